Background: an optimization exercise with open tools, aiming at small area, a short achievable clock period and few clock cycles per item. Do not read the settings as production practice.
RTL that was checked went through simulation tests only; none was proved equivalent to the original.
Order is by start time. A run may have started before the one above it ended, and the first run may already hold edits.
Some runs may be left out. An edit can pass the tests and still lose a function that they never use.
The RTL of runs 8 and 16 was laid out without a check of its function.
Power figures rest on the tool's default switching activity, not on a simulated workload.

==> design/flow/config.mk <==
export PLATFORM = sky130hd
export DESIGN_NAME = unsignedDiv
export DESIGN_NICKNAME = unsignedDiv
export VERILOG_FILES = /design/flow/design.v
export SDC_FILE = /design/flow/constraint.sdc
export NUM_CORES = 4
export LEC_CHECK = 0
export CAP_MARGIN = 20
export CORE_MARGIN = 2
export CORE_UTILIZATION = 40
export SLEW_MARGIN = 20
==> design/flow/constraint.sdc <==
create_clock -name core_clock -period 3.5 [get_ports {CLK}]
set_input_delay 0.7000 -clock core_clock [delete_from_list [all_inputs] [get_ports {CLK}]]
set_output_delay 0.7000 -clock core_clock [all_outputs]
set_load 0.01 [all_outputs]
==> design/flow/design.v <==
`timescale 1ns / 1ps
module unsignedDiv #(parameter N = 32)
                    (input valid, CLK, RST, 
                     input [N-1:0] divisor, dividend,
                     output reg ready,
                     output reg [N-1:0] quotient, remainder);
    localparam IDLE = 0, OP = 1, LAST = 2, DONE = 3;    
    localparam CW = $clog2(N);
    reg [1:0] current_state, next_state;
    reg q;
    reg [N-1:0] d, rh, rl;
    reg [CW-1:0] counter;
    reg [N:0] rem;
    reg [N-1:0] rh_temp;
    always @(*) begin
        rem = {rh, rl[N-1]};
        if(rem >= {1'b0, d}) begin
            rh_temp = rem[N-1:0] - d;
            q = 1;
        end
        else begin
            rh_temp = rem[N-1:0];
            q = 0;
        end
    end
    always @(*) begin
        case(current_state) 
            IDLE: next_state = (valid) ? OP : IDLE;
            OP: next_state = (counter < N-2) ? OP : LAST;
            LAST: next_state = DONE;
            DONE: next_state = IDLE;
            default: next_state = IDLE;
        endcase  
    end
    always @(posedge CLK or posedge RST) begin
        if(RST) begin current_state <= IDLE; 
                      counter <= 0; 
                      d <= 0;
                      rh <= 0;
                      rl <= 0;
                      ready <= 1;
                      quotient <= 0;
                      remainder <= 0;
                      end
        else begin
            current_state <= next_state;
            case(current_state)
                IDLE: if(valid) begin
                        d <= divisor;
                        rl <= dividend;
                        rh <= 0;
                        ready <= 0;
                      end
                OP: begin
                        {rh, rl} <= {rh_temp, rl[N-2:0], q};
                        counter <= counter + 1;
                    end
                LAST: begin
                        {rh, rl} <= {rh_temp, rl[N-2:0], q};
                      end
                DONE: begin
                        counter <= 0;
                        quotient <= rl;
                        remainder <= rh;
                        ready <= 1;
                      end
            endcase
        end
    end
endmodule
==> design/flow/run.sh <==
#!/bin/bash
# synth_recipe.tcl (not shown) runs the flow's synth.tcl, then flattens the netlist and writes it again
# the make line also repeats each setting of config.mk as NAME=value (left out here)
make -C /OpenROAD-flow-scripts/flow DESIGN_CONFIG=/design/flow/config.mk WORK_HOME=/design/flow/orfs CLKGATE_MAP_FILE= SYNTH_SCRIPT=/design/flow/synth_recipe.tcl finish
==> impl_metrics.toml, run 1 <==
[status]
outcome = "complete, no violations"

[cts]
clock_sink_count = 168
cts_setup_buffers = 0
post_cts.resized_instances = 0
cts.clk_slew.worst_paths_ns = 0.07
cts_tree = "yes"
cts_root_buf = "clkbuf_16"
cts_buffer_depth = 2
ctsHtreeMaxLevel = 4
numCtsBuffers = 17
worst_skew_pair_latency_ns = 0.44
ctsHoldBuffers = 0

[placement]
port-buffer-count = 131
routabilityCongestion = 0.873
place_hpwl_mm = 13.7
placement.cell_area_sq_um = 10300
placement.setup.worst_slack_ns = 0.594

[setup_path]
path_max_fanout = 11
cp_cell_instances = "ha_1 > a21o_1 > a21o_1 > a21oi_1 > a21oi_1 > nor3_1 > nand2_1 > nand2_2 > buf_4 > mux2i_1 > o21ai_1"
critical_path.n_buffers_inverters = 1
timing.critical_path.arrival_ns = 3.21
critPathSlowestCell = "dfrtp_1"
crit_path_max_incr_delay_ns = 0.42
timing.rr.end = "rh[19]"
cp.required_ns = 3.80
r2r-start = "rh[21]"
worstSetupStartpointType = "register"
cpLargestDelayFamily = "compound AO/OA/AOI/OAI gates"
critPathKind = "register to register"
r2r_setup_slk_ns = 0.59
cp-end-kind = "register"
r2r.worst_path.cells = 11

[floorplanning]
chipHeight_um = 151
floorplan.io_pins = 132
die_w_um = 151
die_area_sq_um = 22900
initial_core_util = 0.410
core_region_area_sq_um = 21200
std_cell_rows = 53

[global_route]
globalRouteOverflowTotal = 0
number_of_antenna_violations_at_the_first_check_in_global_routing = 0
first_pass_grt_wire_length_mm = 32.7
grtUsageTotal = 0.182
grt_max_degree = 99
grt_pass1_vias = 6206

[logic_synthesis]
netlist_top_cells_count = "dfrtp_1, mux2_2, nand2_1"
ys_async_sr_fraction = 1.00
synth.top_cells.by_area = "dfrtp_1, mux2_2, mux2i_1, ha_1, o21ai_0"
most_common_cell_in_the_netlist = "dfrtp_1"
synth-warning-count = 1
synth_edf_count = 0
synthCells = 794
synth.lib_cells_used.distinct = 58
seq_area_frac_synth = 0.485
synth.largest_area_cell = "dfrtp_1"
syn_nets = 899
netlist.area_leader.share = 0.482
syn_area_per_cell_sq_um = 10.9
yosys_register_bits = 168
synth-main-ff-cell = "dfrtp_1"
syn_area_sq_um = 8670

[min_path]
worst_hold_path.endpoint = "rl[31]"
number_of_stages_on_the_worst_hold_path = 2
holdCritPathClass = "register to register"
worst_hold_startpoint = "rl[31]"

[sta]
drv_slew = 0
hold_violations = 0
period_needed_ns = 2.91
slew-limit-headroom = 0.318
fin_skew_ns = 0.0120
layout_setup_ws_ns = 0.590
setup_repair_after_global_routing_missed_its_margin = "false"
setup_tns_ns = 0
timing_worst_slew_pin_value_ns = 1.02
final.hold.worst_slack_ns = 0.505
timing.fmax_ghz = 0.344
min_period_over_period = 0.831
setup_violations = 0

[finish]
nNetsFinal = 1022
layout.filler_cells = 1940
post_route_cells_drive_above_1_share = 0.168
area_growth_pct = 25.6
antennaDiodeCount = 0
finalInstanceArea_sq_um = 10900

[detailed_routing]
wire_length_after_detailed_routing_mm = 19.7
number_of_design_rule_violations_left_after_detail_routing = 0
first_iter_violations = 395
drtAntennaViolNets = 0
drt-vias-per-instance = 5.15
drt_first_pass_iters = 5
routed_wire_length_per_instance_um = 16.4
vias = 6208

[pwr]
vdd_drop_max_mv = 0.378
power.density_cell_area_nw_per_um2 = 700
cellLeakagePower_nw = 4.90

[job]
max_cap_viol_count = 0
[stage by stage]
step / power [mW] / std cells / util
detailed placement: 5.80 / 1173 / 0.487
global placement: 5.78 / 1173 / 0.487
CTS: 7.70 / 1205 / 0.515
finish: 7.62 / 1205 / 0.515
floorplan: 5.02 / 794 / -
global route: 8.23 / 1205 / 0.515
[tightest hold or removal path, stage by stage, from the launching register on]
cell,delay [ns]
dfrtp_1,0.36
nand2_1,0.05
o21ai_0,0.06
[power by group]
group	leakage [nW]	internal, mW	switching, mW
clock	0.286	0.953	0.903
combinational	2.58	1.31	1.70
sequential	2.04	2.42	0.338
total	4.90	4.68	2.94
[worst max-delay path by stage]
stage,from,cells past startpoint,to,slack [ns]
after floorplan,RST,1,async pin,0.66
after global placement,d[1],12,rh[18],0.66
after global routing,d[10],12,rh[20],0.31
after CTS,d[1],12,rh[19],0.59
final,rh[21],11,rh[19],0.59
after detailed placement,d[1],12,rh[19],0.59
[routing by layer]
metal	routed length (um)	GRT usage	vias up
li1	-	-	3068
met2	9180	0.283	100
met4	209	0.0528	0
met1	9710	0.259	3024
met5	0	0	-
met3	602	0.0367	16
[flip-flops by register name, summed over array words and instances (netlist names), named ones only]
register	cells
d	32
remainder	32
rl	32
rh	32
quotient	32
ready	1
counter	5
current_state	1
[cell type report]
class	count	area, sq um	area share
flip-flops and latches	168	4210	0.386
repair buffers	141	1420	0.131
well taps	275	344	0.0316
multi-input cells	546	4170	0.383
clock inverters	15	153	0.0140
clock buffers	17	425	0.0391
inverters	43	165	0.0152
[kinds of logic after synthesis]
kind of cell | after synthesis | share of synthesized area
flip-flops | 168 | 0.485
multiplexers | 147 | 0.184
AND/OR/NAND/NOR | 155 | 0.0806
buffers and inverters | 80 | 0.0365
XOR/XNOR | 31 | 0.0313
AO/OA/AOI/OAI | 175 | 0.127
adder cells (fa/ha/maj) | 38 | 0.0557
[cells in the final DEF (no fill, tap or decap), drive strengths merged, types with 3 or more instances in the layout]
cell type        n
o22ai            3
nand2           82
buf             10
clkinv           6
mux2            96
o31ai            4
nor2            27
xor2            15
nand4            9
nor3             9
o21ai           81
nand3            9
o21a             6
clkdlybuf4s50  131
mux2i           51
a21oi           34
a31oi            4
a21boi           3
nor2b            5
a21o             8
o21bai           6
clkbuf          17
a32oi           12
dfrtp          167
xnor2           16
ha              37
inv             51
Testbench counts, summed over its fixed seeds: cycles 81,600, items 2,400.
==> run 2, diff against run 1 <==
==> design/flow/design.v (replaced) <==
`timescale 1ns / 1ps
module unsignedDiv #(parameter N = 32)
                    (input valid, CLK, RST,
                     input [N-1:0] divisor, dividend,
                     output reg ready,
                     output [N-1:0] quotient, remainder);
    localparam CW = $clog2(N);
    localparam S_WAIT = 2'd0, S_SHIFT = 2'd1, S_RUN = 2'd2;
    reg [1:0] st;
    reg [N-1:0] R, Q, D;
    reg [CW-1:0] sh, cnt;
    assign quotient  = Q;
    assign remainder = R;
    function automatic [CW:0] lzc(input [N-1:0] x);
        integer i;
        begin
            lzc = N;
            for (i = 0; i < N; i = i + 1)
                if (x[i]) lzc = N - 1 - i;
        end
    endfunction
    wire [CW:0] lza = lzc(dividend);
    wire [CW:0] lzb = lzc(divisor);
    wire bz = lzb[CW];
    wire quick = bz | (lza > lzb);
    wire [CW:0] diff = lzb - lza;
    wire [N:0] sub = {1'b0, R} - {1'b0, D};
    wire ge = ~sub[N];
    always @(posedge CLK or posedge RST) begin
        if (RST) begin
            ready <= 1'b1;
            st <= S_WAIT;
            R <= 0;
            Q <= 0;
        end else if (ready) begin
            if (valid) begin
                ready <= 1'b0;
                R <= dividend;
                Q <= {N{bz}};
                st <= quick ? S_WAIT : S_SHIFT;
            end
        end else begin
            case (st)
                S_WAIT: ready <= 1'b1;
                S_SHIFT: st <= S_RUN;
                default: begin
                    if (ge) R <= sub[N-1:0];
                    Q <= {Q[N-2:0], ge};
                    if (cnt == 0) ready <= 1'b1;
                end
            endcase
        end
    end
    always @(posedge CLK) begin
        if (ready) begin
            D <= divisor;
            sh <= diff[CW-1:0];
            cnt <= diff[CW-1:0];
        end else if (st == S_SHIFT) begin
            D <= D << sh;
        end else begin
            D <= D >> 1;
            cnt <= cnt - 1'b1;
        end
    end
endmodule
==> run 2 against run 1 <==
Effect of this change:
- maximum frequency decreased by 14%
- still clean on timing, DRC and antenna
- sequential share of layout area decreased by 16 points
- global-route usage grew 7.1 points
- core utilization increased by 1.5 points
- synthesized cell count up 41%
- worst hold slack improved by 0.013 ns
- non-clock buffer count is 97 higher
- clock skew down 0.0042 ns
- critical path type is now input pin to register
- count of clock-buffer cells in the layout fell by 7
- critical endpoint is now st[0]
- design area is 5.8% higher
==> impl_metrics.toml, run 2 <==
[status]
outcome = "complete, no violations"

[detailed_routing]
wire_length_after_detailed_routing_mm = 29.9
routed-wl-met2_mm = 13.2
drt_first_pass_iters = 5
wl_met1_mm = 13.6
dr.max_layer_used = "met4"
number_of_design_rule_violations_left_after_detail_routing = 0
first_iter_violations = 723
met3RoutedLength_mm = 2.24
drt-vias-per-instance = 5.71
routed_wire_length_per_instance_um = 18.7
vias = 9103
drtAntennaViolNets = 0

[finish]
nNetsFinal = 1422
largest_registers = "D x32, Q x32, R x32"
layout.cells.most_common = "nand2_1"
finish.utilization = 0.530
post_route_cells_drive_above_1_share = 0.144
layout.cells.most_common_list = "nand2_1, nor2_1, clkdlybuf4s50_1"
layout.filler_cells = 2125
antennaDiodeCount = 0
area_growth_pct = 30.0

[cts]
clock_sink_count = 109
cts_buffer_depth = 2
ctsHoldBuffers = 0
cts_tree = "yes"
cts_root_buf = "clkbuf_16"
worst_skew_pair_latency_ns = 0.37
cts.clk_slew.worst_paths_ns = 0.08
ctsHtreeMaxLevel = 3
numCtsBuffers = 9

[sta]
slew-limit-headroom = 0.264
drv_slew = 0
min_period_over_period = 0.965
fin_skew_ns = 0.00789
hold_violations = 0
period_needed_ns = 3.38
timing_worst_slew_pin_value_ns = 1.10
setup_violations = 0
timing.fmax_ghz = 0.296

[logic_synthesis]
netlist.area_leader.share = 0.186
syn_nets = 1233
most_common_cell_in_the_netlist = "nand2_1"
synth.top_cells.by_area = "dfrtp_1, nand2_1, dfxtp_1, a21oi_1, ha_1"
synth-main-ff-cell = "dfrtp_1"
ys_async_sr_fraction = 0.615
synth.largest_area_cell = "dfrtp_1"
netlist_top_cells_count = "nand2_1, nor2_1, a21oi_1"
synthCells = 1120
synth.lib_cells_used.distinct = 73
yosys_register_bits = 109
syn_area_sq_um = 8860
synth_edf_count = 12
seq_area_frac_synth = 0.298
syn_area_per_cell_sq_um = 7.91
synth-warning-count = 1

[setup_path]
critPathSlowestCell = "a211o_1"
critPathMostFrequentCell = "o21a_1"
cp_cell_instances = "dlygate4sd2_1 > nor2_2 > o31ai_4 > a211oi_2 > o31ai_1 > buf_4 > a211oi_4 > o31ai_2 > a211o_1 > a21oi_2 > ha_4 > nor2b_1 > o21a_1 > o21a_1 > o21ai_1 > nand2b_1 > a21oi_1 > a31oi_1 > o22ai_1"
r2r.worst_path.cells = 11
critical_path.n_buffers_inverters = 2
path_max_fanout = 3
cpLargestDelayFamily = "compound AO/OA/AOI/OAI gates"
worst-path-stages = 19
worstSetupStartpointType = "input pin"
cp.required_ns = 3.79
critPathKind = "input pin to register"
crit_path_max_incr_delay_ns = 0.31
timing.critical_path.arrival_ns = 3.66
cp-end-kind = "register"

[floorplanning]
std_cell_rows = 54
die_w_um = 153
initial_core_util = 0.407
chipHeight_um = 153
floorplan.io_pins = 132
die_area_sq_um = 23400
core_region_area_sq_um = 21800

[global_route]
grtUsageTotal = 0.253
globalRouteOverflowTotal = 0
first_pass_grt_wire_length_mm = 47.2
grt_pass1_vias = 8683
number_of_antenna_violations_at_the_first_check_in_global_routing = 0
grt_max_degree = 65

[job]
max_cap_viol_count = 0

[min_path]
number_of_stages_on_the_worst_hold_path = 2
holdCritPathClass = "register to register"

[placement]
port-buffer-count = 131
place_hpwl_mm = 22.8
routabilityCongestion = 0.932
[run 2: metal layers]
metal,up-vias,GRT usage
met1,4290,0.364
met4,0,0.0838
met2,351,0.385
met3,48,0.0479
li1,4414,-
met5,-,0
[run 2: worst reg2reg max path: cells and delay by family (launching register included)]
| family | cells | cell delay (ns) |
|---|---|---|
| flip-flops | 1 | 0.48 |
| AND/OR/NAND/NOR | 4 | 0.83 |
| AO/OA/AOI/OAI | 4 | 0.99 |
| adder cells (fa/ha/maj) | 1 | 0.38 |
| buffers and inverters | 2 | 0.37 |
[run 2: through the flow]
stage | hold slack [ns] | TNS, ns | std cells | area [sq um] | setup WS (ns)
2_1_floorplan | 0.524 | 0 | 1120 | 8860 | 0.345
3_3_place_gp | 0.501 | -2.53 | 1577 | 11100 | -0.454
3_5_place_dp | 0.506 | -2.98 | 1577 | 11100 | -0.529
4_1_cts | 0.523 | 0 | 1593 | 11400 | 0.00546
5_1_grt | 0.547 | -0.0241 | 1594 | 11500 | -0.0241
6_report | 0.518 | 0 | 1594 | 11500 | 0.122
[run 2: area by class of cell]
cell class	count	area [sq um]	area share
tap	280	350	0.0304
inverter	65	244	0.0212
clock buffer	10	239	0.0207
timing repair buffer	238	2140	0.185
clock inverter	6	50.0	0.00434
multi-input combinational	886	5860	0.509
sequential	109	2640	0.229
[run 2: worst paths after layout]
kind	to	startpoint	slack [ns]
worst max register to register	R[16]	D[18]	0.31
max in group asynchronous	R[11]	RST	1.92
worst min-delay path	R[2]	R[2]	0.52
worst min register to register	R[2]	R[2]	0.52
worst max-delay path	st[0]	dividend[0]	0.12
min in group asynchronous	Q[31]	RST	0.83
[run 2: logic make-up after synthesis]
family,after synthesis,share of synthesized area
compound gates,349,0.248
mux,60,0.101
fa+ha+maj,46,0.0667
simple gates,410,0.209
xor+xnor,21,0.0208
flops,109,0.298
buf+inv,125,0.0563
[run 2: repair_timing]
item / in CTS / in global routing
setup endpoints to repair: 3 / 6
pin swaps: 12 / 26
buffers inserted: 0 / 1
resized for setup: 16 / 28
Testbench counts for the RTL of run 2, summed over its fixed seeds: cycles 19,213, items 2,400.
Power of run 2 is not shown: the default activity estimate is doubtful for this run.
==> run 3, diff against run 2 <==
--- a/design/flow/config.mk
+++ b/design/flow/config.mk
@@ -10,2 +10,3 @@
 export CORE_UTILIZATION = 40
+export SETUP_SLACK_MARGIN = 1.5
 export SLEW_MARGIN = 20
==> run 3 against run 2 <==
Effect of this change:
- still clean on timing, DRC and antenna
- synthesized area is the same
- sequential cell count is the same
- first-iteration DRC count grew 39%
- die area is the same
- critical path depth shrank 1
- critical endpoint is now cnt[4]
==> impl_metrics.toml, run 3 <==
[status]
outcome = "complete, no violations"

[logic_synthesis]
synth-main-ff-cell = "dfrtp_1"
most_common_cell_in_the_netlist = "nand2_1"
syn_area_per_cell_sq_um = 7.91
netlist_top_cells_count = "nand2_1, nor2_1, a21oi_1"
synth-warning-count = 1
syn_nets = 1233
synth_edf_count = 12
seq_area_frac_synth = 0.298
synth.top_cells.by_area = "dfrtp_1, nand2_1, dfxtp_1, a21oi_1, ha_1"
syn_area_sq_um = 8860
ys_async_sr_fraction = 0.615
synth.lib_cells_used.distinct = 73
yosys_register_bits = 109
netlist.area_leader.share = 0.186
synth.largest_area_cell = "dfrtp_1"
synthCells = 1120

[finish]
nNetsFinal = 1517
layout.cells.most_common = "nand2_1"
finalInstanceArea_sq_um = 13800
layout.filler_cells = 1836
seqCellArea_sq_um = 2700
layout.cells.most_common_list = "nand2_1, buf_4, nor2_1"
antennaDiodeCount = 0
area_growth_pct = 56.3
largest_registers = "D x32, Q x32, R x32"
multiInputGateArea_sq_um = 7050
post_route_cells_drive_above_1_share = 0.367

[setup_path]
cp.required_ns = 3.63
r2r-start = "D[9]"
cp_cell_instances = "buf_6 > nor2_4 > o31ai_4 > a211oi_2 > o31ai_1 > buf_4 > a211oi_2 > o31ai_1 > a211o_1 > buf_4 > a21o_1 > fa_2 > inv_2 > a21o_1 > a21oi_2 > xnor2_1 > nand2_1 > o21ai_1"
crit_path_max_incr_delay_ns = 0.38
timing.critical_path.from = "dividend[1]"
critPathSlowestCell = "fa_2"
timing.critical_path.arrival_ns = 3.26
cp-end-kind = "register"
critPathKind = "input pin to register"
path_max_fanout = 2
worstSetupStartpointType = "input pin"

[floorplanning]
die_area_sq_um = 23400
floorplan.io_pins = 132
die_w_um = 153
core_region_area_sq_um = 21800
chipHeight_um = 153
initial_core_util = 0.407
std_cell_rows = 54

[global_route]
number_of_antenna_violations_at_the_first_check_in_global_routing = 0
grt_max_degree = 73
globalRouteOverflowTotal = 0
grtUsageTotal = 0.291
first_pass_grt_wire_length_mm = 53.8
grt_pass1_vias = 9638

[sta]
min_period_over_period = 0.895
hold_violations = 0
drv_slew = 0
timing_worst_slew_pin_value_ns = 1.18
slew-limit-headroom = 0.202
setup_violations = 0
period_needed_ns = 3.13
fin_skew_ns = 0.00987
setup_repair_after_global_routing_missed_its_margin = "true"
timing.fmax_ghz = 0.319

[detailed_routing]
met3RoutedLength_mm = 2.91
routed-wl-met2_mm = 16.8
drt_first_pass_iters = 6
dr.max_layer_used = "met4"
drt-vias-per-instance = 5.97
vias = 10100
routed_wire_length_per_instance_um = 21.2
wire_length_after_detailed_routing_mm = 35.9
number_of_design_rule_violations_left_after_detail_routing = 0
drtAntennaViolNets = 0
first_iter_violations = 1008
wl_met1_mm = 14.9

[min_path]
worst_hold_startpoint = "R[31]"
holdCritPathClass = "register to register"

[cts]
numCtsBuffers = 9
cts_buffer_depth = 2
cts.clk_slew.worst_paths_ns = 0.08
cts_tree = "yes"
ctsHtreeMaxLevel = 3
worst_skew_pair_latency_ns = 0.37
clock_sink_count = 109
cts_root_buf = "clkbuf_16"

[placement]
routabilityCongestion = 0.950
port-buffer-count = 131
place_hpwl_mm = 22.8
placement.cell_area_sq_um = 11100

[job]
max_cap_viol_count = 0
==> run 3: changes by cell type in the layout (fill, tap and decap cells not counted), sizes merged, moves of 3 or more <==
cell	previous run	this run
clkinvlp	0	3
o21a	18	21
nand2	170	173
clkbuf	10	13
dlymetal6s2s	6	15
buf	107	208
clkdlybuf4s50	120	28
dlygate4sd2	5	69
clkdlybuf4s15	0	4
==> run 3: layout make-up <==
cell class,instances,area share
multi-input combinational,892,0.510
timing repair buffer,327,0.232
sequential,109,0.195
tap,280,0.0253
inverter,65,0.0183
clock buffer,10,0.0165
clock inverter,6,0.00371
==> run 3: worst paths after layout <==
check | endpoint | slack [ns] | cells after the start
worst max-delay path | cnt[4] | 0.37 | 18
worst min-delay path | R[31] | 0.53 | 1
worst max register to register | R[10] | 0.71 | 13
worst min register to register | R[31] | 0.53 | 1
max in group asynchronous | ready | 2.01 | 3
min in group asynchronous | R[26] | 0.78 | 2
==> run 3: routing by layer <==
layer,vias to the layer above,track usage
met2,533,0.469
met1,4816,0.399
met4,0,0.107
li1,4622,-
met3,106,0.0394
met5,-,0
==> run 3: critical path, delay by kind of cell <==
family / cells / cell delay (ns)
AO/OA/AOI/OAI: 10 / 1.41
XOR/XNOR: 1 / 0.14
adder cells (fa/ha/maj): 1 / 0.38
buffers and inverters: 4 / 0.45
AND/OR/NAND/NOR: 2 / 0.19
==> run 3: through the flow <==
stage | std cells | utilization | worst slack [ns] | hold slack (ns) | setup TNS (ns)
3_5_place_dp | 1565 | 0.511 | -0.509 | 0.522 | -2.76
5_1_grt | 1689 | 0.636 | 0.227 | 0.543 | 0
2_1_floorplan | 1120 | - | 0.455 | 0.524 | 0
3_3_place_gp | 1565 | 0.511 | -0.424 | 0.512 | -2.11
6_report | 1689 | 0.636 | 0.368 | 0.529 | 0
4_1_cts | 1662 | 0.596 | 0.270 | 0.527 | 0
==> run 3: what timing repair did <==
item	CTS	global route
gates cloned	13	1
pin swaps	78	68
hold buffers	0	0
endpoints found under the setup margin	163	123
setup buffers	68	26
resized for setup	362	187
==> run 3: cells by family (layout without fill, tap and decap cells) <==
logic type	count (synthesis)	in the layout	share of synthesized area
fa+ha+maj	46	46	0.0667
buf+inv	125	408	0.0563
xor+xnor	21	21	0.0208
simple gates	410	413	0.209
compound gates	349	352	0.248
mux	60	60	0.101
flops	109	109	0.298
Power of run 3 is not shown: the default activity estimate is doubtful for this run.
==> run 4, diff against run 3 <==
--- a/design/flow/config.mk
+++ b/design/flow/config.mk
@@ -10,3 +10,3 @@
 export CORE_UTILIZATION = 40
-export SETUP_SLACK_MARGIN = 1.5
+export SETUP_SLACK_MARGIN = 0.8
 export SLEW_MARGIN = 20
==> run 4 against run 3 <==
Effect of this change:
- highest routed layer unchanged
- critical path depth fell by 2
- synthesized area did not move
- global-route usage fell by 2.3 points
- non-clock buffer count fell by 47
- routed wire length fell by 10%
- via count fell by 6.3%
- still clean
==> impl_metrics.toml, run 4 <==
[finish]
largest_registers = "D x32, Q x32, R x32"
layout.cells.most_common_list = "nand2_1, buf_4, clkdlybuf4s50_1"
antennaDiodeCount = 0
post_route_cells_drive_above_1_share = 0.258
area_growth_pct = 42.2
nNetsFinal = 1467
layout.cells.most_common = "nand2_1"
layout.filler_cells = 1942

[logic_synthesis]
seq_area_frac_synth = 0.298
netlist.area_leader.share = 0.186
ys_async_sr_fraction = 0.615
syn_area_per_cell_sq_um = 7.91
most_common_cell_in_the_netlist = "nand2_1"
synth.lib_cells_used.distinct = 73
synth.top_cells.by_area = "dfrtp_1, nand2_1, dfxtp_1, a21oi_1, ha_1"
synth.largest_area_cell = "dfrtp_1"
netlist_top_cells_count = "nand2_1, nor2_1, a21oi_1"
yosys_register_bits = 109
synth-main-ff-cell = "dfrtp_1"
syn_nets = 1233
syn_area_sq_um = 8860
synth_edf_count = 12
synthCells = 1120
synth-warning-count = 1

[min_path]
worst_hold_startpoint = "Q[31]"
holdCritPathClass = "register to register"
number_of_stages_on_the_worst_hold_path = 2
worst_hold_path.endpoint = "Q[31]"

[cts]
numCtsBuffers = 9
worst_skew_pair_latency_ns = 0.37
cts_tree = "yes"
ctsHtreeMaxLevel = 3
cts.clk_slew.worst_paths_ns = 0.09
cts_buffer_depth = 2
cts_root_buf = "clkbuf_16"
clock_sink_count = 109

[detailed_routing]
drt-vias-per-instance = 5.76
routed_wire_length_per_instance_um = 19.7
wire_length_after_detailed_routing_mm = 32.2
drt_first_pass_iters = 5
drtAntennaViolNets = 0
number_of_design_rule_violations_left_after_detail_routing = 0
vias = 9443
first_iter_violations = 743

[setup_path]
cp.required_ns = 3.80
r2r-start = "R[0]"
cp-end-kind = "register"
cp_cell_instances = "clkdlybuf4s50_1 > o31ai_2 > a211oi_1 > buf_4 > o31ai_4 > a211o_1 > a21o_1 > ha_1 > nor2b_1 > o21a_1 > o21a_1 > o21ai_1 > nand2b_1 > a21oi_2 > a31oi_1 > o22ai_1"
r2r.worst_path.cells = 13
critPathKind = "input pin to register"
timing.critical_path.from = "divisor[11]"
r2r_setup_slk_ns = 0.63
crit_path_max_incr_delay_ns = 0.52
timing.rr.end = "R[24]"
path_max_fanout = 3
timing.critical_path.arrival_ns = 3.39
critPathMostFrequentCell = "o21a_1"
worstSetupStartpointType = "input pin"
critPathSlowestCell = "clkdlybuf4s50_1"

[floorplanning]
die_area_sq_um = 23400
floorplan.io_pins = 132
std_cell_rows = 54
die_w_um = 153
chipHeight_um = 153
initial_core_util = 0.407
core_region_area_sq_um = 21800

[global_route]
grt_max_degree = 72
first_pass_grt_wire_length_mm = 49.4
grtUsageTotal = 0.267
grt_pass1_vias = 8830
number_of_antenna_violations_at_the_first_check_in_global_routing = 0
globalRouteOverflowTotal = 0

[placement]
place_hpwl_mm = 23.1
port-buffer-count = 131
routabilityCongestion = 0.988

[sta]
setup_tns_ns = 0
timing_worst_slew_pin_value_ns = 1.17
setup_repair_after_global_routing_missed_its_margin = "true"
hold_violations = 0
period_needed_ns = 3.10
slew-limit-headroom = 0.212
drv_slew = 0
fin_skew_ns = 0.0108
timing.fmax_ghz = 0.323
min_period_over_period = 0.885
setup_violations = 0

[job]
max_cap_viol_count = 0

[status]
outcome = "complete, no violations"
==> run 4: cell type report <==
class / instances / area (sq um) / share of cell area
Sequential cell: 109 / 2690 / 0.214
Tap cell: 280 / 350 / 0.0278
Timing Repair Buffer: 280 / 2620 / 0.208
Clock buffer: 10 / 229 / 0.0182
Clock inverter: 6 / 51.3 / 0.00407
Inverter: 65 / 244 / 0.0194
Multi-Input combinational cell: 889 / 6410 / 0.509
==> run 4: cells by family (layout without fill, tap and decap cells) <==
| logic type | count (synthesis) | after routing | share of synthesized area |
|---|---|---|---|
| compound gates | 349 | 352 | 0.248 |
| flops | 109 | 109 | 0.298 |
| simple gates | 410 | 410 | 0.209 |
| buf+inv | 125 | 361 | 0.0563 |
| mux | 60 | 60 | 0.101 |
| fa+ha+maj | 46 | 46 | 0.0667 |
| xor+xnor | 21 | 21 | 0.0208 |
==> run 4: worst max path at each step <==
| stage | slack (ns) | depth (start not counted) | endpoint |
|---|---|---|---|
| after floorplan | 0.45 | 17 | st[0] |
| after global placement | -0.46 | 19 | st[0] |
| after detailed placement | -0.46 | 19 | st[0] |
| after CTS | 0.29 | 19 | st[0] |
| after global routing | 0.26 | 19 | st[0] |
| final | 0.40 | 16 | st[0] |
==> run 4: metal layers <==
metal | global-route usage | part of all wire | vias up
met3 | 0.0326 | 0.057 | 53
met1 | 0.384 | 0.45 | 4535
met4 | 0.0864 | 0.027 | 0
li1 | - | - | 4518
met5 | 0 | 0 | -
met2 | 0.420 | 0.46 | 337
==> run 4: what timing repair did <==
| item | 4_1_cts | 5_1_grt |
|---|---|---|
| resized for setup | 141 | 126 |
| endpoints found under the hold margin | 0 | 0 |
| pin swaps | 39 | 64 |
| gates cloned | 7 | 0 |
| endpoints found under the setup margin | 75 | 83 |
| hold buffers | 0 | 0 |
| buffers inserted | 19 | 21 |
==> run 4: worst max-delay path: cells and delay by family <==
| kind | cells | cell delay [ns] |
|---|---|---|
| buf+inv | 2 | 0.69 |
| simple gates | 2 | 0.22 |
| fa+ha+maj | 1 | 0.29 |
| compound gates | 11 | 1.49 |
==> run 4: per-stage QoR <==
stage	hold WS, ns	utilization	area (sq um)	cells	setup slack [ns]
detailed placement	0.503	0.511	11100	1576	-0.461
floorplan	0.524	-	8890	1120	0.455
global placement	0.502	0.511	11100	1576	-0.462
CTS	0.532	0.549	11900	1618	0.292
finish	0.532	0.579	12600	1639	0.403
global route	0.564	0.579	12600	1639	0.256
Power of run 4 is not shown: the default activity estimate is doubtful for this run.
==> run 5, diff against run 4 <==
--- a/design/flow/design.v
+++ b/design/flow/design.v
@@ -10,20 +10,45 @@
     reg [N-1:0] R, Q, D;
-    reg [CW-1:0] sh, cnt;
+    reg [CW-1:0] cnt, la;
     assign quotient  = Q;
     assign remainder = R;
-    function automatic [CW:0] lzc(input [N-1:0] x);
-        integer i;
+    function automatic [CW-1:0] lzc(input [N-1:0] x);
+        reg [N-1:0] v;
+        integer s;
         begin
-            lzc = N;
-            for (i = 0; i < N; i = i + 1)
-                if (x[i]) lzc = N - 1 - i;
+            v = x;
+            for (s = CW - 1; s >= 0; s = s - 1) begin
+                lzc[s] = ~|(v >> (N - (1 << s)));
+                if (lzc[s]) v = v << (1 << s);
+            end
         end
     endfunction
-    wire [CW:0] lza = lzc(dividend);
-    wire [CW:0] lzb = lzc(divisor);
-    wire bz = lzb[CW];
-    wire quick = bz | (lza > lzb);
-    wire [CW:0] diff = lzb - lza;
-    wire [N:0] sub = {1'b0, R} - {1'b0, D};
-    wire ge = ~sub[N];
+    wire [N:0] bt;           
+    genvar gi;
+    assign bt[N] = 1'b0;
+    generate for (gi = N - 1; gi >= 0; gi = gi - 1) begin : g_bt
+        assign bt[gi] = bt[gi+1] | divisor[gi];
+    end endgenerate
+    wire bz = ~bt[0];
+    wire quick = bz | ~|(dividend & ~bt[N:1]);
+    wire [CW-1:0] diff = cnt - la;
+    function automatic [N:0] psub(input [N-1:0] a, input [N-1:0] b);
+        reg [N-1:0] p, g, G, P;
+        integer l, i;
+        begin
+            p = a ^ ~b;
+            g = a & ~b;
+            G = g; P = p;
+            G[0] = g[0] | p[0];      
+            for (l = 0; (1 << l) < N; l = l + 1)
+                for (i = 0; i < N; i = i + 1)
+                    if ((i >> l) & 1) begin
+                        G[i] = G[i] | (P[i] & G[((i >> l) << l) - 1]);
+                        P[i] = P[i] & P[((i >> l) << l) - 1];
+                    end
+            psub[N] = G[N-1];                        
+            psub[N-1:0] = p ^ {G[N-2:0], 1'b1};
+        end
+    endfunction
+    wire [N:0] sub = psub(R, D);
+    wire ge = sub[N];
     always @(posedge CLK or posedge RST) begin
@@ -56,6 +81,7 @@
             D <= divisor;
-            sh <= diff[CW-1:0];
-            cnt <= diff[CW-1:0];
+            cnt <= lzc(divisor);
+            la <= lzc(dividend);
         end else if (st == S_SHIFT) begin
-            D <= D << sh;
+            D <= D << diff;
+            cnt <= diff;
         end else begin
--- a/design/flow/config.mk
+++ b/design/flow/config.mk
@@ -10,3 +10,2 @@
 export CORE_UTILIZATION = 40
-export SETUP_SLACK_MARGIN = 0.8
 export SLEW_MARGIN = 20
==> run 5 against run 4 <==
Effect of this change:
- core utilization is 6.1 points lower
- worst hold slack worse by 0.012 ns
- final cell count is 9.8% lower
- critical endpoint is now R[18]
- highest routed layer unchanged
==> impl_metrics.toml, run 5 <==
[setup_path]
worstSetupStartpointType = "register"
timing.critical_path.arrival_ns = 3.53
critPathSlowestCell = "fa_1"
path_max_fanout = 29
crit_path_max_incr_delay_ns = 0.43
critical_path.n_buffers_inverters = 2
cp.required_ns = 3.75
cpLargestDelayFamily = "compound AO/OA/AOI/OAI gates"
cp_cell_instances = "inv_1 > ha_1 > fa_1 > nor2b_1 > o31ai_2 > a21o_1 > a211oi_1 > o211ai_1 > and3_1 > nor2_2 > buf_12 > mux2_4"
cp-end-kind = "register"
critPathKind = "register to register"

[logic_synthesis]
synthCells = 1034
syn_area_sq_um = 8460
syn_nets = 1144
seq_area_frac_synth = 0.306
netlist.area_leader.share = 0.195
netlist_top_cells_count = "nand2_1, a21oi_1, nor2_1"
synth-main-ff-cell = "dfrtp_1"
synth.top_cells.by_area = "dfrtp_1, dfxtp_1, nand2_1, a21oi_1, ha_1"
yosys_register_bits = 109
synth.lib_cells_used.distinct = 72
synth.largest_area_cell = "dfrtp_1"
most_common_cell_in_the_netlist = "nand2_1"
ys_async_sr_fraction = 0.615
synth-warning-count = 1
synth_edf_count = 7
syn_area_per_cell_sq_um = 8.18

[global_route]
first_pass_grt_wire_length_mm = 47.6
number_of_antenna_violations_at_the_first_check_in_global_routing = 0
grt_max_degree = 60
globalRouteOverflowTotal = 0
grtUsageTotal = 0.280
grt_pass1_vias = 8208

[detailed_routing]
first_iter_violations = 909
drt-vias-per-instance = 5.90
routed_wire_length_per_instance_um = 21.0
number_of_design_rule_violations_left_after_detail_routing = 0
wire_length_after_detailed_routing_mm = 31.0
drt_first_pass_iters = 7
drtAntennaViolNets = 0
vias = 8732

[cts]
clock_sink_count = 109
cts_tree = "yes"
worst_skew_pair_latency_ns = 0.37
ctsHoldBuffers = 0
cts_buffer_depth = 2
numCtsBuffers = 9
cts.clk_slew.worst_paths_ns = 0.08
cts_root_buf = "clkbuf_16"
ctsHtreeMaxLevel = 3

[floorplanning]
initial_core_util = 0.405
std_cell_rows = 53
die_w_um = 149
die_area_sq_um = 22300
chipHeight_um = 149
floorplan.io_pins = 132
core_region_area_sq_um = 20900

[placement]
port-buffer-count = 131
place_hpwl_mm = 24.0
routabilityCongestion = 0.976
placement.cell_area_sq_um = 10500

[sta]
setup_tns_ns = 0
timing.fmax_ghz = 0.305
drv_slew = 0
setup_violations = 0
min_period_over_period = 0.937
setup_repair_after_global_routing_missed_its_margin = "false"
period_needed_ns = 3.28
timing_worst_slew_pin_value_ns = 0.996
slew-limit-headroom = 0.331
hold_violations = 0
fin_skew_ns = 0.0193

[finish]
area_growth_pct = 27.9
layout.cells.most_common_list = "nand2_1, clkdlybuf4s50_1, a21oi_1"
antennaDiodeCount = 0
largest_registers = "D x32, Q x32, R x32"
layout.cells.most_common = "nand2_1"
post_route_cells_drive_above_1_share = 0.120
nNetsFinal = 1309
finalInstanceArea_sq_um = 10800
layout.filler_cells = 2012

[min_path]
holdCritPathClass = "register to register"

[status]
outcome = "complete, no violations"

[job]
max_cap_viol_count = 0
-- run 5: changes by cell type after synthesis, moves of 11 or more --
cell / delta
a21oi_1: -13
a221o_1: +14
and3_1: +14
mux2_4: +14
nand2_1: -15
nand3_1: +19
nor2_1: -38
nor3_1: -11
o21a_1: -11
-- run 5: cells by family (layout without fill, tap and decap cells) --
| logic type | after synthesis | in the layout | share of synthesized area |
|---|---|---|---|
| adders and majority gates | 43 | 43 | 0.0689 |
| and+or+nand+nor | 353 | 353 | 0.189 |
| muxes | 63 | 63 | 0.104 |
| DFF | 109 | 109 | 0.306 |
| xor gates and xnor gates | 19 | 19 | 0.0197 |
| buffers and inverters | 120 | 290 | 0.0578 |
| AOI/OAI and AO/OA | 327 | 327 | 0.254 |
-- run 5: final cells by class --
class                   count  area (sq um)  area share
clock inverters             7          75.1     0.00694
flip-flops and latches    109          2590       0.240
multi-input cells         805          5400       0.500
clock buffers               9           225      0.0208
repair buffers            212          1940       0.180
inverters                  62           233      0.0215
well taps                 275           344      0.0318
-- run 5: path summary, 6_finish.rpt --
path	startpoint	endpoint	slack (ns)	cells past startpoint
setup / recovery	R[0]	R[18]	0.22	12
hold / removal	D[0]	D[0]	0.52	2
setup reg to reg	R[0]	R[18]	0.22	12
hold reg to reg	D[0]	D[0]	0.52	2
max in group asynchronous	RST	R[4]	1.92	4
min in group asynchronous	RST	R[28]	0.79	3
-- run 5: per-stage QoR --
step | worst slack (ns) | utilization | hold slack [ns] | instances
global route | 0.0742 | 0.518 | 0.548 | 1479
global placement | -0.0572 | 0.501 | 0.505 | 1457
detailed placement | -0.0690 | 0.501 | 0.517 | 1457
CTS | 0.213 | 0.515 | 0.526 | 1473
floorplan | 0.373 | - | 0.469 | 1034
finish | 0.221 | 0.518 | 0.520 | 1479
-- run 5: tightest hold or removal path, stage by stage (launching register included) --
cell and delay (ns):
dfxtp_1 0.36, nand3_1 0.08, nand2_1 0.04
-- run 5: what timing repair did --
action,in CTS,in global routing
buffers inserted,0,6
gates resized for setup,0,2
endpoints found under the setup margin,0,3
-- run 5: metal layers --
metal / global-route usage / vias to the layer above / wire length (um)
li1: - / 4083 / -
met4: 0.115 / 0 / 1110
met1: 0.392 / 4193 / 13800
met2: 0.423 / 386 / 13700
met5: 0 / - / 0
met3: 0.0550 / 70 / 2480
Testbench counts for the RTL of run 5, summed over its fixed seeds: cycles 19,213, items 2,400.
Power of run 5 is not shown: the default activity estimate is doubtful for this run.
==> run 6, diff against run 5 <==
==> design/flow/flow/run.sh (new file) <==
#!/bin/bash
set -euo pipefail
export BUFFER_PORTS_ARGS="-buffer_cell sky130_fd_sc_hd__buf_1"
bash standard.sh finish > standard_flow.log 2>&1
==> design/flow/standard.sh (new file) <==
#!/bin/bash
# synth_recipe.tcl (not shown) runs the flow's synth.tcl, then flattens the netlist and writes it again
# the make line also repeats each setting of config.mk as NAME=value (left out here)
make -C /OpenROAD-flow-scripts/flow DESIGN_CONFIG=/design/flow/config.mk WORK_HOME=/design/flow/orfs CLKGATE_MAP_FILE= SYNTH_SCRIPT=/design/flow/synth_recipe.tcl "${@:-finish}"
--- a/design/flow/config.mk
+++ b/design/flow/config.mk
@@ -9,3 +9,3 @@
 export CORE_MARGIN = 2
-export CORE_UTILIZATION = 40
+export CORE_UTILIZATION = 60
 export SLEW_MARGIN = 20
removed: design/flow/run.sh
==> run 6 against run 5 <==
Effect of this change:
- critical endpoint is now D[31]
- register-to-register slack better by 0.05 ns
- design area decreased by 11%
- critical path type unchanged
- die area is 33% lower
- routed wire length is 10% lower
- core utilization grew 17 points
- worst setup slack better by 0.049 ns
- first-iteration DRC count is 11% higher
- via count fell by 1.1%
- still clean
- highest routed layer unchanged
- sequential cell count unchanged
==> impl_metrics.toml, run 6 <==
[status]
outcome = "complete, no violations"

[cts]
cts_root_buf = "clkbuf_16"
worst_skew_pair_latency_ns = 0.37
cts.clk_slew.worst_paths_ns = 0.08
clock_sink_count = 109
cts_tree = "yes"
cts_buffer_depth = 2
numCtsBuffers = 9
ctsHtreeMaxLevel = 3
ctsHoldBuffers = 0

[finish]
multiInputGateArea_sq_um = 5410
layout.cells.most_common = "nand2_1"
antennaDiodeCount = 0
seqCellArea_sq_um = 2590
area_growth_pct = 13.2
layout.filler_cells = 1190
largest_registers = "D x32, Q x32, R x32"
layout.cells.most_common_list = "nand2_1, buf_1, a21oi_1"
nNetsFinal = 1269
post_route_cells_drive_above_1_share = 0.0902

[sta]
slew-limit-headroom = 0.399
fin_skew_ns = 0.0107
hold_violations = 0
setup_violations = 0
setup_tns_ns = 0
timing_worst_slew_pin_value_ns = 0.900
setup_repair_after_global_routing_missed_its_margin = "false"
period_needed_ns = 3.23
min_period_over_period = 0.923
timing.fmax_ghz = 0.310
drv_slew = 0

[setup_path]
worstSetupStartpointType = "register"
critPathCapture = "D[31]"
r2r_setup_slk_ns = 0.27
timing.rr.end = "D[31]"
timing.critical_path.from = "cnt[0]"
cp.required_ns = 3.63
critPathKind = "register to register"
timing.critical_path.arrival_ns = 3.36
path_max_fanout = 19
r2r.worst_path.cells = 10
r2r-start = "cnt[0]"
cp-end-kind = "register"

[logic_synthesis]
synth-warning-count = 1
netlist_top_cells_count = "nand2_1, a21oi_1, nor2_1"
synthCells = 1034
syn_nets = 1144
synth-main-ff-cell = "dfrtp_1"
seq_area_frac_synth = 0.306
most_common_cell_in_the_netlist = "nand2_1"
ys_async_sr_fraction = 0.615
syn_area_sq_um = 8460
synth_edf_count = 7
netlist.area_leader.share = 0.195
syn_area_per_cell_sq_um = 8.18
synth.top_cells.by_area = "dfrtp_1, dfxtp_1, nand2_1, a21oi_1, ha_1"
synth.largest_area_cell = "dfrtp_1"
yosys_register_bits = 109
synth.lib_cells_used.distinct = 72

[floorplanning]
core_region_area_sq_um = 13800
floorplan.io_pins = 132
die_w_um = 123
initial_core_util = 0.612
die_area_sq_um = 15100
std_cell_rows = 43
chipHeight_um = 123

[job]
max_cap_viol_count = 0

[detailed_routing]
drt-vias-per-instance = 6.43
vias = 8636
routed_wire_length_per_instance_um = 20.7
first_iter_violations = 1006
number_of_design_rule_violations_left_after_detail_routing = 0
wire_length_after_detailed_routing_mm = 27.9
drt_first_pass_iters = 5
drtAntennaViolNets = 0

[global_route]
grt_pass1_vias = 7724
number_of_antenna_violations_at_the_first_check_in_global_routing = 0
first_pass_grt_wire_length_mm = 42.5
grt_max_degree = 76
grtUsageTotal = 0.374
globalRouteOverflowTotal = 0

[placement]
routabilityCongestion = 1.02
place_hpwl_mm = 21.1
port-buffer-count = 131

[min_path]
holdCritPathClass = "input pin to async pin"
==> run 6: cell counts after synthesis <==
Identical to the previous run, type by type.
==> run 6: cell families (layout without fill, tap and decap cells) <==
kind of cell / Yosys count / after routing / share of synthesized area
buffers and inverters: 120 / 250 / 0.0578
AND/OR/NAND/NOR: 353 / 353 / 0.189
AO/OA/AOI/OAI: 327 / 327 / 0.254
adder cells (fa/ha/maj): 43 / 43 / 0.0689
multiplexers: 63 / 63 / 0.104
XOR/XNOR: 19 / 19 / 0.0197
flip-flops: 109 / 109 / 0.306
==> run 6: what timing repair did <==
item                       CTS  global route
resized for setup            0             1
setup endpoints to repair    0             5
buffers inserted             0             0
==> run 6: critical path, cell delays in order (launching register included) <==
cell and delay, ns:
dfxtp_1 0.31, inv_1 0.11, ha_1 0.17, inv_1 0.07, fa_2 0.73, buf_4 0.32, o21ai_0 0.15, o21ai_0 0.35
o21ai_0 0.17, a211o_1 0.35, a32o_1 0.25
==> run 6: worst min path at each step <==
stage	end	start
final	Q[28]	RST
after global routing	R[28]	RST
after CTS	Q[28]	RST
after detailed placement	D[0]	D[0]
after global placement	D[0]	D[0]
after floorplan	D[0]	D[0]
==> run 6: metrics by stage <==
| stage | cells | util | hold WS (ns) | instance area [sq um] | setup slack [ns] |
|---|---|---|---|---|---|
| finish | 1344 | 0.693 | 0.383 | 9580 | 0.270 |
| detailed placement | 1328 | 0.672 | 0.514 | 9290 | 0.0704 |
| global placement | 1328 | 0.672 | 0.501 | 9290 | 0.158 |
| floorplan | 1034 | - | 0.469 | 8460 | 0.373 |
| CTS | 1344 | 0.692 | 0.390 | 9570 | 0.182 |
| global route | 1344 | 0.693 | 0.407 | 9580 | 0.0832 |
==> run 6: layout make-up <==
cell class | count | area share
Inverter | 62 | 0.0243
Clock buffer | 10 | 0.0239
Sequential cell | 109 | 0.271
Multi-Input combinational cell | 805 | 0.565
Timing Repair Buffer | 172 | 0.0874
Tap cell | 180 | 0.0235
Clock inverter | 6 | 0.00549
==> run 6: metal layers <==
layer | global-route usage | wire [um] | vias up
met5 | 0 | 0 | -
met4 | 0.167 | 1230 | 0
met3 | 0.0888 | 2760 | 84
met2 | 0.544 | 12100 | 455
met1 | 0.526 | 11800 | 4080
li1 | - | - | 4017
Power of run 6 is not shown: the default activity estimate is doubtful for this run.
==> run 7, diff against run 6 <==
--- a/design/flow/config.mk
+++ b/design/flow/config.mk
@@ -7,2 +7,3 @@
 export LEC_CHECK = 0
+export ABC_AREA = 1
 export CAP_MARGIN = 20
==> run 7 against run 6 <==
Effect of this change:
- maximum frequency increased by 8.4%
- non-clock buffer count fell by 21
- clock skew up 0.0030 ns
- routed wire length grew 6.0%
- core utilization down 1.3 points
- count of clock-buffer cells in the layout up 1
- critical endpoint is now R[19]
==> impl_metrics.toml, run 7 <==
[cts]
cts_buffer_depth = 2
cts_root_buf = "clkbuf_16"
numCtsBuffers = 9
cts_tree = "yes"
cts_setup_buffers = 0
worst_skew_pair_latency_ns = 0.37
cts.clk_slew.worst_paths_ns = 0.08
post_cts.resized_instances = 0
clock_sink_count = 109
ctsHoldBuffers = 0
ctsHtreeMaxLevel = 3

[sta]
period_needed_ns = 2.98
layout_setup_ws_ns = 0.519
setup_violations = 0
drv_slew = 0
final.hold.worst_slack_ns = 0.390
setup_repair_after_global_routing_missed_its_margin = "false"
hold_violations = 0
fin_skew_ns = 0.0137
min_period_over_period = 0.852
timing_worst_slew_pin_value_ns = 0.832
timing.fmax_ghz = 0.335
setup_tns_ns = 0
slew-limit-headroom = 0.445

[logic_synthesis]
synth_edf_count = 7
netlist.area_leader.share = 0.184
synth.lib_cells_used.distinct = 55
synth-warning-count = 1
synthCells = 1372
syn_area_sq_um = 8990
ys_async_sr_fraction = 0.615
netlist_top_cells_count = "nand2_1, inv_1, nor2_1"
syn_area_per_cell_sq_um = 6.55
syn_nets = 1482
synth.largest_area_cell = "dfrtp_1"
synth-main-ff-cell = "dfrtp_1"
synth.top_cells.by_area = "dfrtp_1, nand2_1, dfxtp_1, inv_1, nand3_1"
seq_area_frac_synth = 0.288
yosys_register_bits = 109
most_common_cell_in_the_netlist = "nand2_1"

[global_route]
globalRouteOverflowTotal = 0
number_of_antenna_violations_at_the_first_check_in_global_routing = 0
grt_max_degree = 69
grt_pass1_vias = 8621
first_pass_grt_wire_length_mm = 46.6
grtUsageTotal = 0.372

[finish]
layout.cells.most_common = "nand2_1"
layout.filler_cells = 1452
nNetsFinal = 1584
largest_registers = "D x32, Q x32, R x32"
finish.utilization = 0.679
layout.cells.most_common_list = "nand2_1, inv_1, buf_1"
antennaDiodeCount = 0
post_route_cells_drive_above_1_share = 0.0676
area_growth_pct = 10.2

[placement]
routabilityCongestion = 0.991
port-buffer-count = 131
place_hpwl_mm = 22.7
placement.setup.worst_slack_ns = 0.625

[setup_path]
path_max_fanout = 37
critPathKind = "register to register"
timing.critical_path.arrival_ns = 3.28
cp.required_ns = 3.80
worstSetupStartpointType = "register"
cp-end-kind = "register"

[floorplanning]
chipHeight_um = 126
std_cell_rows = 44
floorplan.io_pins = 132
core_region_area_sq_um = 14600
die_w_um = 126
die_area_sq_um = 16000
initial_core_util = 0.616

[detailed_routing]
routed_wire_length_per_instance_um = 17.8
number_of_design_rule_violations_left_after_detail_routing = 0
drtAntennaViolNets = 0
met3RoutedLength_mm = 3.15
wl_met1_mm = 12.7
drt_first_pass_iters = 6
drt-vias-per-instance = 5.84
vias = 9708
wire_length_after_detailed_routing_mm = 29.5
routed-wl-met2_mm = 12.8
first_iter_violations = 1251
dr.max_layer_used = "met4"

[min_path]
holdCritPathClass = "input pin to async pin"

[status]
outcome = "complete, no violations"

[job]
max_cap_viol_count = 0
-- run 7: kinds of logic (layout without fill, tap and decap cells) --
| group | count (synthesis) | count (layout) | share of synthesized area |
|---|---|---|---|
| simple gates | 721 | 721 | 0.347 |
| compound gates | 239 | 239 | 0.159 |
| buf+inv | 225 | 332 | 0.102 |
| flops | 109 | 109 | 0.288 |
| fa+ha+maj | 43 | 43 | 0.0648 |
| mux | 25 | 25 | 0.0278 |
| xor+xnor | 10 | 10 | 0.0106 |
-- run 7: critical path: stages, from the launching register on --
cell and delay (ns):
dfxtp_1 0.39, ha_1 0.24, fa_1 0.41, inv_1 0.07, nand3_1 0.06, nand2_1 0.09
nand3_1 0.07, nand2_1 0.11, nand2_1 0.08, nand2_2 0.07, nand2_1 0.07, nand2_2 0.15
nand3_2 0.09, nand2_2 0.19, nand2_2 0.09, nand3_2 0.09, nand2_4 0.06, inv_4 0.34
nand3_1 0.16, nand2_1 0.09
-- run 7: area by class of cell --
class	count	area (sq um)	area share
clock buffers	11	243	0.0245
clock inverters	5	86.3	0.00871
inverters	165	622	0.0628
multi-input cells	1038	5500	0.555
flip-flops and latches	109	2590	0.261
well taps	184	230	0.0232
repair buffers	151	642	0.0648
-- run 7: path summary, 6_finish.rpt --
path	start	to	slack, ns	cells past startpoint
max	D[0]	R[19]	0.52	19
min	RST	Q[13]	0.39	3
max reg2reg	D[0]	R[19]	0.52	19
min reg2reg	D[26]	D[25]	0.51	2
max in group asynchronous	RST	ready	2.67	3
min in group core_clock	D[26]	D[25]	0.51	2
-- run 7: layer usage --
layer | up-vias | GRT usage
li1 | 4707 | -
met1 | 4400 | 0.541
met2 | 533 | 0.563
met3 | 68 | 0.0692
met4 | 0 | 0.114
met5 | - | 0
-- run 7: through the flow --
step,instance area (sq um),instances
floorplan,8990,1372
global placement,9580,1647
detailed placement,9580,1647
CTS,9910,1663
global route,9910,1663
finish,9910,1663
Power of run 7 is not shown: the default activity estimate is doubtful for this run.
==> run 8, diff against run 7 <==
--- a/design/flow/design.v
+++ b/design/flow/design.v
@@ -42,7 +42,6 @@
             for (l = 0; (1 << l) < N; l = l + 1)
-                for (i = 0; i < N; i = i + 1)
-                    if ((i >> l) & 1) begin
-                        G[i] = G[i] | (P[i] & G[((i >> l) << l) - 1]);
-                        P[i] = P[i] & P[((i >> l) << l) - 1];
-                    end
+                for (i = N - 1; i >= (1 << l); i = i - 1) begin
+                    G[i] = G[i] | (P[i] & G[i - (1 << l)]);
+                    P[i] = P[i] & P[i - (1 << l)];
+                end
             psub[N] = G[N-1];                        
==> run 8 against run 7 <==
Effect of this change:
- first-iteration DRC count decreased by 11%
- critical path depth decreased by 12
- synthesized cell count increased by 3.4%
- maximum frequency increased by 1.5%
==> impl_metrics.toml, run 8 <==
[status]
outcome = "complete, no violations"

[finish]
post_route_cells_drive_above_1_share = 0.0596
layout.cells.most_common = "nand2_1"
multiInputGateArea_sq_um = 5790
layout.filler_cells = 1448
layout.cells.most_common_list = "nand2_1, nor2_1, inv_1"
largest_registers = "D x32, Q x32, R x32"
area_growth_pct = 9.85
nNetsFinal = 1628
seqCellArea_sq_um = 2590
antennaDiodeCount = 0

[setup_path]
r2r.worst_path.cells = 7
path_max_fanout = 27
cp_cell_instances = "inv_1 > ha_1 > o21ai_0 > o21ai_0 > o21ai_0 > o21ai_0 > o221ai_1"
worstSetupStartpointType = "register"
critPathKind = "register to register"
worst-path-stages = 7
critPathSlowestCell = "ha_1"
timing.critical_path.arrival_ns = 3.15
cp-end-kind = "register"
cpLargestDelayFamily = "compound AO/OA/AOI/OAI gates"
cp.required_ns = 3.72
critical_path.n_buffers_inverters = 1
crit_path_max_incr_delay_ns = 0.82
critPathMostFrequentCell = "o21ai_0"

[floorplanning]
die_w_um = 128
chipHeight_um = 128
initial_core_util = 0.611
core_region_area_sq_um = 15100
floorplan.io_pins = 132
std_cell_rows = 45
die_area_sq_um = 16400

[sta]
setup_tns_ns = 0
min_period_over_period = 0.839
slew-limit-headroom = 0.218
fin_skew_ns = 0.00867
layout_setup_ws_ns = 0.563
timing.fmax_ghz = 0.340
hold_violations = 0
setup_violations = 0
period_needed_ns = 2.94
timing_worst_slew_pin_value_ns = 1.17
setup_repair_after_global_routing_missed_its_margin = "false"
drv_slew = 0

[logic_synthesis]
synth.top_cells.by_area = "dfrtp_1, nand2_1, dfxtp_1, o21ai_0, nor2_1"
syn_area_sq_um = 9260
yosys_register_bits = 109
netlist.area_leader.share = 0.178
netlist_top_cells_count = "nand2_1, nor2_1, inv_1"
most_common_cell_in_the_netlist = "nand2_1"
ys_async_sr_fraction = 0.615
synth-main-ff-cell = "dfrtp_1"
synthCells = 1419
synth-warning-count = 1
seq_area_frac_synth = 0.280
syn_nets = 1526
synth_edf_count = 7
syn_area_per_cell_sq_um = 6.52
synth.largest_area_cell = "dfrtp_1"
synth.lib_cells_used.distinct = 58

[cts]
worst_skew_pair_latency_ns = 0.38
numCtsBuffers = 9
clock_sink_count = 109
cts_tree = "yes"
ctsHtreeMaxLevel = 3
cts_setup_buffers = 0
cts.clk_slew.worst_paths_ns = 0.08
ctsHoldBuffers = 0
post_cts.resized_instances = 0
cts_buffer_depth = 2
cts_root_buf = "clkbuf_16"

[global_route]
grt_max_degree = 53
first_pass_grt_wire_length_mm = 51.4
grt_pass1_vias = 9389
grtUsageTotal = 0.412
globalRouteOverflowTotal = 0
number_of_antenna_violations_at_the_first_check_in_global_routing = 0

[min_path]
holdCritPathClass = "input pin to async pin"

[job]
max_cap_viol_count = 0

[detailed_routing]
first_iter_violations = 1116
routed_wire_length_per_instance_um = 19.8
drt-vias-per-instance = 6.16
drt_first_pass_iters = 8
drtAntennaViolNets = 0
number_of_design_rule_violations_left_after_detail_routing = 0
wire_length_after_detailed_routing_mm = 33.9
vias = 10600

[placement]
port-buffer-count = 131
routabilityCongestion = 1.07
placement.setup.worst_slack_ns = 0.523
place_hpwl_mm = 26.6
## run 8: cell count changes after synthesis, sizes merged, moves of 4 or more
cell / previous run / this run
fa: 6 / 2
xor2: 6 / 12
nand3: 113 / 88
a21o: 3 / 9
o211ai: 5 / 10
nand4: 4 / 14
nand3b: 7 / 1
nand2: 438 / 389
a21oi: 31 / 51
a31oi: 35 / 39
nor2: 140 / 170
o21ai: 116 / 152
xnor2: 4 / 8
## run 8: kinds of logic (layout without fill, tap and decap cells)
group,count (synthesis),after routing,share of synthesized area
AND/OR/NAND/NOR,685,685,0.318
AO/OA/AOI/OAI,322,322,0.208
flip-flops,109,109,0.280
multiplexers,22,22,0.0238
buffers and inverters,221,328,0.0950
adder cells (fa/ha/maj),40,40,0.0557
XOR/XNOR,20,20,0.0197
## run 8: area by class of cell
| type | count | area share |
|---|---|---|
| multi-input combinational | 1089 | 0.569 |
| inverter | 161 | 0.0594 |
| clock inverter | 7 | 0.00837 |
| timing repair buffer | 151 | 0.0631 |
| sequential | 109 | 0.255 |
| clock buffer | 9 | 0.0221 |
| tap | 188 | 0.0231 |
## run 8: worst paths after layout
kind                         from  slack, ns  endpoint
max                        cnt[0]       0.56     D[11]
min                           RST       0.39      R[7]
max reg2reg                cnt[0]       0.56     D[11]
min reg2reg                 D[29]       0.49     D[28]
max in group asynchronous     RST       2.31     ready
min in group core_clock     D[29]       0.49     D[28]
## run 8: stage by stage
| stage | cell area (sq um) | util | hold slack, ns | cells |
|---|---|---|---|---|
| after floorplan | 9260 | - | 0.438 | 1419 |
| after global placement | 9860 | 0.651 | 0.466 | 1698 |
| after detailed placement | 9860 | 0.651 | 0.468 | 1698 |
| after CTS | 10200 | 0.671 | 0.419 | 1714 |
| after global routing | 10200 | 0.671 | 0.466 | 1714 |
| final | 10200 | 0.671 | 0.394 | 1714 |
## run 8: per-layer routing
metal	global-route usage	part of all wire	vias up
li1	-	-	4946
met1	0.559	0.40	4844
met2	0.629	0.43	662
met3	0.0843	0.11	111
met4	0.198	0.056	0
met5	0	0	-
Power of run 8 is not shown: the default activity estimate is doubtful for this run.
==> run 9, diff against run 8 <==
--- a/design/flow/design.v
+++ b/design/flow/design.v
@@ -42,6 +42,7 @@
             for (l = 0; (1 << l) < N; l = l + 1)
-                for (i = N - 1; i >= (1 << l); i = i - 1) begin
-                    G[i] = G[i] | (P[i] & G[i - (1 << l)]);
-                    P[i] = P[i] & P[i - (1 << l)];
-                end
+                for (i = 0; i < N; i = i + 1)
+                    if ((i >> l) & 1) begin
+                        G[i] = G[i] | (P[i] & G[((i >> l) << l) - 1]);
+                        P[i] = P[i] & P[((i >> l) << l) - 1];
+                    end
             psub[N] = G[N-1];                        
--- a/design/flow/config.mk
+++ b/design/flow/config.mk
@@ -8,5 +8,5 @@
 export ABC_AREA = 1
-export CAP_MARGIN = 20
+export CAP_MARGIN = 0
 export CORE_MARGIN = 2
-export CORE_UTILIZATION = 60
-export SLEW_MARGIN = 20
+export CORE_UTILIZATION = 70
+export SLEW_MARGIN = 0
==> run 9 against run 8 <==
Effect of this change:
- register-to-register slack better by 0.02 ns
- clock skew is 0.0030 ns higher
- non-clock buffer count is 3 lower
- synthesized cell count is 3.3% lower
- worst setup slack better by 0.023 ns
- design area is 3.3% lower
- critical path depth is 13 higher
- final cell count is 3.9% lower
- global-route usage is 1.8 points higher
- count of clock-buffer cells in the layout is 1 higher
- critical path type unchanged
==> impl_metrics.toml, run 9 <==
[status]
outcome = "complete, no violations"

[logic_synthesis]
syn_area_per_cell_sq_um = 6.55
netlist_top_cells_count = "nand2_1, inv_1, nor2_1"
netlist.area_leader.share = 0.184
synth-warning-count = 1
synth.top_cells.by_area = "dfrtp_1, nand2_1, dfxtp_1, inv_1, nand3_1"
synth-main-ff-cell = "dfrtp_1"
most_common_cell_in_the_netlist = "nand2_1"
syn_nets = 1482
synth.largest_area_cell = "dfrtp_1"
syn_area_sq_um = 8990
ys_async_sr_fraction = 0.615
synth.lib_cells_used.distinct = 55
yosys_register_bits = 109
synth_edf_count = 7
synthCells = 1372
seq_area_frac_synth = 0.288

[detailed_routing]
wire_length_after_detailed_routing_mm = 29.8
first_iter_violations = 1443
routed_wire_length_per_instance_um = 18.1
drtAntennaViolNets = 0
drt_first_pass_iters = 7
number_of_design_rule_violations_left_after_detail_routing = 0
drt-vias-per-instance = 6.16
vias = 10100

[cts]
ctsHoldBuffers = 0
worst_skew_pair_latency_ns = 0.37
cts_buffer_depth = 2
post_cts.resized_instances = 0
cts_setup_buffers = 0
ctsHtreeMaxLevel = 3
cts_root_buf = "clkbuf_16"
clock_sink_count = 109
cts_tree = "yes"
numCtsBuffers = 9
cts.clk_slew.worst_paths_ns = 0.08

[job]
max_cap_viol_count = 0

[sta]
setup_tns_ns = 0
min_period_over_period = 0.833
period_needed_ns = 2.91
fin_skew_ns = 0.0117
timing.fmax_ghz = 0.343
drv_slew = 0
layout_setup_ws_ns = 0.586
slew-limit-headroom = 0.278
hold_violations = 0
setup_repair_after_global_routing_missed_its_margin = "false"
setup_violations = 0
timing_worst_slew_pin_value_ns = 1.08

[setup_path]
cp-end-kind = "register"
worstSetupStartpointType = "register"
cp_cell_instances = "inv_1 > ha_1 > fa_1 > inv_1 > nand3_1 > nand2_1 > nand3_1 > nand2_1 > nand2_1 > nand2_2 > nand2_1 > nand2_2 > nand3_2 > nand2_2 > nand2_2 > nand3_2 > nand2_4 > inv_4 > nand3_1 > nand2_1"
critPathMostFrequentCell = "nand2_1"
path_max_fanout = 37
timing.critical_path.arrival_ns = 3.22
cp.required_ns = 3.80
critPathSlowestCell = "fa_1"
critPathKind = "register to register"
crit_path_max_incr_delay_ns = 0.41

[finish]
antennaDiodeCount = 0
post_route_cells_drive_above_1_share = 0.0664
layout.cells.most_common_list = "nand2_1, inv_1, buf_1"
final_cells = 1648
nNetsFinal = 1581
finalInstanceArea_sq_um = 9830
layout.cells.most_common = "nand2_1"
largest_registers = "D x32, Q x32, R x32"
area_growth_pct = 9.35

[floorplanning]
initial_core_util = 0.715
floorplan.io_pins = 132
die_area_sq_um = 13800
core_region_area_sq_um = 12600
chipHeight_um = 117
die_w_um = 117
std_cell_rows = 41

[min_path]
holdCritPathClass = "input pin to async pin"

[global_route]
globalRouteOverflowTotal = 0
grt_max_degree = 65
grt_pass1_vias = 9200
first_pass_grt_wire_length_mm = 47.1
number_of_antenna_violations_at_the_first_check_in_global_routing = 0
grtUsageTotal = 0.430

[placement]
placement.cell_area_sq_um = 9540
placedCellCount = 1632
port-buffer-count = 131
place_hpwl_mm = 22.6
routabilityCongestion = 1.06
placement.setup.worst_slack_ns = 0.679
[run 9: cell types whose count changed in the layout (fill, tap and decap cells not counted), sizes merged, moves of 5 or more]
cell	before	now
nand2	389	438
o21ai	152	116
nor2	170	140
nand3	88	113
a21oi	51	31
nand4	14	4
a21o	9	3
nand3b	1	7
xor2	12	6
o211ai	10	5
[run 9: cell type report]
cell class,count,area (sq um)
tap,172,215
fill,1022,2740
clock buffer,10,239
multi-input combinational,1038,5500
inverter,165,622
clock inverter,6,52.6
sequential,109,2590
timing repair buffer,148,619
[run 9: worst paths after layout]
| check | start | end | slack, ns | depth (start not counted) |
|---|---|---|---|---|
| max reg2reg | R[0] | R[18] | 0.59 | 20 |
| min in group core_clock | st[0] | st[0] | 0.50 | 2 |
| min reg2reg | st[0] | st[0] | 0.50 | 2 |
| max | R[0] | R[18] | 0.59 | 20 |
| max in group asynchronous | RST | R[13] | 2.29 | 3 |
| min | RST | Q[12] | 0.45 | 2 |
[run 9: cells by family (layout without fill, tap and decap cells)]
group / count (synthesis) / after routing / synth area share
AO/OA/AOI/OAI: 239 / 239 / 0.159
multiplexers: 25 / 25 / 0.0278
AND/OR/NAND/NOR: 721 / 721 / 0.347
XOR/XNOR: 10 / 10 / 0.0106
buffers and inverters: 225 / 329 / 0.102
flip-flops: 109 / 109 / 0.288
adder cells (fa/ha/maj): 43 / 43 / 0.0648
[run 9: metal layers]
layer	wire (um)	track usage	vias to the layer above
met5	0	0	-
met2	13000	0.656	747
met4	1540	0.203	0
li1	-	-	4695
met1	11700	0.584	4577
met3	3650	0.0919	130
[run 9: worst max-delay path, delay by kind of cell (launching register included)]
family,cells,cell delay (ns)
DFF,1,0.35
buffers and inverters,3,0.46
adders and majority gates,2,0.60
and+or+nand+nor,15,1.43
[run 9: stage by stage]
step | utilization | hold slack [ns]
after global placement | 0.759 | 0.465
after global routing | 0.782 | 0.526
after floorplan | - | 0.449
final | 0.782 | 0.447
after detailed placement | 0.759 | 0.476
after CTS | 0.782 | 0.470
Testbench counts for the RTL of run 9, summed over its fixed seeds: cycles 19,213, items 2,400.
Power of run 9 is not shown: the default activity estimate is doubtful for this run.
==> run 10, diff against run 9 <==
--- a/design/flow/config.mk
+++ b/design/flow/config.mk
@@ -11,2 +11,3 @@
 export CORE_UTILIZATION = 70
+export CTS_BUF_LIST = sky130_fd_sc_hd__clkbuf_4 sky130_fd_sc_hd__clkbuf_8
 export SLEW_MARGIN = 0
==> run 10 against run 9 <==
Effect of this change:
- sequential cell count unchanged
- critical path type unchanged
- synthesized area unchanged
- count of clock-buffer cells in the layout unchanged
- global-route usage fell by 0.65 points
- die area stayed put
==> impl_metrics.toml, run 10 <==
[sta]
setup_repair_after_global_routing_missed_its_margin = "false"
period_needed_ns = 2.90
setup_violations = 0
timing.fmax_ghz = 0.345
timing_worst_slew_pin_value_ns = 1.08
setup_tns_ns = 0
drv_slew = 0
slew-limit-headroom = 0.275
fin_skew_ns = 0.0128
min_period_over_period = 0.829
hold_violations = 0

[cts]
cts.clk_slew.worst_paths_ns = 0.11
worst_skew_pair_latency_ns = 0.40
cts_tree = "yes"
clock_sink_count = 109
post_cts.resized_instances = 0
ctsHtreeMaxLevel = 3
numCtsBuffers = 9
cts_root_buf = "clkbuf_8"
cts_setup_buffers = 0
ctsHoldBuffers = 0
cts_buffer_depth = 2

[finish]
layout.cells.most_common = "nand2_1"
layout.filler_cells = 1045
layout.cells.most_common_list = "nand2_1, inv_1, buf_1"
post_route_cells_drive_above_1_share = 0.0664
largest_registers = "D x32, Q x32, R x32"
antennaDiodeCount = 0
nNetsFinal = 1581
area_growth_pct = 8.22

[logic_synthesis]
netlist_top_cells_count = "nand2_1, inv_1, nor2_1"
most_common_cell_in_the_netlist = "nand2_1"
synth-main-ff-cell = "dfrtp_1"
synthCells = 1372
seq_area_frac_synth = 0.288
netlist.area_leader.share = 0.184
syn_area_sq_um = 8990
yosys_register_bits = 109
syn_nets = 1482
synth.top_cells.by_area = "dfrtp_1, nand2_1, dfxtp_1, inv_1, nand3_1"
syn_area_per_cell_sq_um = 6.55
synth_edf_count = 7
synth.largest_area_cell = "dfrtp_1"
synth-warning-count = 1
synth.lib_cells_used.distinct = 55
ys_async_sr_fraction = 0.615

[detailed_routing]
first_iter_violations = 1504
wire_length_after_detailed_routing_mm = 29.2
drt_first_pass_iters = 8
drt-vias-per-instance = 6.07
number_of_design_rule_violations_left_after_detail_routing = 0
vias = 10000
drtAntennaViolNets = 0
routed_wire_length_per_instance_um = 17.7

[floorplanning]
chipHeight_um = 117
std_cell_rows = 41
die_area_sq_um = 13800
initial_core_util = 0.715
core_region_area_sq_um = 12600
floorplan.io_pins = 132
die_w_um = 117

[setup_path]
cp.required_ns = 3.82
cp-end-kind = "register"
critPathKind = "register to register"
r2r.worst_path.cells = 12
critPathCapture = "D[23]"
path_max_fanout = 18
timing.rr.end = "D[23]"
critPathSlowestCell = "fa_1"
timing.critical_path.arrival_ns = 3.22
cp_cell_instances = "inv_1 > ha_1 > inv_1 > fa_1 > nand3_1 > nand2_1 > xor2_2 > nand2_1 > buf_4 > nor2_1 > o21ai_0 > o2111ai_1"
r2r_setup_slk_ns = 0.60
timing.critical_path.from = "cnt[0]"
r2r-start = "cnt[0]"
worstSetupStartpointType = "register"
crit_path_max_incr_delay_ns = 0.44

[global_route]
globalRouteOverflowTotal = 0
first_pass_grt_wire_length_mm = 46.4
grt_max_degree = 65
grt_pass1_vias = 9047
grtUsageTotal = 0.423
number_of_antenna_violations_at_the_first_check_in_global_routing = 0

[min_path]
holdCritPathClass = "input pin to async pin"

[placement]
routabilityCongestion = 1.06
port-buffer-count = 131
place_hpwl_mm = 22.6

[status]
outcome = "complete, no violations"

[job]
max_cap_viol_count = 0
[run 10: routing by layer]
| metal | vias up | share of wire | global-route usage |
|---|---|---|---|
| li1 | 4695 | - | - |
| met1 | 4551 | 0.40 | 0.584 |
| met2 | 642 | 0.43 | 0.632 |
| met3 | 121 | 0.12 | 0.0837 |
| met4 | 0 | 0.055 | 0.218 |
| met5 | - | 0 | 0 |
[run 10: cells by family after synthesis]
group | after synthesis | share of synthesized area
flip-flops | 109 | 0.288
adder cells (fa/ha/maj) | 43 | 0.0648
multiplexers | 25 | 0.0278
AO/OA/AOI/OAI | 239 | 0.159
AND/OR/NAND/NOR | 721 | 0.347
buffers and inverters | 225 | 0.102
XOR/XNOR | 10 | 0.0106
[run 10: final cells by class]
type                    count  area (sq um)  area share
clock buffers              10           138      0.0141
clock inverters             6          52.6     0.00540
inverters                 165           622      0.0639
multi-input cells        1038          5500       0.565
flip-flops and latches    109          2590       0.266
well taps                 172           215      0.0221
repair buffers            148           619      0.0636
[run 10: worst min path at each step]
stage             to  cells past startpoint  slack (ns)  startpoint
6_report       Q[12]                      2        0.40         RST
4_1_cts        Q[12]                      2        0.42         RST
2_1_floorplan  st[0]                      2        0.45       st[0]
5_1_grt        Q[12]                      2        0.46         RST
3_5_place_dp   st[0]                      2        0.48       st[0]
3_3_place_gp   D[28]                      2        0.46       D[29]
[run 10: stage by stage]
stage	util	cells	instance area [sq um]	setup WS [ns]	hold WS (ns)
6_report	0.774	1648	9730	0.599	0.398
5_1_grt	0.774	1648	9730	0.371	0.465
4_1_cts	0.774	1648	9730	0.646	0.417
3_5_place_dp	0.759	1632	9540	0.679	0.476
3_3_place_gp	0.759	1632	9540	0.741	0.465
2_1_floorplan	-	1372	8990	0.742	0.449
[run 10: critical path: cells and delay by family, from the launching register on]
kind / cells / cell delay, ns
buf+inv: 3 / 0.51
fa+ha+maj: 2 / 0.61
simple gates: 4 / 0.74
flops: 1 / 0.33
compound gates: 2 / 0.21
xor+xnor: 1 / 0.41
Power of run 10 is not shown: the default activity estimate is doubtful for this run.
==> run 11, diff against run 10 <==
--- a/design/flow/config.mk
+++ b/design/flow/config.mk
@@ -11,3 +11,3 @@
 export CORE_UTILIZATION = 70
-export CTS_BUF_LIST = sky130_fd_sc_hd__clkbuf_4 sky130_fd_sc_hd__clkbuf_8
+export SETUP_SLACK_MARGIN = 0.8
 export SLEW_MARGIN = 0
==> run 11 against run 10 <==
Effect of this change:
- critical path type unchanged
- core utilization increased by 4.7 points
- die area unchanged
- still clean
- worst setup slack improved by 0.18 ns
==> impl_metrics.toml, run 11 <==
[sta]
timing_worst_slew_pin_value_ns = 0.885
setup_tns_ns = 0
fin_skew_ns = 0.00866
drv_slew = 0
slew-limit-headroom = 0.410
setup_violations = 0
layout_setup_ws_ns = 0.780
period_needed_ns = 2.72
min_period_over_period = 0.777
hold_violations = 0
timing.fmax_ghz = 0.368
setup_repair_after_global_routing_missed_its_margin = "true"

[cts]
ctsHtreeMaxLevel = 3
cts_root_buf = "clkbuf_16"
clock_sink_count = 109
cts_buffer_depth = 2
worst_skew_pair_latency_ns = 0.37
ctsHoldBuffers = 0
numCtsBuffers = 9
cts.clk_slew.worst_paths_ns = 0.09
cts_tree = "yes"

[setup_path]
cp_cell_instances = "ha_4 > inv_2 > fa_2 > buf_4 > clkbuf_16 > o21ai_0 > inv_1 > nand2_1 > o21ai_0 > mux2i_1 > o221ai_1"
r2r_setup_slk_ns = 0.78
r2r-start = "la[0]"
cp-end-kind = "register"
timing.rr.end = "D[12]"
critical_path.n_buffers_inverters = 4
path_max_fanout = 10
critPathCapture = "D[12]"
cpLargestDelayFamily = "adder cells"
timing.critical_path.from = "la[0]"
worstSetupStartpointType = "register"
worst-path-stages = 11
critPathKind = "register to register"
cp.required_ns = 3.74
crit_path_max_incr_delay_ns = 0.54
r2r.worst_path.cells = 11
critPathSlowestCell = "fa_2"
critPathMostFrequentCell = "o21ai_0"
timing.critical_path.arrival_ns = 2.96

[min_path]
holdCritPathClass = "register to register"
number_of_stages_on_the_worst_hold_path = 2

[logic_synthesis]
syn_area_sq_um = 8990
synth_edf_count = 7
seq_area_frac_synth = 0.288
synth-warning-count = 1
syn_nets = 1482
netlist_top_cells_count = "nand2_1, inv_1, nor2_1"
synth-main-ff-cell = "dfrtp_1"
most_common_cell_in_the_netlist = "nand2_1"
synth.largest_area_cell = "dfrtp_1"
synth.lib_cells_used.distinct = 55
synthCells = 1372
syn_area_per_cell_sq_um = 6.55
yosys_register_bits = 109
synth.top_cells.by_area = "dfrtp_1, nand2_1, dfxtp_1, inv_1, nand3_1"
netlist.area_leader.share = 0.184
ys_async_sr_fraction = 0.615

[global_route]
number_of_antenna_violations_at_the_first_check_in_global_routing = 0
grt_max_degree = 69
first_pass_grt_wire_length_mm = 46.3
globalRouteOverflowTotal = 0
grtUsageTotal = 0.421
grt_pass1_vias = 9017

[finish]
area_growth_pct = 14.8
antennaDiodeCount = 0
seqCellArea_sq_um = 2600
layout.cells.most_common = "nand2_1"
largest_registers = "D x32, Q x32, R x32"
post_route_cells_drive_above_1_share = 0.0976
nNetsFinal = 1601
multiInputGateArea_sq_um = 5670
layout.filler_cells = 871
layout.cells.most_common_list = "nand2_1, inv_1, buf_1"

[detailed_routing]
routed_wire_length_per_instance_um = 19.0
drt-vias-per-instance = 6.21
number_of_design_rule_violations_left_after_detail_routing = 0
drtAntennaViolNets = 0
first_iter_violations = 1655
wire_length_after_detailed_routing_mm = 31.6
vias = 10400
drt_first_pass_iters = 10

[floorplanning]
core_region_area_sq_um = 12600
die_w_um = 117
die_area_sq_um = 13800
initial_core_util = 0.715
floorplan.io_pins = 132
chipHeight_um = 117
std_cell_rows = 41

[placement]
routabilityCongestion = 1.03
placement.setup.worst_slack_ns = 0.514
port-buffer-count = 131
place_hpwl_mm = 21.7

[job]
max_cap_viol_count = 0

[status]
outcome = "complete, no violations"
[run 11: changes by cell type in the layout (fill, tap and decap cells not counted), moves of 4 or more]
cell	before	now
buf_4	17	26
o21ai_1	13	19
clkbuf_8	10	0
ha_4	0	5
clkbuf_16	0	12
nand2_1	422	418
o21ai_0	101	95
a21oi_1	30	26
inv_1	151	147
ha_1	37	32
clkinv_8	0	4
a21oi_2	1	5
[run 11: cells by family after synthesis]
kind of cell,after synthesis,share of synthesized area
multiplexers,25,0.0278
flip-flops,109,0.288
AO/OA/AOI/OAI,239,0.159
buffers and inverters,225,0.102
adder cells (fa/ha/maj),43,0.0648
AND/OR/NAND/NOR,721,0.347
XOR/XNOR,10,0.0106
[run 11: layer usage]
layer,global-route usage,vias to the layer above,wire (um)
li1,-,4739,-
met1,0.577,4620,11600
met2,0.639,827,13600
met3,0.0880,175,4470
met4,0.198,0,1980
met5,0,-,0
[run 11: what timing repair did]
| item | CTS | global route |
|---|---|---|
| endpoints found under the setup margin | 38 | 57 |
| cloned | 0 | 7 |
| resized for setup | 14 | 51 |
| pin swaps | 2 | 15 |
| setup buffers | 1 | 14 |
[run 11: stage by stage]
step | hold WS (ns) | utilization | std cells | area (sq um)
floorplan | 0.449 | - | 1372 | 9000
global route | 0.532 | 0.821 | 1668 | 10300
global placement | 0.467 | 0.758 | 1630 | 9530
CTS | 0.490 | 0.788 | 1647 | 9900
detailed placement | 0.468 | 0.758 | 1630 | 9530
finish | 0.496 | 0.821 | 1668 | 10300
[run 11: worst min-delay path by stage]
| stage | from | endpoint |
|---|---|---|
| 2_1_floorplan | st[0] | st[0] |
| 3_3_place_gp | st[0] | st[0] |
| 3_5_place_dp | st[0] | st[0] |
| 4_1_cts | st[0] | st[0] |
| 5_1_grt | st[0] | st[0] |
| 6_report | st[0] | st[0] |
[run 11: final cells by class]
class,instances,area share
clock buffers,9,0.0218
clock inverters,7,0.00836
inverters,165,0.0638
multi-input cells,1039,0.550
flip-flops and latches,109,0.252
well taps,172,0.0209
repair buffers,165,0.0813
repair inverters,2,0.00242
[run 11: worst min-delay path: cells and delay by family, from the launching register on]
family | cells | cell delay, ns
DFF | 1 | 0.35
and+or+nand+nor | 2 | 0.12
Power of run 11 is not shown: the default activity estimate is doubtful for this run.
==> run 12, diff against run 11 <==
--- a/design/flow/config.mk
+++ b/design/flow/config.mk
@@ -11,3 +11,3 @@
 export CORE_UTILIZATION = 70
-export SETUP_SLACK_MARGIN = 0.8
+export SETUP_SLACK_MARGIN = 1.5
 export SLEW_MARGIN = 0
==> run 12 against run 11 <==
Effect of this change:
- the flow now stops in global routing (5_1_grt)
- synthesized cell count stayed put
- synthesized area stayed put
==> impl_metrics.toml, run 12 <==
[logic_synthesis]
synthCells = 1372
synth.top_cells.by_area = "dfrtp_1, nand2_1, dfxtp_1, inv_1, nand3_1"
netlist.area_leader.share = 0.184
syn_area_per_cell_sq_um = 6.55
seq_area_frac_synth = 0.288
syn_area_sq_um = 8990
synth-warning-count = 1
ys_async_sr_fraction = 0.615
syn_nets = 1482
synth_edf_count = 7
most_common_cell_in_the_netlist = "nand2_1"
synth.largest_area_cell = "dfrtp_1"
synth-main-ff-cell = "dfrtp_1"
netlist_top_cells_count = "nand2_1, inv_1, nor2_1"
synth.lib_cells_used.distinct = 55
yosys_register_bits = 109

[global_route]
grt_pass1_vias = 15600
grtUsageTotal = 0.881
globalRouteOverflowTotal = 347
grt_max_degree = 69
first_pass_grt_wire_length_mm = 95.8

[status]
flow.stopped_at = "global routing (5_1_grt)"
error_msg = "[ERROR GRT-0116] Global routing finished with congestion. Check the congestion regions in the DRC Viewer."
outcome = "stopped before the end"

[cts]
ctsHoldBuffers = 0
clock_sink_count = 109
cts_buffer_depth = 2
numCtsBuffers = 9
cts_root_buf = "clkbuf_16"
ctsHtreeMaxLevel = 3

[placement]
port-buffer-count = 131
placement.setup.worst_slack_ns = 0.606
routabilityCongestion = 1.14
place_hpwl_mm = 23.7

[floorplanning]
initial_core_util = 0.715
floorplan.io_pins = 132
chipHeight_um = 117
die_w_um = 117
std_cell_rows = 41
-- run 12: cells by family after synthesis --
logic type / after synthesis / synth area share
AO/OA/AOI/OAI: 239 / 0.159
XOR/XNOR: 10 / 0.0106
adder cells (fa/ha/maj): 43 / 0.0648
buffers and inverters: 225 / 0.102
flip-flops: 109 / 0.288
multiplexers: 25 / 0.0278
AND/OR/NAND/NOR: 721 / 0.347
-- run 12: worst min path at each step --
stage	startpoint	endpoint	slack, ns	cells past startpoint
after floorplan	st[0]	st[0]	0.45	2
after global placement	st[0]	st[0]	0.47	2
after detailed placement	D[29]	D[28]	0.48	2
after CTS	st[0]	st[0]	0.51	2
-- run 12: what timing repair did --
action / CTS
setup buffers: 77
resized for setup: 260
gates cloned: 19
pin swaps: 62
setup endpoints to repair: 107
-- run 12: metrics by stage --
stage          hold WS [ns]  utilization  cell area, sq um  cells
4_1_cts               0.508        0.942             11800   1736
3_5_place_dp          0.478        0.773              9720   1624
3_3_place_gp          0.465        0.773              9720   1624
2_1_floorplan         0.449            -              9300   1372
-- run 12: routing by layer --
layer	overflow	track usage
met5	0	0.441
met4	135	0.926
met3	7	0.741
met2	198	1.03
met1	7	0.859
==> run 13, diff against run 12 <==
--- a/design/flow/design.v
+++ b/design/flow/design.v
@@ -7,4 +7,3 @@
     localparam CW = $clog2(N);
-    localparam S_WAIT = 2'd0, S_SHIFT = 2'd1, S_RUN = 2'd2;
-    reg [1:0] st;
+    reg run;                 
     reg [N-1:0] R, Q, D;
@@ -24,11 +23,4 @@
     endfunction
-    wire [N:0] bt;           
-    genvar gi;
-    assign bt[N] = 1'b0;
-    generate for (gi = N - 1; gi >= 0; gi = gi - 1) begin : g_bt
-        assign bt[gi] = bt[gi+1] | divisor[gi];
-    end endgenerate
-    wire bz = ~bt[0];
-    wire quick = bz | ~|(dividend & ~bt[N:1]);
-    wire [CW-1:0] diff = cnt - la;
+    wire [CW:0] diff = {1'b0, cnt} - {1'b0, la};
+    wire quick = diff[CW] | Q[0];
     function automatic [N:0] psub(input [N-1:0] a, input [N-1:0] b);
@@ -56,3 +48,3 @@
             ready <= 1'b1;
-            st <= S_WAIT;
+            run <= 1'b0;
             R <= 0;
@@ -62,16 +54,13 @@
                 ready <= 1'b0;
+                run <= 1'b0;
                 R <= dividend;
-                Q <= {N{bz}};
-                st <= quick ? S_WAIT : S_SHIFT;
+                Q <= {N{~|divisor}};
             end
+        end else if (!run) begin
+            if (quick) ready <= 1'b1;
+            else run <= 1'b1;
         end else begin
-            case (st)
-                S_WAIT: ready <= 1'b1;
-                S_SHIFT: st <= S_RUN;
-                default: begin
-                    if (ge) R <= sub[N-1:0];
-                    Q <= {Q[N-2:0], ge};
-                    if (cnt == 0) ready <= 1'b1;
-                end
-            endcase
+            if (ge) R <= sub[N-1:0];
+            Q <= {Q[N-2:0], ge};
+            if (cnt == 0) ready <= 1'b1;
         end
@@ -83,5 +72,5 @@
             la <= lzc(dividend);
-        end else if (st == S_SHIFT) begin
-            D <= D << diff;
-            cnt <= diff;
+        end else if (!run) begin
+            D <= D << diff[CW-1:0];
+            cnt <= diff[CW-1:0];
         end else begin
--- a/design/flow/config.mk
+++ b/design/flow/config.mk
@@ -11,3 +11,3 @@
 export CORE_UTILIZATION = 70
-export SETUP_SLACK_MARGIN = 1.5
+export SETUP_SLACK_MARGIN = 0.8
 export SLEW_MARGIN = 0
==> run 13 against run 12 <==
Effect of this change:
- now clean on timing, DRC and antenna
- synthesized cell count shrank 5.5%
- synthesized area shrank 3.4%
==> impl_metrics.toml, run 13 <==
[cts]
cts_root_buf = "clkbuf_16"
clock_sink_count = 108
cts.clk_slew.worst_paths_ns = 0.09
cts_buffer_depth = 2
worst_skew_pair_latency_ns = 0.38
cts_tree = "yes"
numCtsBuffers = 9
ctsHtreeMaxLevel = 3
ctsHoldBuffers = 0

[floorplanning]
floorplan.io_pins = 132
die_area_sq_um = 13300
initial_core_util = 0.720
chipHeight_um = 115
die_w_um = 115
std_cell_rows = 40
core_region_area_sq_um = 12100

[sta]
setup_violations = 0
period_needed_ns = 2.75
layout_setup_ws_ns = 0.746
timing.fmax_ghz = 0.363
drv_slew = 0
min_period_over_period = 0.787
hold_violations = 0
setup_repair_after_global_routing_missed_its_margin = "true"
timing_worst_slew_pin_value_ns = 0.655
fin_skew_ns = 0.0135
setup_tns_ns = 0
slew-limit-headroom = 0.560

[logic_synthesis]
synth.top_cells.by_area = "dfrtp_1, nand2_1, dfxtp_1, inv_1, o21ai_0"
synth_edf_count = 7
syn_area_per_cell_sq_um = 6.70
syn_area_sq_um = 8690
most_common_cell_in_the_netlist = "nand2_1"
synth-main-ff-cell = "dfrtp_1"
seq_area_frac_synth = 0.295
syn_nets = 1408
synth-warning-count = 1
synth.lib_cells_used.distinct = 57
ys_async_sr_fraction = 0.611
synthCells = 1297
synth.largest_area_cell = "dfrtp_1"
netlist_top_cells_count = "nand2_1, inv_1, nor2_1"
netlist.area_leader.share = 0.187
yosys_register_bits = 108

[setup_path]
crit_path_max_incr_delay_ns = 0.56
critPathMostFrequentCell = "nand2_1"
cp-end-kind = "register"
cp_cell_instances = "inv_2 > ha_4 > inv_1 > fa_1 > buf_8 > mux2i_1 > nand2_1 > a31oi_2 > o22ai_1 > nand2_1 > o21ai_0"
cp.required_ns = 3.73
worstSetupStartpointType = "register"
r2r_setup_slk_ns = 0.75
critPathKind = "register to register"
critPathSlowestCell = "fa_1"
path_max_fanout = 24
timing.critical_path.arrival_ns = 2.98

[detailed_routing]
drt_first_pass_iters = 10
number_of_design_rule_violations_left_after_detail_routing = 0
drtAntennaViolNets = 0
routed_wire_length_per_instance_um = 19.1
wire_length_after_detailed_routing_mm = 30.3
drt-vias-per-instance = 6.27
first_iter_violations = 1491
vias = 9935

[global_route]
grt_pass1_vias = 8608
globalRouteMet1Util = 0.596
number_of_antenna_violations_at_the_first_check_in_global_routing = 0
groute.layer.met3.usage = 0.118
grtUsageTotal = 0.438
grt-busiest-layer = "met2"
grt.met2_usage = 0.655
grt_max_degree = 70
first_pass_grt_wire_length_mm = 44.9
globalRouteOverflowTotal = 0

[finish]
seqCellArea_sq_um = 2560
antennaDiodeCount = 0
layout.cells.most_common_list = "nand2_1, inv_1, buf_1"
multiInputGateArea_sq_um = 5420
area_growth_pct = 14.1
nNetsFinal = 1523
layout.cells.most_common = "nand2_1"
layout.filler_cells = 839
post_route_cells_drive_above_1_share = 0.105
largest_registers = "D x32, Q x32, R x32"

[placement]
placement.setup.worst_slack_ns = 0.575
port-buffer-count = 131
routabilityCongestion = 1.01
place_hpwl_mm = 21.1

[job]
max_cap_viol_count = 0

[min_path]
holdCritPathClass = "input pin to async pin"

[status]
outcome = "complete, no violations"
run 13: kinds of logic after synthesis:
kind of cell,count (synthesis),share of synthesized area
xor gates and xnor gates,9,0.00907
AOI/OAI and AO/OA,261,0.182
and+or+nand+nor,651,0.327
DFF,108,0.295
buffers and inverters,208,0.0992
adders and majority gates,44,0.0685
muxes,16,0.0184
run 13: final timing paths:
| kind | from | endpoint | cells after the start |
|---|---|---|---|
| hold reg to reg | D[29] | D[28] | 2 |
| hold / removal | RST | Q[2] | 2 |
| setup reg to reg | cnt[0] | D[8] | 11 |
| max in group asynchronous | RST | R[29] | 3 |
| setup / recovery | cnt[0] | D[8] | 11 |
| min in group core_clock | D[29] | D[28] | 2 |
run 13: metal layers:
metal / share of wire / vias to the layer above
li1: - / 4508
met1: 0.37 / 4547
met2: 0.43 / 723
met3: 0.13 / 157
met4: 0.062 / 0
met5: 0 / -
run 13: final cells by class:
cell class                      count  share of cell area
Tap cell                          168              0.0212
Sequential cell                   108               0.259
Timing Repair Buffer              165              0.0844
Inverter                          147              0.0572
Clock buffer                        9              0.0227
Multi-Input combinational cell    981               0.547
Clock inverter                      7             0.00896
run 13: repair_timing:
| item | in CTS | in global routing |
|---|---|---|
| pin swaps | 3 | 9 |
| endpoints found under the setup margin | 53 | 59 |
| setup buffers | 3 | 9 |
| gates cloned | 0 | 1 |
| gates resized for setup | 9 | 46 |
| endpoints found under the hold margin | 0 | 0 |
run 13: per-stage QoR:
step                      utilization  area, sq um  std cells  hold WS, ns
after detailed placement        0.770         9290       1556        0.476
after global placement          0.770         9290       1556        0.466
final                           0.822         9910       1585        0.350
after CTS                       0.801         9660       1575        0.371
after floorplan                     -         8710       1297        0.453
after global routing            0.822         9910       1585        0.400
run 13: worst max-delay path: cells and delay by family, from the launching register on:
kind | cells | cell delay, ns
AO/OA/AOI/OAI | 3 | 0.58
adder cells (fa/ha/maj) | 2 | 0.70
buffers and inverters | 3 | 0.40
flip-flops | 1 | 0.34
multiplexers | 1 | 0.35
AND/OR/NAND/NOR | 2 | 0.24
Testbench counts for the RTL of run 13, summed over its fixed seeds: cycles 19,213, items 2,400.
Power of run 13 is left out: the tool's default activity adds up to more than one toggle a clock period on the data nets, which glitch-free logic cannot reach.
==> run 14, diff against run 13 <==
--- a/design/flow/config.mk
+++ b/design/flow/config.mk
@@ -10,4 +10,4 @@
 export CORE_MARGIN = 2
-export CORE_UTILIZATION = 70
-export SETUP_SLACK_MARGIN = 0.8
+export CORE_UTILIZATION = 65
+export SETUP_SLACK_MARGIN = 1.1
 export SLEW_MARGIN = 0
==> run 14 against run 13 <==
Effect of this change:
- still clean on timing, DRC and antenna
- register-to-register slack better by 0.05 ns
- global-route usage is 3.9 points lower
- die area is 7.4% higher
- sequential cell count stayed put
- critical path type unchanged
- largest cell class unchanged
- first-iteration DRC count is 17% higher
- final cell count is 4.3% higher
- critical path depth stayed put
- core utilization is 2.4 points higher
==> impl_metrics.toml, run 14 <==
[status]
outcome = "complete, no violations"

[setup_path]
path_max_fanout = 15
timing.rr.end = "D[30]"
cp.required_ns = 3.60
cp_cell_instances = "ha_4 > inv_4 > fa_2 > inv_4 > buf_12 > mux2i_1 > nand2_1 > nand2_1 > nand2_1 > o211ai_1 > o2111ai_1"
r2r.worst_path.cells = 11
timing.critical_path.arrival_ns = 2.80
critPathSlowestCell = "fa_2"
crit_path_max_incr_delay_ns = 0.51
critPathMostFrequentCell = "nand2_1"
cp-end-kind = "register"
critPathKind = "register to register"
r2r_setup_slk_ns = 0.79
r2r-start = "la[0]"
worstSetupStartpointType = "register"

[detailed_routing]
drt-vias-per-instance = 6.34
first_iter_violations = 1746
drt_first_pass_iters = 10
routed_wire_length_per_instance_um = 19.9
wire_length_after_detailed_routing_mm = 32.9
number_of_design_rule_violations_left_after_detail_routing = 0
drtAntennaViolNets = 0
vias = 10500

[sta]
slew-limit-headroom = 0.451
fin_skew_ns = 0.0115
min_period_over_period = 0.773
period_needed_ns = 2.71
timing_worst_slew_pin_value_ns = 0.822
setup_repair_after_global_routing_missed_its_margin = "true"
drv_slew = 0
timing.fmax_ghz = 0.370
hold_violations = 0
setup_violations = 0
setup_tns_ns = 0

[finish]
post_route_cells_drive_above_1_share = 0.217
layout.cells.most_common_list = "nand2_1, buf_1, inv_1"
largest_registers = "D x32, Q x32, R x32"
area_growth_pct = 27.9
layout.cells.most_common = "nand2_1"
antennaDiodeCount = 0
layout.filler_cells = 814
nNetsFinal = 1583

[logic_synthesis]
seq_area_frac_synth = 0.295
synth-warning-count = 1
synthCells = 1297
most_common_cell_in_the_netlist = "nand2_1"
yosys_register_bits = 108
synth.lib_cells_used.distinct = 57
synth.largest_area_cell = "dfrtp_1"
syn_area_per_cell_sq_um = 6.70
netlist_top_cells_count = "nand2_1, inv_1, nor2_1"
synth_edf_count = 7
syn_area_sq_um = 8690
synth.top_cells.by_area = "dfrtp_1, nand2_1, dfxtp_1, inv_1, o21ai_0"
syn_nets = 1408
synth-main-ff-cell = "dfrtp_1"
netlist.area_leader.share = 0.187
ys_async_sr_fraction = 0.611

[cts]
clock_sink_count = 108
numCtsBuffers = 9
ctsHtreeMaxLevel = 3
cts_tree = "yes"
cts_buffer_depth = 2
cts_root_buf = "clkbuf_16"
worst_skew_pair_latency_ns = 0.37
ctsHoldBuffers = 0
cts.clk_slew.worst_paths_ns = 0.08

[floorplanning]
die_w_um = 120
initial_core_util = 0.661
chipHeight_um = 120
floorplan.io_pins = 132
die_area_sq_um = 14300
core_region_area_sq_um = 13100
std_cell_rows = 42

[placement]
routabilityCongestion = 0.985
port-buffer-count = 131
place_hpwl_mm = 20.8

[global_route]
grt_max_degree = 53
globalRouteOverflowTotal = 0
grtUsageTotal = 0.399
number_of_antenna_violations_at_the_first_check_in_global_routing = 0
first_pass_grt_wire_length_mm = 44.7
grt_pass1_vias = 8680

[job]
max_cap_viol_count = 0

[min_path]
holdCritPathClass = "input pin to async pin"
## run 14: worst max-delay path by stage
stage	from	endpoint	slack, ns	depth (start not counted)
after floorplan	R[0]	R[16]	0.75	18
after global placement	R[0]	R[13]	0.68	18
after detailed placement	R[0]	R[13]	0.61	18
after CTS	R[0]	R[17]	1.02	18
after global routing	R[0]	R[17]	0.77	18
final	la[0]	D[30]	0.79	11
## run 14: per-stage QoR
stage                     cells  utilization  setup WS, ns  cell area, sq um  hold WS, ns
after floorplan            1297            -         0.754              8780        0.453
after global placement     1565        0.711         0.684              9350        0.471
after detailed placement   1565        0.711         0.611              9350        0.485
after CTS                  1614        0.782          1.02             10300        0.502
after global routing       1653        0.846         0.773             11100        0.546
final                      1653        0.846         0.795             11100        0.475
## run 14: routing by layer
layer / part of all wire / global-route usage / vias up
met1: 0.37 / 0.538 / 4765
met3: 0.12 / 0.0946 / 253
met4: 0.075 / 0.182 / 0
li1: - / - / 4638
met2: 0.43 / 0.611 / 819
met5: 0 / 0 / -
## run 14: cells by family (layout without fill, tap and decap cells)
group | after synthesis | after routing | share of synthesized area
AOI/OAI and AO/OA | 261 | 261 | 0.182
xor gates and xnor gates | 9 | 9 | 0.00907
adders and majority gates | 44 | 44 | 0.0685
buffers and inverters | 208 | 387 | 0.0992
DFF | 108 | 108 | 0.295
muxes | 16 | 16 | 0.0184
and+or+nand+nor | 651 | 652 | 0.327
## run 14: repair_timing
action / in CTS / in global routing
pin swaps: 27 / 29
gates resized for setup: 101 / 134
setup buffers: 31 / 33
endpoints found under the setup margin: 63 / 98
cloned: 2 / 6
## run 14: cell type report
cell class,instances,area [sq um],area share
Clock buffer,10,239,0.0215
Clock inverter,6,61.3,0.00551
Inverter,147,576,0.0518
Multi-Input combinational cell,982,6000,0.540
Timing Repair inverter,3,43.8,0.00394
Timing Repair Buffer,221,1400,0.126
Tap cell,176,220,0.0198
Sequential cell,108,2580,0.232
## run 14: worst max-delay path, delay by kind of cell, from the launching register on
| kind | cells | cell delay (ns) |
|---|---|---|
| buffers and inverters | 3 | 0.35 |
| AND/OR/NAND/NOR | 3 | 0.33 |
| adder cells (fa/ha/maj) | 2 | 0.70 |
| flip-flops | 1 | 0.43 |
| AO/OA/AOI/OAI | 2 | 0.29 |
| multiplexers | 1 | 0.32 |
Power of run 14 is left out for the same reason.
==> run 15, diff against run 14 <==
--- a/design/flow/config.mk
+++ b/design/flow/config.mk
@@ -10,4 +10,4 @@
 export CORE_MARGIN = 2
-export CORE_UTILIZATION = 65
-export SETUP_SLACK_MARGIN = 1.1
+export CORE_UTILIZATION = 70
+export SETUP_SLACK_MARGIN = 0.55
 export SLEW_MARGIN = 0
==> run 15 against run 14 <==
Effect of this change:
- still clean
- count of clock-buffer cells in the layout down 1
- sequential cell count unchanged
- worst hold slack worse by 0.074 ns
- critical path type unchanged
- largest cell class unchanged
==> impl_metrics.toml, run 15 <==
[status]
outcome = "complete, no violations"

[cts]
cts.clk_slew.worst_paths_ns = 0.08
ctsHoldBuffers = 0
worst_skew_pair_latency_ns = 0.37
ctsHtreeMaxLevel = 3
clock_sink_count = 108
numCtsBuffers = 9
cts_buffer_depth = 2
cts_root_buf = "clkbuf_16"
cts_tree = "yes"

[floorplanning]
initial_core_util = 0.720
std_cell_rows = 40
die_w_um = 115
core_region_area_sq_um = 12100
die_area_sq_um = 13300
chipHeight_um = 115
floorplan.io_pins = 132

[detailed_routing]
first_iter_violations = 1236
vias = 9563
routed_wire_length_per_instance_um = 17.6
wl_met1_mm = 10.9
met3RoutedLength_mm = 3.63
wire_length_after_detailed_routing_mm = 27.9
drt_first_pass_iters = 9
drtAntennaViolNets = 0
routed-wl-met2_mm = 12.0
number_of_design_rule_violations_left_after_detail_routing = 0
drt-vias-per-instance = 6.03
dr.max_layer_used = "met4"

[global_route]
grt_max_degree = 63
globalRouteOverflowTotal = 0
grtUsageTotal = 0.417
number_of_antenna_violations_at_the_first_check_in_global_routing = 0
first_pass_grt_wire_length_mm = 43.1
grt_pass1_vias = 8531

[placement]
placement.cell_area_sq_um = 9300
port-buffer-count = 131
place_hpwl_mm = 21.2
routabilityCongestion = 1.03

[logic_synthesis]
synth-warning-count = 1
most_common_cell_in_the_netlist = "nand2_1"
syn_nets = 1408
synth.largest_area_cell = "dfrtp_1"
syn_area_sq_um = 8690
synth.top_cells.by_area = "dfrtp_1, nand2_1, dfxtp_1, inv_1, o21ai_0"
syn_area_per_cell_sq_um = 6.70
synth_edf_count = 7
yosys_register_bits = 108
seq_area_frac_synth = 0.295
netlist.area_leader.share = 0.187
netlist_top_cells_count = "nand2_1, inv_1, nor2_1"
synth-main-ff-cell = "dfrtp_1"
synthCells = 1297
synth.lib_cells_used.distinct = 57
ys_async_sr_fraction = 0.611

[setup_path]
critical_path.n_buffers_inverters = 3
crit_path_max_incr_delay_ns = 0.55
r2r_setup_slk_ns = 0.63
timing.critical_path.arrival_ns = 3.10
critPathMostFrequentCell = "o21ai_0"
timing.rr.end = "D[13]"
critPathKind = "register to register"
r2r.worst_path.cells = 12
cp.required_ns = 3.73
path_max_fanout = 14
worstSetupStartpointType = "register"
critPathSlowestCell = "fa_1"
r2r-start = "cnt[0]"
cp-end-kind = "register"
cpLargestDelayFamily = "compound AO/OA/AOI/OAI gates"
cp_cell_instances = "inv_1 > ha_2 > inv_1 > fa_1 > buf_4 > nand2_1 > o21ai_0 > o21ai_0 > o21ai_0 > o22ai_1 > nand2_1 > o21ai_0"

[sta]
setup_violations = 0
fin_skew_ns = 0.00918
min_period_over_period = 0.820
slew-limit-headroom = 0.537
final.hold.worst_slack_ns = 0.401
timing_worst_slew_pin_value_ns = 0.687
drv_slew = 0
period_needed_ns = 2.87
hold_violations = 0
setup_repair_after_global_routing_missed_its_margin = "true"
setup_tns_ns = 0
timing.fmax_ghz = 0.349

[job]
max_cap_viol_count = 0

[min_path]
holdCritPathClass = "input pin to async pin"

[finish]
post_route_cells_drive_above_1_share = 0.0910
largest_registers = "D x32, Q x32, R x32"
antennaDiodeCount = 0
layout.cells.most_common = "nand2_1"
finalInstanceArea_sq_um = 9740
area_growth_pct = 12.1
layout.cells.most_common_list = "nand2_1, inv_1, buf_1"
layout.filler_cells = 897
nNetsFinal = 1523
multiInputGateArea_sq_um = 5330
seqCellArea_sq_um = 2560
-- run 15: cell types whose count changed in the layout (fill, tap and decap cells not counted), moves of 16 or more --
cell	previous run	this run
buf_4	66	31
o21ai_0	59	92
o21ai_2	26	3
nand3_2	21	5
nand2_1	363	381
nand3_1	76	93
-- run 15: cell families (layout without fill, tap and decap cells) --
group / Yosys count / after routing / synth area share
muxes: 16 / 16 / 0.0184
AOI/OAI and AO/OA: 261 / 261 / 0.182
and+or+nand+nor: 651 / 651 / 0.327
xor gates and xnor gates: 9 / 9 / 0.00907
DFF: 108 / 108 / 0.295
adders and majority gates: 44 / 44 / 0.0685
buffers and inverters: 208 / 328 / 0.0992
-- run 15: worst max path at each step --
| stage | start | to | slack, ns | cells past startpoint |
|---|---|---|---|---|
| 6_report | cnt[0] | D[13] | 0.63 | 12 |
| 3_5_place_dp | R[0] | R[13] | 0.42 | 18 |
| 2_1_floorplan | R[0] | R[17] | 0.63 | 19 |
| 5_1_grt | cnt[0] | D[2] | 0.50 | 12 |
| 4_1_cts | cnt[0] | D[2] | 0.61 | 12 |
| 3_3_place_gp | R[0] | R[17] | 0.58 | 18 |
-- run 15: repair_timing --
item,CTS,global route
resized for setup,3,15
endpoints found under the hold margin,0,0
pin swaps,1,3
buffers inserted,1,7
setup endpoints to repair,31,46
-- run 15: worst reg2reg max path, delay by kind of cell (launching register included) --
kind / cells / cell delay, ns
AOI/OAI and AO/OA: 5 / 1.01
adders and majority gates: 2 / 0.75
buffers and inverters: 3 / 0.49
DFF: 1 / 0.33
and+or+nand+nor: 2 / 0.16
-- run 15: per-stage QoR --
stage / util / instances / setup WS (ns)
floorplan: - / 1297 / 0.632
global placement: 0.771 / 1561 / 0.576
detailed placement: 0.771 / 1561 / 0.419
CTS: 0.799 / 1578 / 0.614
global route: 0.807 / 1585 / 0.504
finish: 0.807 / 1585 / 0.631
-- run 15: layout make-up --
| cell class | instances | area share |
|---|---|---|
| clock inverter | 7 | 0.00861 |
| multi-input combinational | 981 | 0.547 |
| sequential | 108 | 0.263 |
| tap | 168 | 0.0216 |
| inverter | 147 | 0.0574 |
| timing repair buffer | 165 | 0.0788 |
| clock buffer | 9 | 0.0231 |
-- run 15: layer usage --
layer  vias up  track usage
met5         -            0
met4         0        0.197
met3        88        0.134
met2       633        0.620
met1      4341        0.555
li1       4501            -
Power of run 15 is left out for the same reason.
==> run 16, diff against run 15 <==
--- a/design/flow/design.v
+++ b/design/flow/design.v
@@ -29,13 +29,15 @@
         begin
-            p = a ^ ~b;
-            g = a & ~b;
-            G = g; P = p;
+            p = a ^ ~b; g = a & ~b; G = g; P = p;
             G[0] = g[0] | p[0];      
             for (l = 0; (1 << l) < N; l = l + 1)
-                for (i = 0; i < N; i = i + 1)
-                    if ((i >> l) & 1) begin
-                        G[i] = G[i] | (P[i] & G[((i >> l) << l) - 1]);
-                        P[i] = P[i] & P[((i >> l) << l) - 1];
-                    end
-            psub[N] = G[N-1];                        
+                for (i = (2 << l) - 1; i < N; i = i + (2 << l)) begin
+                    G[i] = G[i] | (P[i] & G[i - (1 << l)]);
+                    P[i] = P[i] & P[i - (1 << l)];
+                end
+            for (l = 3; l >= 0; l = l - 1)
+                for (i = (3 << l) - 1; i < N; i = i + (2 << l)) begin
+                    G[i] = G[i] | (P[i] & G[i - (1 << l)]);
+                    P[i] = P[i] & P[i - (1 << l)];
+                end
+            psub[N] = G[N-1];
             psub[N-1:0] = p ^ {G[N-2:0], 1'b1};
--- a/design/flow/config.mk
+++ b/design/flow/config.mk
@@ -11,3 +11,3 @@
 export CORE_UTILIZATION = 70
-export SETUP_SLACK_MARGIN = 0.55
+export SETUP_SLACK_MARGIN = 0.8
 export SLEW_MARGIN = 0
==> run 16 against run 15 <==
Effect of this change:
- design area is 0.80% higher
- first-iteration DRC count is 53% higher
- final cell count is 7.8% lower
- synthesized cell count is 9.6% lower
- register-to-register slack worse by 0.12 ns
- synthesized area is 5.3% lower
- via count is 2.2% higher
- sequential share of layout area is 0.081 points lower
- sequential cell count stayed put
- count of clock-buffer cells in the layout stayed put
- non-clock buffer count is 23 higher
- worst setup slack worse by 0.12 ns
- critical path type unchanged
- largest cell class unchanged
- highest routed layer unchanged
==> impl_metrics.toml, run 16 <==
[cts]
cts_tree = "yes"
cts.clk_slew.worst_paths_ns = 0.10
ctsHoldBuffers = 0
clock_sink_count = 108
ctsHtreeMaxLevel = 3
numCtsBuffers = 9
cts_buffer_depth = 2
cts_root_buf = "clkbuf_16"
worst_skew_pair_latency_ns = 0.39

[finish]
multiInputGateArea_sq_um = 5230
layout.filler_cells = 659
largest_registers = "D x32, Q x32, R x32"
layout.cells.most_common = "nand2_1"
nNetsFinal = 1435
layout.cells.most_common_list = "nand2_1, buf_1, inv_1"
finalInstanceArea_sq_um = 9810
post_route_cells_drive_above_1_share = 0.146
finish.utilization = 0.856
antennaDiodeCount = 0
area_growth_pct = 19.3
seqCellArea_sq_um = 2580

[detailed_routing]
routed_wire_length_per_instance_um = 22.6
dr.max_layer_used = "met4"
drtAntennaViolNets = 0
met3RoutedLength_mm = 5.01
first_iter_violations = 1891
wl_met1_mm = 11.2
drt-vias-per-instance = 6.69
wire_length_after_detailed_routing_mm = 33.0
drt_first_pass_iters = 10
vias = 9776
number_of_design_rule_violations_left_after_detail_routing = 0
routed-wl-met2_mm = 13.8

[global_route]
grtUsageTotal = 0.458
number_of_antenna_violations_at_the_first_check_in_global_routing = 0
grt_max_degree = 72
globalRouteOverflowTotal = 0
grt_pass1_vias = 8636
first_pass_grt_wire_length_mm = 44.9

[floorplanning]
die_w_um = 112
std_cell_rows = 39
initial_core_util = 0.718
floorplan.io_pins = 132
core_region_area_sq_um = 11500
die_area_sq_um = 12600
chipHeight_um = 112

[job]
max_cap_viol_count = 0

[logic_synthesis]
syn_area_per_cell_sq_um = 7.02
ys_async_sr_fraction = 0.611
netlist.area_leader.share = 0.198
synth-main-ff-cell = "dfrtp_1"
syn_area_sq_um = 8230
synthCells = 1172
most_common_cell_in_the_netlist = "nand2_1"
synth.lib_cells_used.distinct = 49
synth-warning-count = 1
synth.largest_area_cell = "dfrtp_1"
netlist_top_cells_count = "nand2_1, inv_1, o21ai_0"
yosys_register_bits = 108
seq_area_frac_synth = 0.312
syn_nets = 1294
synth_edf_count = 7
synth.top_cells.by_area = "dfrtp_1, nand2_1, dfxtp_1, o21ai_0, ha_1"

[sta]
setup_repair_after_global_routing_missed_its_margin = "true"
slew-limit-headroom = 0.482
drv_slew = 0
period_needed_ns = 2.99
timing_worst_slew_pin_value_ns = 0.777
fin_skew_ns = 0.0237
final.hold.worst_slack_ns = 0.279
hold_violations = 0
min_period_over_period = 0.854
setup_violations = 0
timing.fmax_ghz = 0.335
setup_tns_ns = 0

[status]
outcome = "complete, no violations"

[setup_path]
path_max_fanout = 3
worstSetupStartpointType = "register"
critPathKind = "register to register"
timing.critical_path.arrival_ns = 3.25
cp.required_ns = 3.76
cp-end-kind = "register"

[placement]
port-buffer-count = 131
place_hpwl_mm = 20.8
routabilityCongestion = 1.08
placement.cell_area_sq_um = 8860

[min_path]
holdCritPathClass = "input pin to async pin"
==> run 16: cell types whose count changed after synthesis, sizes merged, moves of 10 or more <==
cell | previous run | this run
nand2 | 402 | 326
nand3 | 99 | 56
nor2 | 119 | 90
o21ai | 105 | 132
inv | 146 | 132
fa | 6 | 17
a22oi | 6 | 16
==> run 16: cell families (layout without fill, tap and decap cells) <==
kind of cell / after synthesis / in the layout / synth area share
AOI/OAI and AO/OA: 285 / 285 / 0.204
adders and majority gates: 55 / 55 / 0.0991
DFF: 108 / 108 / 0.312
buffers and inverters: 192 / 337 / 0.0938
xor gates and xnor gates: 10 / 10 / 0.0106
and+or+nand+nor: 504 / 505 / 0.259
muxes: 18 / 18 / 0.0219
==> run 16: final timing paths <==
| path | from | to | slack [ns] | cells after the start |
|---|---|---|---|---|
| setup / recovery | R[0] | R[30] | 0.51 | 19 |
| hold / removal | RST | R[22] | 0.28 | 2 |
| setup reg to reg | R[0] | R[30] | 0.51 | 19 |
| hold reg to reg | R[27] | R[27] | 0.54 | 2 |
| max in group asynchronous | RST | Q[26] | 2.21 | 3 |
| min in group core_clock | R[27] | R[27] | 0.54 | 2 |
==> run 16: worst max-delay path: stages, from the launching register on <==
cell	delay [ns]
dfrtp_1	0.38
inv_1	0.06
ha_2	0.17
fa_2	0.36
inv_2	0.08
nand3_2	0.07
nand2_2	0.08
nand3_2	0.07
nand2_2	0.08
nand3_2	0.09
nand2_4	0.10
nand3_4	0.08
nand2_4	0.12
a21oi_4	0.08
o21ai_2	0.20
a21oi_2	0.08
fa_2	0.51
nand2_1	0.06
o21ai_2	0.11
o21ai_2	0.09
==> run 16: layer usage <==
metal / up-vias / track usage
li1: 4186 / -
met1: 4363 / 0.598
met2: 946 / 0.684
met3: 281 / 0.124
met4: 0 / 0.274
met5: - / 0.00392
==> run 16: per-stage QoR <==
step,instances,setup slack (ns)
after detailed placement,1408,0.480
final,1461,0.510
after CTS,1436,0.662
after global placement,1408,0.459
after floorplan,1172,0.713
after global routing,1461,0.339
==> run 16: layout make-up <==
cell class                 instances  share of cell area
timing repair buffer             188               0.102
timing repair inverter             1            0.000510
inverter                         132              0.0514
multi-input combinational        873               0.532
clock buffer                       9              0.0229
sequential                       108               0.262
tap                              143              0.0182
clock inverter                     7              0.0105
==> run 16: timing repair <==
item                       4_1_cts  5_1_grt
cloned                           0        3
setup endpoints to repair       48       52
pin swaps                       14       26
setup buffers                   12       22
resized for setup               38       69
Power of run 16 is left out for the same reason.
==> run 17, diff against run 16 <==
--- a/design/flow/design.v
+++ b/design/flow/design.v
@@ -29,15 +29,13 @@
         begin
-            p = a ^ ~b; g = a & ~b; G = g; P = p;
+            p = a ^ ~b;
+            g = a & ~b;
+            G = g; P = p;
             G[0] = g[0] | p[0];      
             for (l = 0; (1 << l) < N; l = l + 1)
-                for (i = (2 << l) - 1; i < N; i = i + (2 << l)) begin
-                    G[i] = G[i] | (P[i] & G[i - (1 << l)]);
-                    P[i] = P[i] & P[i - (1 << l)];
-                end
-            for (l = 3; l >= 0; l = l - 1)
-                for (i = (3 << l) - 1; i < N; i = i + (2 << l)) begin
-                    G[i] = G[i] | (P[i] & G[i - (1 << l)]);
-                    P[i] = P[i] & P[i - (1 << l)];
-                end
-            psub[N] = G[N-1];
+                for (i = 0; i < N; i = i + 1)
+                    if ((i >> l) & 1) begin
+                        G[i] = G[i] | (P[i] & G[((i >> l) << l) - 1]);
+                        P[i] = P[i] & P[((i >> l) << l) - 1];
+                    end
+            psub[N] = G[N-1];                        
             psub[N-1:0] = p ^ {G[N-2:0], 1'b1};
--- a/design/flow/config.mk
+++ b/design/flow/config.mk
@@ -11,3 +11,3 @@
 export CORE_UTILIZATION = 70
-export SETUP_SLACK_MARGIN = 0.8
+export SETUP_SLACK_MARGIN = 0.7
 export SLEW_MARGIN = 0
==> run 17 against run 16 <==
Effect of this change:
- routed wire length down 11%
- core utilization down 3.5 points
- die area up 5.4%
- sequential share of layout area down 0.36 points
- global-route usage down 2.5 points
- clock skew down 0.0096 ns
- critical path type unchanged
- critical endpoint is now D[12]
==> impl_metrics.toml, run 17 <==
[floorplanning]
chipHeight_um = 115
std_cell_rows = 40
die_area_sq_um = 13300
floorplan.io_pins = 132
initial_core_util = 0.720
die_w_um = 115
core_region_area_sq_um = 12100

[global_route]
first_pass_grt_wire_length_mm = 44.2
grt_max_degree = 52
globalRouteOverflowTotal = 0
grtUsageTotal = 0.432
grt_pass1_vias = 8571
number_of_antenna_violations_at_the_first_check_in_global_routing = 0

[sta]
drv_slew = 0
timing_worst_slew_pin_value_ns = 0.682
setup_repair_after_global_routing_missed_its_margin = "true"
slew-limit-headroom = 0.545
min_period_over_period = 0.819
hold_violations = 0
setup_violations = 0
period_needed_ns = 2.87
timing.fmax_ghz = 0.349
fin_skew_ns = 0.0140
setup_tns_ns = 0

[detailed_routing]
vias = 9778
drt_first_pass_iters = 8
number_of_design_rule_violations_left_after_detail_routing = 0
routed_wire_length_per_instance_um = 18.4
wire_length_after_detailed_routing_mm = 29.4
first_iter_violations = 1592
drtAntennaViolNets = 0
drt-vias-per-instance = 6.13

[cts]
clock_sink_count = 108
cts_tree = "yes"
ctsHtreeMaxLevel = 3
worst_skew_pair_latency_ns = 0.38
cts_root_buf = "clkbuf_16"
cts.clk_slew.worst_paths_ns = 0.09
ctsHoldBuffers = 0
cts_buffer_depth = 2
numCtsBuffers = 9

[finish]
post_route_cells_drive_above_1_share = 0.107
layout.cells.most_common_list = "nand2_1, inv_1, buf_1"
final_cells = 1595
area_growth_pct = 13.9
layout.cells.most_common = "nand2_1"
antennaDiodeCount = 0
nNetsFinal = 1533
finalInstanceArea_sq_um = 9900
finish.utilization = 0.821
largest_registers = "D x32, Q x32, R x32"

[setup_path]
cp.required_ns = 3.75
r2r-start = "cnt[0]"
cp-end-kind = "register"
timing.critical_path.from = "cnt[0]"
critPathKind = "register to register"
worstSetupStartpointType = "register"
path_max_fanout = 24
timing.critical_path.arrival_ns = 3.11

[logic_synthesis]
synth.largest_area_cell = "dfrtp_1"
netlist_top_cells_count = "nand2_1, inv_1, nor2_1"
yosys_register_bits = 108
syn_area_per_cell_sq_um = 6.70
seq_area_frac_synth = 0.295
synth.top_cells.by_area = "dfrtp_1, nand2_1, dfxtp_1, inv_1, o21ai_0"
synthCells = 1297
synth.lib_cells_used.distinct = 57
syn_area_sq_um = 8690
netlist.area_leader.share = 0.187
most_common_cell_in_the_netlist = "nand2_1"
ys_async_sr_fraction = 0.611
syn_nets = 1408
synth-warning-count = 1
synth_edf_count = 7
synth-main-ff-cell = "dfrtp_1"

[job]
max_cap_viol_count = 0

[placement]
routabilityCongestion = 1.07
place_hpwl_mm = 21.4
port-buffer-count = 131
placement.cell_area_sq_um = 9280
placedCellCount = 1558

[min_path]
holdCritPathClass = "input pin to async pin"

[status]
outcome = "complete, no violations"
run 17: cell count changes after synthesis, sizes merged, moves of 6 or more:
| cell | change |
|---|---|
| or2 | -7 |
| nand3b | +6 |
| nand2 | +76 |
| o21ai | -27 |
| fa | -11 |
| a22oi | -10 |
| nand3 | +43 |
| nor2 | +29 |
| inv | +14 |
run 17: worst paths after layout:
kind,depth (start not counted),endpoint,slack [ns]
setup / recovery,13,D[12],0.63
hold / removal,2,Q[8],0.25
setup reg to reg,13,D[12],0.63
hold reg to reg,2,R[19],0.52
max in group asynchronous,3,R[23],2.27
min in group core_clock,2,R[19],0.52
run 17: kinds of logic (layout without fill, tap and decap cells):
kind of cell / after synthesis / after routing / share of synthesized area
AO/OA/AOI/OAI: 261 / 261 / 0.182
XOR/XNOR: 9 / 9 / 0.00907
adder cells (fa/ha/maj): 44 / 44 / 0.0685
buffers and inverters: 208 / 338 / 0.0992
flip-flops: 108 / 108 / 0.295
multiplexers: 16 / 16 / 0.0184
AND/OR/NAND/NOR: 651 / 651 / 0.327
run 17: worst max-delay path: stages, from the launching register on:
cell and delay (ns):
dfxtp_1 0.34, inv_2 0.09, ha_2 0.16, inv_1 0.06, fa_2 0.59, buf_8 0.23, mux2i_1 0.21, inv_1 0.08
o21ai_0 0.30, nand2_1 0.12, o21ai_1 0.26, o22ai_1 0.12, nand2_1 0.09, o21ai_0 0.07
run 17: final cells by class:
class                           count  area, sq um
Sequential cell                   108         2560
Clock buffer                        9          225
Clock inverter                      7         83.8
Timing Repair Buffer              173          848
Fill cell                         832         2160
Multi-Input combinational cell    981         5380
Timing Repair inverter              2         12.5
Inverter                          147          574
Tap cell                          168          210
run 17: timing repair:
item                       4_1_cts  5_1_grt
buffers inserted                 2       16
setup endpoints to repair       17       62
pin swaps                        2       10
gates cloned                     0        3
gates resized for setup          2       46
run 17: metrics by stage:
step | worst slack, ns | hold slack, ns
CTS | 0.705 | 0.262
global route | 0.579 | 0.285
detailed placement | 0.604 | 0.485
floorplan | 0.732 | 0.453
finish | 0.632 | 0.247
global placement | 0.697 | 0.487
run 17: per-layer routing:
metal,vias to the layer above,routed length (um),track usage
met5,-,0,0
met4,0,1510,0.200
met3,130,3960,0.125
met2,748,12700,0.639
met1,4377,11200,0.588
li1,4523,-,-
Testbench counts for the RTL of run 17, summed over its fixed seeds: cycles 19,213, items 2,400.
Power of run 17 is left out for the same reason.
==> run 18, diff against run 17 <==
--- a/design/flow/config.mk
+++ b/design/flow/config.mk
@@ -10,4 +10,4 @@
 export CORE_MARGIN = 2
-export CORE_UTILIZATION = 70
-export SETUP_SLACK_MARGIN = 0.7
+export CORE_UTILIZATION = 65
+export SETUP_SLACK_MARGIN = 0.8
 export SLEW_MARGIN = 0
==> run 18 against run 17 <==
Effect of this change:
- non-clock buffer count is 7 lower
- highest routed layer unchanged
- critical path type unchanged
- still clean on timing, DRC and antenna
- sequential cell count unchanged
- clock skew is 0.0024 ns lower
==> impl_metrics.toml, run 18 <==
[global_route]
globalRouteOverflowTotal = 0
number_of_antenna_violations_at_the_first_check_in_global_routing = 0
first_pass_grt_wire_length_mm = 43.5
grt_max_degree = 96
grt_pass1_vias = 8417
grtUsageTotal = 0.389

[logic_synthesis]
synthMuxAreaShare = 0.0184
combinational_family_with_the_most_area_after_synthesis = "simple AND/OR/NAND/NOR gates"
synth-main-ff-cell = "dfrtp_1"
synth_edf_count = 7
synth_adder_area_share = 0.0685
synth.largest_area_cell = "dfrtp_1"
syn_area_per_cell_sq_um = 6.70
synth_compound_gate_area_share = 0.182
synth.top_cells.by_area = "dfrtp_1, nand2_1, dfxtp_1, inv_1, o21ai_0"
synthCells = 1297
seq_area_frac_synth = 0.295
syn_area_sq_um = 8690
xor_and_xnor_area_share_after_synthesis = 0.00907
syn_nets = 1408
synth.lib_cells_used.distinct = 57
netlist_top_cells_count = "nand2_1, inv_1, nor2_1"
netlist.area_leader.share = 0.187
ys_async_sr_fraction = 0.611
yosys_register_bits = 108
most_common_cell_in_the_netlist = "nand2_1"
synth-warning-count = 1
simple_gate_share_of_the_synthesized_area = 0.327

[cts]
cts_root_buf = "clkbuf_16"
ctsHtreeMaxLevel = 3
cts_buffer_depth = 2
clock_sink_count = 108
ctsHoldBuffers = 0
cts.clk_slew.worst_paths_ns = 0.08
worst_skew_pair_latency_ns = 0.38
numCtsBuffers = 9
cts_tree = "yes"

[finish]
layout.cells.most_common = "nand2_1"
layout.filler_cells = 1057
area_growth_pct = 15.2
post_route_cells_drive_above_1_share = 0.116
antennaDiodeCount = 0
nNetsFinal = 1525
layout.cells.most_common_list = "nand2_1, inv_1, buf_1"
largest_registers = "D x32, Q x32, R x32"

[sta]
setup_violations = 0
setup_repair_after_global_routing_missed_its_margin = "true"
timing_worst_slew_pin_value_ns = 0.978
fin_skew_ns = 0.0116
period_needed_ns = 2.68
timing.fmax_ghz = 0.374
hold_violations = 0
setup_tns_ns = 0
min_period_over_period = 0.765
slew-limit-headroom = 0.348
layout_setup_ws_ns = 0.823
drv_slew = 0

[min_path]
worst_hold_path.endpoint = "D[28]"
worst_hold_startpoint = "D[29]"
holdCritPathClass = "register to register"
number_of_stages_on_the_worst_hold_path = 2

[setup_path]
cp-end-kind = "register"
r2r.worst_path.cells = 12
r2r-start = "cnt[0]"
r2r_setup_slk_ns = 0.82
critPathKind = "register to register"
timing.critical_path.arrival_ns = 2.76
timing.rr.end = "D[31]"
worstSetupStartpointType = "register"
cp.required_ns = 3.58
path_max_fanout = 10
timing.critical_path.from = "cnt[0]"

[floorplanning]
core_region_area_sq_um = 13100
std_cell_rows = 42
die_w_um = 120
initial_core_util = 0.661
die_area_sq_um = 14300
chipHeight_um = 120
floorplan.io_pins = 132

[detailed_routing]
routed_wire_length_per_instance_um = 18.0
vias = 9533
wire_length_after_detailed_routing_mm = 28.7
number_of_design_rule_violations_left_after_detail_routing = 0
first_iter_violations = 1269
drtAntennaViolNets = 0
drt_first_pass_iters = 6
drt-vias-per-instance = 5.98

[placement]
port-buffer-count = 131
routabilityCongestion = 0.998
placement.setup.worst_slack_ns = 0.572
place_hpwl_mm = 20.7

[job]
max_cap_viol_count = 0

[status]
outcome = "complete, no violations"
run 18: cell counts after synthesis:
Identical to the previous run, type by type.
run 18: cell type report:
class,instances,area [sq um],area share
Multi-Input combinational cell,981,5490,0.549
Sequential cell,108,2560,0.256
Timing Repair Buffer,166,833,0.0833
Inverter,147,569,0.0569
Clock buffer,9,225,0.0225
Tap cell,176,220,0.0220
Clock inverter,7,97.6,0.00975
Timing Repair inverter,1,5.00,0.000500
run 18: critical path: stages (launching register included):
cell	delay [ns]
dfxtp_1	0.32
inv_2	0.09
ha_2	0.16
inv_1	0.06
fa_2	0.60
clkinv_4	0.12
or2_2	0.30
o21ai_0	0.11
mux2i_1	0.19
nand2_1	0.11
nand2_1	0.09
o211ai_1	0.15
o21ai_0	0.10
run 18: kinds of logic after synthesis:
group,Yosys count
buf+inv,208
xor+xnor,9
simple gates,651
compound gates,261
fa+ha+maj,44
flops,108
mux,16
run 18: worst max path at each step:
stage          endpoint  slack, ns
2_1_floorplan     R[16]       0.75
3_3_place_gp      R[16]       0.70
3_5_place_dp      R[13]       0.57
4_1_cts           D[12]       0.79
5_1_grt           R[16]       0.71
6_report          D[31]       0.82
run 18: metal layers:
layer | vias up | wire length [um] | global-route usage
li1 | 4526 | - | -
met1 | 4334 | 11400 | 0.532
met2 | 600 | 12500 | 0.575
met3 | 73 | 3440 | 0.101
met4 | 0 | 1340 | 0.182
met5 | - | 0 | 0
run 18: stage by stage:
| stage | cells | instance area, sq um | util | hold slack, ns |
|---|---|---|---|---|
| after floorplan | 1297 | 8710 | - | 0.453 |
| after global placement | 1561 | 9250 | 0.704 | 0.476 |
| after detailed placement | 1561 | 9250 | 0.704 | 0.480 |
| after CTS | 1579 | 9660 | 0.735 | 0.502 |
| after global routing | 1595 | 10000 | 0.762 | 0.539 |
| final | 1595 | 10000 | 0.762 | 0.504 |
run 18: timing repair:
| action | 4_1_cts | 5_1_grt |
|---|---|---|
| buffers inserted | 2 | 14 |
| resized for setup | 16 | 54 |
| pin swaps | 3 | 10 |
| endpoints found under the setup margin | 57 | 60 |
| gates cloned | 0 | 2 |
Power of run 18 is left out for the same reason.
==> run 19, diff against run 18 <==
--- a/design/flow/config.mk
+++ b/design/flow/config.mk
@@ -10,3 +10,3 @@
 export CORE_MARGIN = 2
-export CORE_UTILIZATION = 65
+export CORE_UTILIZATION = 60
 export SETUP_SLACK_MARGIN = 0.8
==> run 19 against run 18 <==
Effect of this change:
- clock skew up 0.0062 ns
- first-iteration DRC count down 22%
- register-to-register slack worse by 0.09 ns
- largest cell class unchanged
- maximum frequency down 3.2%
- critical endpoint is now D[26]
- non-clock buffer count up 3
- highest routed layer is now met5
- global-route usage down 3.3 points
- design area down 0.52%
- synthesized cell count unchanged
- count of clock-buffer cells in the layout unchanged
==> impl_metrics.toml, run 19 <==
[logic_synthesis]
synth.largest_area_cell = "dfrtp_1"
synth-warning-count = 1
synth_edf_count = 7
syn_nets = 1408
netlist_top_cells_count = "nand2_1, inv_1, nor2_1"
synth.top_cells.by_area = "dfrtp_1, nand2_1, dfxtp_1, inv_1, o21ai_0"
seq_area_frac_synth = 0.295
yosys_register_bits = 108
most_common_cell_in_the_netlist = "nand2_1"
netlist.area_leader.share = 0.187
ys_async_sr_fraction = 0.611
synth-main-ff-cell = "dfrtp_1"
synth.lib_cells_used.distinct = 57
syn_area_per_cell_sq_um = 6.70
synthCells = 1297
syn_area_sq_um = 8690

[sta]
timing_worst_slew_pin_value_ns = 0.873
hold_violations = 0
setup_violations = 0
period_needed_ns = 2.77
timing.fmax_ghz = 0.362
setup_tns_ns = 0
fin_skew_ns = 0.0178
slew-limit-headroom = 0.418
min_period_over_period = 0.790
setup_repair_after_global_routing_missed_its_margin = "true"
drv_slew = 0

[detailed_routing]
routed_wire_length_per_instance_um = 17.8
number_of_design_rule_violations_left_after_detail_routing = 0
first_iter_violations = 990
vias = 9383
drtAntennaViolNets = 0
wire_length_after_detailed_routing_mm = 28.5
drt_first_pass_iters = 6
drt-vias-per-instance = 5.85

[placement]
port-buffer-count = 131
place_hpwl_mm = 21.1
routabilityCongestion = 0.983

[floorplanning]
chipHeight_um = 124
core_region_area_sq_um = 14000
die_area_sq_um = 15500
die_w_um = 124
initial_core_util = 0.621
floorplan.io_pins = 132
std_cell_rows = 43

[finish]
layout.cells.most_common_list = "nand2_1, inv_1, buf_1"
nNetsFinal = 1530
seqCellArea_sq_um = 2560
largest_registers = "D x32, Q x32, R x32"
finish.utilization = 0.712
area_growth_pct = 14.6
layout.cells.most_common = "nand2_1"
post_route_cells_drive_above_1_share = 0.110
multiInputGateArea_sq_um = 5420
antennaDiodeCount = 0
layout.filler_cells = 1255

[min_path]
holdCritPathClass = "register to register"
worst_hold_startpoint = "D[30]"

[global_route]
number_of_antenna_violations_at_the_first_check_in_global_routing = 1
grtUsageTotal = 0.355
grt_max_degree = 67
first_pass_grt_wire_length_mm = 44.1
globalRouteOverflowTotal = 0
grt_pass1_vias = 8322

[setup_path]
timing.critical_path.arrival_ns = 2.96
worstSetupStartpointType = "register"
path_max_fanout = 12
cp-end-kind = "register"
r2r-start = "cnt[2]"
timing.critical_path.from = "cnt[2]"
critPathKind = "register to register"
cp.required_ns = 3.70

[cts]
cts_tree = "yes"
ctsHtreeMaxLevel = 3
cts_buffer_depth = 2
cts_root_buf = "clkbuf_16"
worst_skew_pair_latency_ns = 0.37
cts.clk_slew.worst_paths_ns = 0.09
clock_sink_count = 108
numCtsBuffers = 9

[job]
max_cap_viol_count = 0

[status]
outcome = "complete, no violations"
## run 19: critical path, cell delays in order, from the launching register on
cell and delay (ns):
dfxtp_1 0.36, ha_1 0.39, a21oi_1 0.18, inv_1 0.07, a31oi_1 0.20, nand2_1 0.10
nand2_2 0.25, clkinvlp_4 0.32, o311ai_1 0.47, o2111ai_1 0.25
## run 19: final timing paths
kind / to / cells past startpoint / slack [ns]
min in group asynchronous: Q[2] / 3 / 0.58
max in group asynchronous: R[18] / 3 / 2.37
worst min-delay path: D[29] / 2 / 0.51
worst min register to register: D[29] / 2 / 0.51
worst max-delay path: D[26] / 9 / 0.73
worst max register to register: D[26] / 9 / 0.73
## run 19: cell type report
type                    instances  share of cell area
clock inverters                 7             0.00917
multi-input cells             981               0.544
repair inverters                3             0.00201
flip-flops and latches        108               0.258
inverters                     147              0.0576
well taps                     180              0.0226
repair buffers                169              0.0840
clock buffers                   9              0.0226
## run 19: per-layer routing
| metal | track usage | vias to the layer above | wire length (um) |
|---|---|---|---|
| met5 | 0 | - | 13 |
| met3 | 0.0872 | 76 | 3090 |
| met2 | 0.514 | 543 | 12000 |
| met4 | 0.147 | 2 | 1200 |
| met1 | 0.509 | 4235 | 12200 |
| li1 | - | 4527 | - |
## run 19: cells by family (layout without fill, tap and decap cells)
group,Yosys count,in the layout,share of synthesized area
buffers and inverters,208,335,0.0992
flip-flops,108,108,0.295
XOR/XNOR,9,9,0.00907
multiplexers,16,16,0.0184
adder cells (fa/ha/maj),44,44,0.0685
AND/OR/NAND/NOR,651,651,0.327
AO/OA/AOI/OAI,261,261,0.182
## run 19: timing repair
| item | in CTS | in global routing |
|---|---|---|
| endpoints found under the setup margin | 40 | 55 |
| cloned | 1 | 4 |
| hold buffers | 0 | 0 |
| gates resized for setup | 11 | 46 |
| buffers inserted | 2 | 10 |
| pin swaps | 2 | 10 |
## run 19: stage by stage
stage	instances	setup slack [ns]	hold WS, ns	area, sq um
detailed placement	1571	0.575	0.487	9300
global placement	1571	0.475	0.491	9300
finish	1604	0.735	0.507	9960
CTS	1590	0.767	0.509	9670
floorplan	1297	0.754	0.453	8710
global route	1604	0.686	0.553	9960
Power of run 19 is left out for the same reason.

afterwards: timing with drivers on the ports:
Ports are ideal in the flow. The routed layouts listed here were re-timed in OpenROAD. Step 1 assumes that a clkbuf_16 drives the clock port and a buf_2 every other input. Step 2 also shifts input and output timing later by t, the mid clock arrival at the registers, as if the neighbouring blocks saw the same clock. Slacks: ideal / step 1 / step 2; pairs: ideal / step 1.
| run | t, ns | slack for setup (ns) | latest minus earliest clock arrival (ns) | cell pins on the clock port's net |
|---|---|---|---|---|
| run 1 | 0.474 | 0.590 / 0.590 / 0.590 | 0.013 / 0.013 | 1 |
| run 2 | 0.409 | 0.122 / 0.151 / -0.258 | 0.009 / 0.008 | 1 |
| run 3 | 0.415 | 0.368 / 0.380 / -0.035 | 0.011 / 0.011 | 1 |
| run 4 | 0.417 | 0.403 / 0.414 / -0.004 | 0.010 / 0.011 | 1 |
| run 5 | 0.410 | 0.221 / 0.221 / -0.078 | 0.019 / 0.019 | 1 |
| run 6 | 0.407 | 0.270 / 0.270 / 0.041 | 0.012 / 0.013 | 1 |
| run 7 | 0.410 | 0.519 / 0.519 / 0.519 | 0.014 / 0.014 | 1 |
| run 8 | 0.418 | 0.563 / 0.563 / 0.468 | 0.009 / 0.008 | 1 |
| run 9 | 0.408 | 0.586 / 0.586 / 0.586 | 0.012 / 0.012 | 1 |
| run 10 | 0.441 | 0.599 / 0.599 / 0.599 | 0.013 / 0.013 | 1 |
| run 11 | 0.411 | 0.780 / 0.780 / 0.491 | 0.009 / 0.008 | 1 |
| run 13 | 0.410 | 0.746 / 0.746 / 0.550 | 0.014 / 0.014 | 1 |
| run 14 | 0.409 | 0.795 / 0.795 / 0.646 | 0.011 / 0.012 | 1 |
| run 15 | 0.402 | 0.631 / 0.631 / 0.631 | 0.010 / 0.010 | 1 |
| run 16 | 0.420 | 0.510 / 0.510 / 0.510 | 0.024 / 0.024 | 1 |
| run 17 | 0.415 | 0.632 / 0.632 / 0.632 | 0.015 / 0.015 | 1 |
| run 18 | 0.411 | 0.823 / 0.823 / 0.685 | 0.011 / 0.012 | 1 |
| run 19 | 0.408 | 0.735 / 0.735 / 0.676 | 0.017 / 0.018 | 1 |
Met with ideal ports but missed after step 2: setup timing in run 2, run 3, run 4 and run 5. For run 4, which loses most, drivers alone change the setup slack by +0.011 ns; drivers and shift together by -0.407 ns.
